From an optimization exercise on the open Yosys and OpenROAD flow, aimed at small area; shortcuts taken in it are not production practice. RTL that was checked went through simulation tests only; none was proved equivalent to the original. Runs are listed by start time; runs that overlapped did not see each other's results, and the first one shown may already differ from the original design. Not every run is shown, and edits may drop behaviour that the tests do not exercise. No functional check of the RTL was part of runs 2 to 4. The clock port is modelled as an ideal driver, which makes a skipped or thinned clock tree look cheaper than it is; a real chip needs a root buffer or a tree. Power figures rest on the tool's default switching activity, not on a simulated workload.

`design/flow/config.mk`:
```
export PLATFORM = sky130hd
export DESIGN_NAME = clock
export DESIGN_NICKNAME = clock
export VERILOG_FILES = /design/flow/design.v
export SDC_FILE = /design/flow/constraint.sdc
export NUM_CORES = 4
export LEC_CHECK = 0
export CAP_MARGIN = 20
export CORE_MARGIN = 2
export CORE_UTILIZATION = 40
export SLEW_MARGIN = 20
```
`design/flow/run.sh`:
```
#!/bin/bash
# synth_recipe.tcl (not shown) runs the flow's synth.tcl, then flattens the netlist and writes it again
# the make line also repeats each setting of config.mk as NAME=value (left out here)
make -C /OpenROAD-flow-scripts/flow DESIGN_CONFIG=/design/flow/config.mk WORK_HOME=/design/flow/orfs CLKGATE_MAP_FILE= SYNTH_SCRIPT=/design/flow/synth_recipe.tcl finish
```
`design/flow/constraint.sdc`:
```
create_clock -name core_clock -period 20.0 [get_ports {clk}]
set_input_delay 4.0000 -clock core_clock [delete_from_list [all_inputs] [get_ports {clk}]]
set_output_delay 4.0000 -clock core_clock [all_outputs]
set_load 0.01 [all_outputs]
```
`design/flow/design.v`:
```
module clock (
  input clk,
  input reset,
  input switch,
  output [6:0] led_a,
  output [6:0] led_b,
  output [6:0] led_c,
  output [6:0] led_d,
  output [6:0] led_e,
  output [6:0] led_f
);
reg [16:0] elapsed_seconds;
reg [7:0] current_second;
reg [7:0] current_minute;
reg [4:0] current_hour;
localparam CYCLES_PER_SECOND = 10;
reg [3:0] cycles;
reg [6:0] seg_data0;
reg [6:0] seg_data1;
reg [6:0] seg_data2;
reg [6:0] seg_data3;
reg [6:0] seg_data4;
reg [6:0] seg_data5;
always @ (posedge clk) begin
  if (reset == 0) begin
    cycles <= 0;
    elapsed_seconds <= (12 * 60 * 60) + (59 * 60);
  end
  else begin
    if (elapsed_seconds == 86_400)
      elapsed_seconds <= 0;
    if (cycles == CYCLES_PER_SECOND - 1) begin
      elapsed_seconds <= elapsed_seconds + 1;
      cycles <= 0;
    end
    else
      cycles <= cycles + 1;
  end
end
always @ (*) begin
  current_second = elapsed_seconds % 60;
  case (current_second % 10)
    0:
      seg_data0 = 7'b0000001;
    1:
      seg_data0 = 7'b1001111;
    2:
      seg_data0 = 7'b0010010;
    3:
      seg_data0 = 7'b0000110;
    4:
      seg_data0 = 7'b1001100;
    5:
      seg_data0 = 7'b0100100;
    6:
      seg_data0 = 7'b0100000;
    7:
      seg_data0 = 7'b0001111;
    8:
      seg_data0 = 7'b0000000;
    9:
      seg_data0 = 7'b0000100;
    default:
      seg_data0 = 7'b1111111;
  endcase
  case (current_second / 10)
    0:
      seg_data1 = 7'b0000001;
    1:
      seg_data1 = 7'b1001111;
    2:
      seg_data1 = 7'b0010010;
    3:
      seg_data1 = 7'b0000110;
    4:
      seg_data1 = 7'b1001100;
    5:
      seg_data1 = 7'b0100100;
    default:
      seg_data1 = 7'b1111111;
  endcase
  current_minute = (elapsed_seconds / 60) % 60;
  case (current_minute % 10)
    0:
      seg_data2 = 7'b0000001;
    1:
      seg_data2 = 7'b1001111;
    2:
      seg_data2 = 7'b0010010;
    3:
      seg_data2 = 7'b0000110;
    4:
      seg_data2 = 7'b1001100;
    5:
      seg_data2 = 7'b0100100;
    6:
      seg_data2 = 7'b0100000;
    7:
      seg_data2 = 7'b0001111;
    8:
      seg_data2 = 7'b0000000;
    9:
      seg_data2 = 7'b0000100;
    default:
      seg_data2 = 7'b1111111;
  endcase
  case (current_minute / 10)
    0:
      seg_data3 = 7'b0000001;
    1:
      seg_data3 = 7'b1001111;
    2:
      seg_data3 = 7'b0010010;
    3:
      seg_data3 = 7'b0000110;
    4:
      seg_data3 = 7'b1001100;
    5:
      seg_data3 = 7'b0100100;
    default:
      seg_data3 = 7'b1111111;
  endcase
  current_hour = (elapsed_seconds / 3_600) % 24;
  if (switch) begin  
    if (current_hour % 12 == 0)
      current_hour = 12;
    else
      current_hour = current_hour % 12;
  end
  case (current_hour % 10)
    0:
      seg_data4 = 7'b0000001;
    1:
      seg_data4 = 7'b1001111;
    2:
      seg_data4 = 7'b0010010;
    3:
      seg_data4 = 7'b0000110;
    4:
      seg_data4 = 7'b1001100;
    5:
      seg_data4 = 7'b0100100;
    6:
      seg_data4 = 7'b0100000;
    7:
      seg_data4 = 7'b0001111;
    8:
      seg_data4 = 7'b0000000;
    9:
      seg_data4 = 7'b0000100;
    default:
      seg_data4 = 7'b1111111;
  endcase
  case (current_hour / 10)
    0:
      seg_data5 = 7'b0000001;
    1:
      seg_data5 = 7'b1001111;
    2:
      seg_data5 = 7'b0010010;
    default:
      seg_data5 = 7'b1111111;
  endcase
end
assign led_a = seg_data0;
assign led_b = seg_data1;
assign led_c = seg_data2;
assign led_d = seg_data3;
assign led_e = seg_data4;
assign led_f = seg_data5;
endmodule
```
==> results list, run 1 <==
* Leakage power: ~2.6 nW
- Net count of the finished layout: 978
* Path type of the worst setup path: flip-flop to output port
- The die covers 17300 sq um.
* Crit. End Element: output port
- The clock reaches the later pin of the worst-skew pair after around 0.25 ns.
* Antenna violations before repair: 0
- Cell internal power was estimated by the tool at around 85 uW.
- In this run the biggest area consumer among cell types represents under 10% of the synthesized area.
* Post-synth net total: roughly 1000
- Average footprint of a synthesized cell: 6.94 sq um
- Share of flip-flops with an asynchronous set or reset: 0%
- For this configuration, the core starts out at a cell density of ~41%.
- Along the worst path, the maximum fanout reaches 22.
- Tmin final: between 10 and 15 ns
- The worst setup path is launched from a flip-flop.
- sky130_fd_sc_hd__ha_1 takes more of the synthesized area than any other cell.
- Synthesis warning total: 1
- The clock passes through at most 2 buffers.
* Combinational Power Share: between 20% and 30%
* Critical-path cell with the highest stage delay: sky130_fd_sc_hd__dfxtp_1
* Via Count: 7150
- Wire length per cell: 15.5 um
* Share of the clock period used by the worst path: 67.3%
- Design area: a little over 7000 sq um
- Critical path depth in cells: 30
- After clock tree synthesis, the clock-pin slew on the worst setup and hold paths is about 0.05 ns.
- IR analysis of the VDD net gives a maximum drop of ~0.043 mV.
- Result of the run: finished clean
* Transition time at the pin with the least slew margin: ~0.86 ns
* Number of H-tree branching levels: 1
- The count of nets left with antenna violations once routing finished came out at 0.
- Total negative setup slack: 0 ns
* Most numerous cell types in the synthesized netlist: sky130_fd_sc_hd__nand2_1, sky130_fd_sc_hd__nor2_1, sky130_fd_sc_hd__a21oi_1
* Final hold violation count: 0
* FILL cells: 1656
- Number of setup violations in the final report: 0
- The largest single stage delay on the critical path is approximately 0.8 ns.
- In the post-synthesis netlist, the cell with the most instances is sky130_fd_sc_hd__nand2_1.
- Number of clock sinks: 21
* CP top delay family: compound AO/OA/AOI/OAI gates
- Length of the first detailed-routing pass in iterations: 5
- Number of different library cells in the post-synthesis netlist: between 100 and 150
* Cell area after technology mapping: approximately 6500 sq um
- The total overflow left after global routing is 0.
- Sequential cells account for approximately 37% of the total power.
* Register bit total from synthesis: 21
* Areal power density over the cells: roughly 16 nW/um^2
- Net load switching power: 30.2 uW
- Clock network fraction of design power: a little over a third
- At the worst endpoint, the required time is 16.00 ns.
* Number of cells on the worst reg-to-reg path: 9
- The number of pins exceeding their max-slew limit in the final report was 0.
- The first global-routing pass estimated between 30000 and 40000 um of wire.
- Setup repair after global routing left no endpoint under its margin.
- Overall global routing resource usage: around a fifth
- Total core area: roughly 16000 sq um
- The repair_antennas step left the layout with diodes totalling 0.
- During I/O placement, the number of pins put on the boundary was between 40 and 50.
- Maximum number of pins on one net before global-route repair: 23
* Die outline width: 132 um
* Initial drt markers: between 500 and 600
* Sequential area share after synthesis: about 6.4%
- Top FF cell, synth: sky130_fd_sc_hd__dfxtp_1
* Count of unresolved DRC violations after routing: 0
- Across all hold checks on the routed design, the worst slack comes to around 0.46 ns.
- The initialized floorplan defines between 40 and 50 standard-cell rows.
- Post-CTS setup buffer count: 0
- The worst hold path belongs to the class flip-flop to flip-flop.
- Dividing the detail-routed via count by the number of cells gives 6.19.
- Vias in the first global route: between 6000 and 7000
* # port buffers: 44
* Worst-case headroom to the max-slew limit: between 40% and 50%
- Total power for the finished layout comes to 115 uW.
* Total CTS buffers: 3
* Cell chosen for the clock root: sky130_fd_sc_hd__clkbuf_16
- Number of hold buffers added after CTS: 0
* HPWL after DPL: roughly 14000 um
- Worst path arrival time: approximately 9.5 ns
- TritonCTS built the clock tree.
- In the synthesized netlist, the number of instances is 940.
* Maximum capacitance violations: 0
- Net switching is about a quarter of the power.
- In this run the vertical extent of the chip is around 130 um.
* Relative area change from synthesis to final layout: 8.14%
- Cell depth of the worst min-delay path: 1
- In the final layout, the share of cells above drive strength 1 is around a tenth.
* Number of buffer and inverter stages on the critical path: 2
* Routability cong.: 0.902
- The cell that appears most often on the critical path is sky130_fd_sc_hd__ha_1.
- For the final database, setup skew stands at approximately 0.0038 ns.
* Number of gates given a new drive strength after cts: 0
- Number of flops mapped to enable cells by yosys: 0
- After detailed placement, the total cell area comes to about 7000 sq um.
- Derived from the worst setup path, the maximum achievable clock frequency is about 0.074 GHz.
- Largest cells by area after synthesis: sky130_fd_sc_hd__ha_1, sky130_fd_sc_hd__dfxtp_1, sky130_fd_sc_hd__nand2_1, sky130_fd_sc_hd__nor2_1, sky130_fd_sc_hd__a21oi_1
- DRT Wirelength: 17900 um
==> cell usage in the layout (no fill, tap or decap), types with 22 or more instances in the layout <==
cell,n
sky130_fd_sc_hd__nor2_1,90
sky130_fd_sc_hd__ha_1,35
sky130_fd_sc_hd__o21ai_0,51
sky130_fd_sc_hd__nand2_1,98
sky130_fd_sc_hd__xnor2_1,22
sky130_fd_sc_hd__nor3_1,28
sky130_fd_sc_hd__a21oi_1,56
sky130_fd_sc_hd__clkdlybuf4s50_1,44
sky130_fd_sc_hd__a211oi_1,23
sky130_fd_sc_hd__inv_1,37
sky130_fd_sc_hd__nand3_1,49
==> layer usage <==
layer / global-route usage [%] / wire [um] / share of wire [%]
met3: 0.965 / 723 / 4.0
met2: 33.0 / 8100 / 45
met4: 2.48 / 180 / 1.0
met5: 0 / 0 / 0
met1: 28.4 / 8860 / 50
==> path summary, 6_finish.rpt <==
path	end	start	slack, ns
setup / recovery	led_c[6]	elapsed_seconds[16]	6.53
hold / removal	cycles[0]	cycles[0]	0.46
setup reg to reg	elapsed_seconds[14]	elapsed_seconds[4]	17.11
hold reg to reg	cycles[0]	cycles[0]	0.46
==> per-stage QoR <==
step                util [%]  setup WS, ns  instances
finish                  44.4          6.53       1155
global route            44.4          5.76       1155
CTS                     44.4          6.54       1155
detailed placement      43.9          6.85       1151
global placement        43.9          6.97       1151
floorplan                  -          8.77        940
==> area by class of cell <==
class	instances	area, sq um	share of cell area [%]
timing repair buffer	44	440	6.25
clock buffer	4	78.8	1.12
inverter	40	150	2.13
tap	216	270	3.83
multi-input combinational	830	5690	80.7
sequential	21	420	5.96
==> power groups by stage <==
stage / Combinational [mW] / Sequential, mW / Clock (mW)
finish: 0.0302 / 0.0429 / 0.0419
global route: 0.0331 / 0.0430 / 0.0448
CTS: 0.0306 / 0.0429 / 0.0422
detailed placement: 0.0304 / 0.0439 / 0
global placement: 0.0305 / 0.0439 / 0
floorplan: 0.0185 / 0.0437 / 0
==> sequential cells by signal, indices dropped and copies added (netlist names) <==
signal,flops
elapsed_seconds,17
cycles,4
==> cells by family after synthesis <==
| group | synth area share [%] |
|---|---|
| fa+ha+maj | 7.20 |
| xor+xnor | 4.38 |
| buf+inv | 6.35 |
| simple gates | 29.5 |
| mux | 6.06 |
| compound gates | 40.1 |
| flops | 6.45 |
==> run 2: changes to the inputs <==
==> design/flow/design.v (replaced) <==
module clock (
  input clk,
  input reset,
  input switch,
  output [6:0] led_a,
  output [6:0] led_b,
  output [6:0] led_c,
  output [6:0] led_d,
  output [6:0] led_e,
  output [6:0] led_f
);
reg [3:0] cyc;
wire [3:0] cyc_n;
wire cyc_last;
reg [3:0] s0;
wire [3:0] s0_n;
wire s0_last;
reg [2:0] s1;
wire [2:0] s1_n;
wire s1_last;
reg [3:0] m0;
wire [3:0] m0_n;
wire m0_last;
reg [2:0] m1;
wire [2:0] m1_n;
wire m1_last;
reg [4:0] hr;
wire [4:0] hr_n;
wire hr_last;
wire en_s0 = cyc_last;
wire en_s1 = en_s0 & s0_last;
wire en_m0 = en_s1 & s1_last;
wire en_m1 = en_m0 & m0_last;
wire en_hr = en_m1 & m1_last;
assign cyc_n[0] = (~cyc[0] & reset);
assign cyc_n[1] = (cyc[0] & ~cyc[1] & ~cyc[3] & reset) | (~cyc[0] & cyc[1] & reset);
assign cyc_n[2] = (cyc[0] & cyc[1] & ~cyc[2] & reset) | (~cyc[1] & cyc[2] & reset) | (~cyc[0] & cyc[2] & reset);
assign cyc_n[3] = (~cyc[0] & cyc[3] & reset) | (cyc[0] & cyc[1] & cyc[2] & reset);
assign cyc_last = (cyc[0] & cyc[3]);
assign s0_n[0] = (s0[0] & ~en_s0 & reset) | (~s0[0] & en_s0 & reset);
assign s0_n[1] = (s0[1] & ~en_s0 & reset) | (s0[0] & ~s0[1] & ~s0[3] & en_s0 & reset) | (~s0[0] & s0[1] & reset);
assign s0_n[2] = (s0[2] & ~en_s0 & reset) | (s0[0] & s0[1] & ~s0[2] & en_s0 & reset) | (~s0[1] & s0[2] & reset) | (~s0[0] & s0[2] & reset);
assign s0_n[3] = (s0[3] & ~en_s0 & reset) | (~s0[0] & s0[3] & reset) | (s0[0] & s0[1] & s0[2] & en_s0 & reset);
assign s0_last = (s0[0] & s0[3]);
assign led_a[0] = (~s0[1] & ~s0[2] & ~s0[3]) | (s0[0] & s0[1] & s0[2]);
assign led_a[1] = (s0[0] & ~s0[2] & ~s0[3]) | (s0[1] & ~s0[2]) | (s0[0] & s0[1]);
assign led_a[2] = (s0[0]) | (~s0[1] & s0[2]);
assign led_a[3] = (s0[0] & ~s0[1] & ~s0[2] & ~s0[3]) | (~s0[0] & ~s0[1] & s0[2]) | (s0[0] & s0[1] & s0[2]);
assign led_a[4] = (~s0[0] & s0[1] & ~s0[2]);
assign led_a[5] = (s0[0] & ~s0[1] & s0[2]) | (~s0[0] & s0[1] & s0[2]);
assign led_a[6] = (s0[0] & ~s0[1] & ~s0[2] & ~s0[3]) | (~s0[0] & ~s0[1] & s0[2]);
assign s1_n[0] = (s1[0] & ~en_s1 & reset) | (~s1[0] & en_s1 & reset);
assign s1_n[1] = (s1[1] & ~en_s1 & reset) | (s1[0] & ~s1[1] & ~s1[2] & en_s1 & reset) | (~s1[0] & s1[1] & reset);
assign s1_n[2] = (s1[2] & ~en_s1 & reset) | (s1[0] & s1[1] & en_s1 & reset) | (~s1[0] & s1[2] & reset);
assign s1_last = (s1[0] & s1[2]);
assign led_b[0] = (~s1[1] & ~s1[2]);
assign led_b[1] = (s1[0] & ~s1[2]) | (s1[1]);
assign led_b[2] = (s1[0]) | (s1[2]);
assign led_b[3] = (s1[0] & ~s1[1] & ~s1[2]) | (~s1[0] & s1[2]);
assign led_b[4] = (~s1[0] & s1[1]);
assign led_b[5] = (s1[0] & s1[2]);
assign led_b[6] = (s1[0] & ~s1[1] & ~s1[2]) | (~s1[0] & s1[2]);
assign m0_n[0] = (~reset) | (m0[0] & ~en_m0) | (~m0[0] & en_m0);
assign m0_n[1] = (m0[1] & ~en_m0 & reset) | (m0[0] & ~m0[1] & ~m0[3] & en_m0 & reset) | (~m0[0] & m0[1] & reset);
assign m0_n[2] = (m0[2] & ~en_m0 & reset) | (m0[0] & m0[1] & ~m0[2] & en_m0 & reset) | (~m0[1] & m0[2] & reset) | (~m0[0] & m0[2] & reset);
assign m0_n[3] = (~reset) | (m0[3] & ~en_m0) | (~m0[0] & m0[3]) | (m0[0] & m0[1] & m0[2] & en_m0);
assign m0_last = (m0[0] & m0[3]);
assign led_c[0] = (~m0[1] & ~m0[2] & ~m0[3]) | (m0[0] & m0[1] & m0[2]);
assign led_c[1] = (m0[0] & ~m0[2] & ~m0[3]) | (m0[1] & ~m0[2]) | (m0[0] & m0[1]);
assign led_c[2] = (m0[0]) | (~m0[1] & m0[2]);
assign led_c[3] = (m0[0] & ~m0[1] & ~m0[2] & ~m0[3]) | (~m0[0] & ~m0[1] & m0[2]) | (m0[0] & m0[1] & m0[2]);
assign led_c[4] = (~m0[0] & m0[1] & ~m0[2]);
assign led_c[5] = (m0[0] & ~m0[1] & m0[2]) | (~m0[0] & m0[1] & m0[2]);
assign led_c[6] = (m0[0] & ~m0[1] & ~m0[2] & ~m0[3]) | (~m0[0] & ~m0[1] & m0[2]);
assign m1_n[0] = (~reset) | (m1[0] & ~en_m1) | (~m1[0] & en_m1);
assign m1_n[1] = (m1[1] & ~en_m1 & reset) | (m1[0] & ~m1[1] & ~m1[2] & en_m1 & reset) | (~m1[0] & m1[1] & reset);
assign m1_n[2] = (~reset) | (~m1[0] & m1[2]) | (m1[0] & m1[1] & en_m1) | (m1[2] & ~en_m1);
assign m1_last = (m1[0] & m1[2]);
assign led_d[0] = (~m1[1] & ~m1[2]);
assign led_d[1] = (m1[0] & ~m1[2]) | (m1[1]);
assign led_d[2] = (m1[0]) | (m1[2]);
assign led_d[3] = (m1[0] & ~m1[1] & ~m1[2]) | (~m1[0] & m1[2]);
assign led_d[4] = (~m1[0] & m1[1]);
assign led_d[5] = (m1[0] & m1[2]);
assign led_d[6] = (m1[0] & ~m1[1] & ~m1[2]) | (~m1[0] & m1[2]);
assign hr_n[0] = (hr[0] & ~en_hr & reset) | (~hr[0] & en_hr & reset);
assign hr_n[1] = (hr[1] & ~en_hr & reset) | (hr[0] & ~hr[1] & en_hr & reset) | (~hr[0] & hr[1] & reset);
assign hr_n[2] = (~reset) | (hr[2] & ~en_hr) | (hr[0] & hr[1] & ~hr[2] & en_hr) | (~hr[1] & hr[2]) | (~hr[0] & hr[2]);
assign hr_n[3] = (~reset) | (hr[0] & hr[1] & hr[2] & ~hr[3] & ~hr[4] & en_hr) | (hr[3] & ~en_hr) | (~hr[2] & hr[3]) | (~hr[1] & hr[3]) | (~hr[0] & hr[3]);
assign hr_n[4] = (hr[4] & ~en_hr & reset) | (hr[0] & hr[1] & hr[2] & hr[3] & en_hr & reset) | (~hr[2] & hr[4] & reset) | (~hr[1] & hr[4] & reset) | (~hr[0] & hr[4] & reset);
assign hr_last = 1'b0;
assign led_e[0] = (~hr[1] & ~hr[2] & ~hr[3] & ~hr[4] & ~switch) | (hr[0] & hr[1] & hr[2] & ~hr[3] & ~hr[4]) | (hr[0] & ~hr[1] & ~hr[2] & ~hr[3] & ~hr[4]) | (hr[1] & ~hr[2] & hr[3]) | (hr[0] & ~hr[1] & hr[2] & hr[3] & switch) | (hr[0] & hr[1] & hr[4] & switch) | (~hr[1] & hr[2] & hr[4] & ~switch) | (hr[1] & hr[2] & hr[4] & switch) | (hr[0] & ~hr[1] & hr[4] & ~switch);
assign led_f[0] = (~hr[4]) | (~hr[2]) | (switch);
assign led_e[1] = (hr[1] & ~hr[2] & ~hr[3] & ~hr[4]) | (~hr[1] & hr[2] & hr[3]) | (~hr[2] & ~hr[3] & ~hr[4] & switch) | (hr[2] & hr[3] & switch) | (hr[0] & hr[1] & switch) | (hr[1] & hr[2] & hr[4] & ~switch) | (hr[0] & ~hr[2] & ~hr[3] & ~hr[4]) | (hr[0] & ~hr[1] & hr[4] & ~switch) | (hr[0] & hr[1] & ~hr[2] & ~hr[4]) | (hr[0] & hr[1] & ~hr[3] & ~hr[4]);
assign led_f[1] = (hr[2] & hr[3] & ~switch) | (hr[4] & ~switch) | (~hr[0] & ~hr[1] & ~hr[2] & ~hr[3] & ~hr[4] & switch) | (hr[1] & ~hr[2] & hr[3]) | (~hr[0] & ~hr[1] & hr[2] & hr[3]) | (hr[1] & hr[2] & hr[4]);
assign led_e[2] = (hr[0]) | (~hr[1] & ~hr[2] & hr[4] & switch) | (~hr[1] & hr[2] & ~hr[3] & ~hr[4]) | (hr[1] & hr[2] & hr[3] & ~switch);
assign led_f[2] = (hr[2] & hr[3] & ~switch) | (~hr[0] & ~hr[1] & ~hr[2] & ~hr[3] & ~hr[4] & switch) | (hr[1] & ~hr[2] & hr[3]) | (~hr[0] & ~hr[1] & hr[2] & hr[3]) | (~hr[2] & hr[4] & ~switch) | (hr[1] & hr[2] & hr[4] & switch);
assign led_e[3] = (hr[0] & ~hr[1] & ~hr[2] & ~hr[3] & ~hr[4]) | (~hr[0] & ~hr[1] & hr[2] & ~hr[3] & ~hr[4]) | (hr[0] & hr[1] & hr[2] & ~hr[3] & ~hr[4]) | (hr[0] & hr[1] & ~hr[2] & hr[3]) | (hr[0] & ~hr[1] & hr[2] & hr[3] & switch) | (~hr[0] & hr[1] & hr[2] & hr[3] & ~switch) | (~hr[0] & ~hr[1] & ~hr[2] & hr[4] & switch) | (hr[0] & hr[1] & hr[4] & switch) | (hr[0] & ~hr[1] & hr[4] & ~switch);
assign led_f[3] = (hr[2] & hr[3] & ~switch) | (~hr[0] & ~hr[1] & ~hr[2] & ~hr[3] & ~hr[4] & switch) | (hr[1] & ~hr[2] & hr[3]) | (~hr[0] & ~hr[1] & hr[2] & hr[3]) | (~hr[2] & hr[4] & ~switch) | (hr[1] & hr[2] & hr[4] & switch);
assign led_e[4] = (~hr[0] & ~hr[2] & ~hr[3] & ~hr[4] & switch) | (~hr[0] & hr[1] & ~hr[2] & ~hr[3] & ~hr[4]) | (~hr[0] & hr[2] & hr[3] & switch) | (~hr[0] & ~hr[1] & hr[2] & hr[3]) | (~hr[0] & hr[1] & hr[2] & hr[4] & ~switch);
assign led_f[4] = (hr[2] & hr[4] & ~switch);
assign led_e[5] = (hr[0] & ~hr[1] & hr[2] & ~hr[3] & ~hr[4]) | (~hr[0] & hr[1] & hr[2] & ~hr[3] & ~hr[4]) | (~hr[0] & ~hr[1] & ~hr[2] & hr[4] & ~switch) | (hr[0] & ~hr[1] & ~hr[2] & hr[4] & switch) | (~hr[0] & hr[1] & ~hr[2] & hr[4] & switch) | (hr[0] & hr[1] & hr[2] & hr[3] & ~switch);
assign led_f[5] = 1'b0;
assign led_e[6] = (hr[0] & ~hr[1] & ~hr[2] & ~hr[3] & ~hr[4]) | (~hr[0] & ~hr[1] & hr[2] & ~hr[3] & ~hr[4]) | (hr[0] & hr[1] & ~hr[2] & hr[3]) | (hr[0] & ~hr[1] & hr[2] & hr[3] & switch) | (~hr[0] & ~hr[1] & ~hr[2] & hr[4] & switch) | (hr[0] & ~hr[1] & hr[2] & hr[4] & ~switch) | (~hr[0] & hr[1] & hr[2] & hr[3] & ~switch) | (hr[0] & hr[1] & hr[2] & hr[4] & switch);
assign led_f[6] = (hr[2] & hr[3] & ~switch) | (~hr[0] & ~hr[1] & ~hr[2] & ~hr[3] & ~hr[4] & switch) | (hr[1] & ~hr[2] & hr[3]) | (~hr[0] & ~hr[1] & hr[2] & hr[3]) | (~hr[2] & hr[4] & ~switch) | (hr[1] & hr[2] & hr[4] & switch);
always @(posedge clk) begin
  cyc <= cyc_n;
  s0 <= s0_n;
  s1 <= s1_n;
  m0 <= m0_n;
  m1 <= m1_n;
  hr <= hr_n;
end
endmodule
--- a/design/flow/config.mk
+++ b/design/flow/config.mk
@@ -6,4 +6,5 @@
 export NUM_CORES = 4
 export LEC_CHECK = 0
+export ABC_AREA = 1
 export CAP_MARGIN = 20
 export CORE_MARGIN = 2
==> run 2 against run 1 <==
  * Critical endpoint is now led_e[4]
  * Synthesized cell count is 73% lower
  * Utilization grew 9.8 points
  * Still clean on timing, DRC and antenna
  * Combinational power decreased by about 90%
  * First-iteration DRC count is 72% lower
==> results list, run 2 <==
* Areal power density over the cells: 39.3 nW/um^2 (+140%)
* Overall global routing resource usage: 17.2% (-2.5 points)
* Clock tree from TritonCTS: built
* Maximum fanout count along the critical path: 11 (-50%)
* Number of clock sinks: 23 (+9.5%)
- Cell chosen for the clock root: sky130_fd_sc_hd__clkbuf_8
* Number of different library cells in the post-synthesis netlist: 32 (-73%)
* FILL cells: 392 (-76%)
- The cell area after placement came to 1960 sq um (-72%).
- The worst register-to-register path begins at hr[1].
- Clock insertion delay at the later pin of the skew report: 0.27 ns (+0.02 ns)
- Initial drt markers: 166 (-72%)
- Peak supply drop: 0.0316 mV (-26%)
- Startpoint of the worst hold path: cyc[2]
- Leakage power: 0.914 nW (-65%)
* Share of the synthesized area in the top cell type: 29.4% (+23 points)
- Number of flops mapped to enable cells by yosys: 0 (unchanged)
* Worst-case headroom to the max-slew limit: 57.9% (+16 points)
* Number of setup violations in the final report: 0 (unchanged)
- The floorplan die width is 66.6 um (-49%).
- Endpoint of the worst register-to-register path: hr[4]
- Commonest cells after routing, fill and taps aside: sky130_fd_sc_hd__nand2_1, sky130_fd_sc_hd__clkdlybuf4s50_1, sky130_fd_sc_hd__inv_1, sky130_fd_sc_hd__nor2_1, sky130_fd_sc_hd__dfxtp_1
- Net count of the finished layout: 289 (-70%)
- The fraction of the cycle the final worst path needs came to 49.2% (-18 points).
* Worst hold slack across all endpoints: 0.455 ns (-0.00525 ns)
- Path type of the worst setup path: input port to output port
- # port buffers: 43 (-2.3%)
- The aggregate global routing overflow was 0 (unchanged).
- In this run the worst hold path is classified as flip-flop to flip-flop.
- Cell Rows: 22 (-52%)
- Starting utilization of the core area: 42.2% (+1.1 points)
- Worst Hold Path EP: cyc[2]
- Antenna violations before repair: 0 (unchanged)
* Cell depth of the worst min-delay path: 1 (unchanged)
- The overall routed net length was 3460 um (-81%).
- Number of hold buffers added after CTS: 0 (unchanged)
- The net switching power figure was 17.9 uW (-41%).
- R2R Setup Slk: 18.66 ns (+1.55 ns)
* Number of H-tree branching levels: 1 (unchanged)
* Top FF cell, synth: sky130_fd_sc_hd__dfxtp_1
- Worst path arrival time: 5.83 ns (-3.64 ns)
- Number of flip-flops in the largest register: 5 (-12)
- The highest layer touched by signal routing is met4.
- The netlist area before placement is 1570 sq um (-76%).
- The sequential fraction of the synthesis area came to 29.4% (+23 points).
- Setup repair after global routing left no endpoint under its margin.
- Maximum capacitance violations: 0 (unchanged)
- The die outline area came to 4440 sq um (-74%).
- Clock network fraction of design power: 37.6% (+1.2 points)
- Design area: 2010 sq um (-71%)
- Sw frac: 22.6% (-3.6 points)
* Synthesis warning total: 1 (unchanged)
- The post-route minimum period is 9.83 ns (-3.63 ns).
- The remaining routing DRC violations is 0 (unchanged).
* Number of placed I/O pins: 45 (unchanged)
- Die height: 66.6 um (-49%)
- Post-CTS setup buffer count: 0 (unchanged)
- The clock transition at the registers of the reported paths came to 0.09 ns (+0.04 ns).
* Post-synth net total: 255 (-74%)
- HPWL after DPL: 2670 um (-81%)
- Final slew viol count: 0 (unchanged)
* Result of the run: finished clean
- Int Pwr: 61.3 uW (-28%)
* Total CTS buffers: 3 (unchanged)
- The library cell used most frequently in the layout, excluding fill and tap cells, is sky130_fd_sc_hd__nand2_1.
- The wire length on met3 was 227 um (-69%).
- Required time at the endpoint of the critical path: 16.00 ns (about the same)
* Largest cells by area after synthesis: sky130_fd_sc_hd__dfxtp_1, sky130_fd_sc_hd__nand2_1, sky130_fd_sc_hd__inv_1, sky130_fd_sc_hd__nor2_1, sky130_fd_sc_hd__o21ai_0
- Skew final: 0.00925 ns (+0.00545 ns)
- Max frequency: 0.102 GHz (+37%)
- The cell count of the worst reg-to-reg path came to 6 (-3).
- Vias in the first global route: 1492 (-76%)
- Length of the first detailed-routing pass in iterations: 4 (-1)
* Wire length of the first global-routing pass: 6150 um (-80%)
- The combinational fraction of design power is 3.6% (-23 points).
- The aggregate negative setup slack was 0 ns (unchanged).
- The worst-margin pin slew came to 0.629 ns (-0.235 ns).
- The synthesized flop and latch total is 23 (+9.5%).
- In the synthesized netlist, the cells that appear most often are sky130_fd_sc_hd__nand2_1, sky130_fd_sc_hd__inv_1, sky130_fd_sc_hd__nor2_1.
- Part of the power in registers: 58.8% (+21 points)
* Antenna diodes: 0 (unchanged)
- The overall via count from detail_route is 1652 (-77%).
- The met1 wire length was 1670 um (-81%).
- The proportion of synthesized flip-flops having asynchronous set or reset is 0% (unchanged).
- Ratio of cells with drive above 1 in the final layout: 4.91% (-5.0 points)
- The per-cell routed wire length came to 10.4 um (-33%).
- The core area was 3720 sq um (-77%).
* Most frequent cell after synthesis: sky130_fd_sc_hd__nand2_1
- Routed length on met2: 1560 um (-81%)
- Maximum number of pins on one net before global-route repair: 19 (-17%)
- Crit. End Element: output port
- Largest area contributor in the synthesized netlist: sky130_fd_sc_hd__dfxtp_1
- Startpoint class of the critical path: input port
* Reg with most FFs: hr
- Longest Clk Path Bufs: 2 (unchanged)
* DP Worst Slack: 10.15 ns (+3.31 ns)
* Setup slack of the critical path after layout: 10.17 ns (+3.63 ns)
- Number of routed nets with antenna violations: 0 (unchanged)
- Synthesized instance count: 252 (-73%)
* Avg Vias per Cell: 4.96 (-20%)
- Average footprint of a synthesized cell: 6.22 sq um (-10%)
* Number of gates given a new drive strength after cts: 0 (unchanged)
* Final hold violation count: 0 (unchanged)
- The area growth from synthesis to layout is 28.4%.
- The final weighted congestion in routability-driven placement was 0.859 (-4.7%).
==> run 2: worst max-delay path by stage <==
stage                     startpoint       end  slack (ns)  cells after the start
after floorplan               switch  led_f[3]       11.10                      5
after global placement        switch  led_e[4]       10.21                      7
after detailed placement      switch  led_e[4]       10.15                      7
after CTS                     switch  led_e[4]       10.15                      7
after global routing          switch  led_e[4]       10.01                      7
final                         switch  led_e[4]       10.17                      7
==> run 2: stage by stage <==
step | power [mW] | cells | utilization [%]
after floorplan | 0.0498 | 252 | -
after global placement | 0.0505 | 329 | 52.9
after detailed placement | 0.0505 | 329 | 52.9
after CTS | 0.0803 | 333 | 54.2
after global routing | 0.0828 | 333 | 54.2
final | 0.0792 | 333 | 54.2
==> run 2: cell families after synthesis <==
kind of cell / share of synthesized area (%)
AND/OR/NAND/NOR: 37.5
AO/OA/AOI/OAI: 18.0
buffers and inverters: 14.8
flip-flops: 29.4
other: 0.239
==> run 2: per-layer routing <==
metal / vias up / GRT usage [%]
met5: - / 0
met4: 0 / 5.61
met3: 2 / 2.87
met2: 68 / 28.2
met1: 705 / 22.8
li1: 877 / -
==> run 2: cell type report <==
type	instances	area (sq um)	area share, %
Multi-Input combinational cell	178	875	43.4
Tap cell	48	60.1	2.98
Clock inverter	1	7.51	0.373
Sequential cell	23	460	22.9
Clock buffer	3	41.3	2.05
Timing Repair Buffer	43	430	21.4
Inverter	37	139	6.90
==> run 2: power groups by stage <==
stage,sequential (mW),clock [mW],combinational (mW)
finish,0.0465,0.0297,0.00289
CTS,0.0465,0.0308,0.00291
detailed placement,0.0476,0,0.00291
global placement,0.0476,0,0.00289
global route,0.0466,0.0328,0.00335
floorplan,0.0476,0,0.00224
==> run 2: worst max-delay path, stage by stage <==
cell and delay, ns:
sky130_fd_sc_hd__clkdlybuf4s50_1 0.59, sky130_fd_sc_hd__nor2_2 0.23, sky130_fd_sc_hd__nand2_1 0.12, sky130_fd_sc_hd__a21oi_1 0.15, sky130_fd_sc_hd__nor2_1 0.07, sky130_fd_sc_hd__o21bai_1 0.12
sky130_fd_sc_hd__clkdlybuf4s50_1 0.55
==> run 3: changes to the inputs <==
==> design/flow/flow/run.sh (new file) <==
#!/bin/bash
# Standard ORFS flow, with two changes: the combinational logic of the standard
# synthesis netlist is re-optimised with a stronger ABC script (registers are kept
# as the standard synthesis made them), and ports are buffered with buf_1.
set -euo pipefail
W=$(pwd)
R=$W/orfs/results/$FLOW_PLATFORM/clock/base
LIB=$FLOW_HOME/platforms/$FLOW_PLATFORM/lib/sky130_fd_sc_hd__tt_025C_1v80.lib

bash standard.sh synth > $W/std_synth.log 2>&1
cp $R/1_2_yosys.v $W/std_netlist.v

cat > $W/reopt.ys <<EOF
read_liberty -ignore_miss_func $LIB
read_verilog $W/std_netlist.v
hierarchy -top $FLOW_TOP
setattr -mod -set keep_hierarchy 1 sky130_fd_sc_hd__df*
flatten
opt_clean -purge
abc -script $W/flow/deep.abc -liberty $LIB -dont_use *probe* -dont_use *lpflow* -dont_use *clkbuf* -dont_use *clkinv*
opt_clean -purge
hilomap -singleton -hicell sky130_fd_sc_hd__conb_1 HI -locell sky130_fd_sc_hd__conb_1 LO
select $FLOW_TOP
write_verilog -noattr -noexpr -selected $W/reopt_netlist.v
EOF
yosys -l $W/reopt.log -q $W/reopt.ys > /dev/null 2>&1

rm -f $R/1_synth.odb $R/1_synth.sdc
cp $W/reopt_netlist.v $R/1_2_yosys.v
bash standard.sh BUFFER_PORTS_ARGS="-buffer_cell sky130_fd_sc_hd__buf_1" CTS_ARGS="-sink_clustering_enable -repair_clock_nets -buf_list sky130_fd_sc_hd__clkbuf_8 -root_buf sky130_fd_sc_hd__clkbuf_8 -sink_clustering_size 30 -dont_use_dummy_load" finish > $W/std_flow.log 2>&1
==> design/flow/flow/deep.abc (new file) <==
strash
dc2
&get -n
&deepsyn -T 20
&put
dch -f
amap
topo
==> design/flow/standard.sh (new file) <==
#!/bin/bash
# synth_recipe.tcl (not shown) runs the flow's synth.tcl, then flattens the netlist and writes it again
# the make line also repeats each setting of config.mk as NAME=value (left out here)
make -C /OpenROAD-flow-scripts/flow DESIGN_CONFIG=/design/flow/config.mk WORK_HOME=/design/flow/orfs CLKGATE_MAP_FILE= SYNTH_SCRIPT=/design/flow/synth_recipe.tcl "${@:-finish}"
removed: design/flow/run.sh
==> run 3 against run 2 <==
  * Utilization decreased by 3.1 points
  * Register-to-register slack got worse by 1.3 ns
  * Routed wire length decreased by 23%
  * Non-clock buffer count did not move
  * Cell area is 29% lower
  * Total power fell by 3.5%
  * Critical endpoint is now led_f[3]
  * Hold slack improved by 0.0083 ns
  * Sequential share of layout area rose by 9.2 points
  * Critical path type unchanged
==> results list, run 3 <==
- Result of the run: finished clean
- STA classifies the critical path endpoint as an output port.
* Die height: 58.6 um (-12%)
- Routability cong.: 0.911 (+6.1%)
- Overall global routing resource usage: 16.6% (-0.60 points)
- Final hold violation count: 0 (unchanged)
* Clock tree from TritonCTS: built
- Maximum fanout count along the critical path: 3 (-8)
* Via Count: 1283 (-22%)
* Leakage power: 0.610 nW (-33%)
* FILL cells: 306 (-22%)
* Setup repair after global routing missed its margin: false
- More flip-flops sit in one register than any other, and that register is hr.
* # port buffers: 43 (unchanged)
* Number of hold buffers added after CTS: 0 (unchanged)
- Cell area after technology mapping: 1190 sq um (-24%)
* Total CTS buffers: 3 (unchanged)
- The worst stage delay on the critical path is 0.34 ns (-0.25 ns).
- Final slew viol count: 0 (unchanged)
* Wire length of the first global-routing pass: 4450 um (-28%)
- Utilization after layout: 51.1% (-3.1 points)
* Cell chosen for the clock root: sky130_fd_sc_hd__clkbuf_8
- Design area: 1430 sq um (-29%)
* Total negative setup slack: 0 ns (unchanged)
* Number of clock sinks: 23 (unchanged)
- The final antenna-violating net count is 0 (unchanged).
- The cell area after placement came to 1390 sq um (-29%).
* Combinational Power Share: 4.4% (+0.8 points)
* Number of flip-flops in the largest register: 5 (unchanged)
- Leaving out fill and tap cells, the most frequent cell in the layout is sky130_fd_sc_hd__nor2_1.
* Die Area: 3430 sq um (-23%)
- The aggregate global routing overflow came to 0 (unchanged).
- HPWL after DPL: 2180 um (-19%)
* Total core area: 2810 sq um (-25%)
* Skew final: 0.0119 ns (+0.00266 ns)
* Flip-flop and latch area: 460 sq um (unchanged)
* Path type of the worst setup path: input port to output port
- STA classifies the critical path startpoint as an input port.
* Maximum capacitance violations: 0 (unchanged)
* Synthesized instance count: 177 (-30%)
- The standard-cell row count is 19 (-14%).
- Clock transition at path regs: 0.08 ns (about the same)
- The per-cell routed wire length is 10.5 um (+1.2%).
* Peak supply drop: 0.0532 mV (+68%)
- The number of post-CTS setup repair buffers is 0 (unchanged).
- The switching share of total power came to 20.7% (-2.0 points).
- Compared with the post-synthesis result, the final layout area differs by 20.3%.
- Max frequency: 0.0998 GHz (-1.9%)
- Synthesis warning total: 1 (unchanged)
* CP top delay family: compound AO/OA/AOI/OAI gates
- Starting utilization of the core area: 42.5% (+0.32 points)
* Number of gates given a new drive strength after cts: 0 (unchanged)
- The first-pass iteration count of the detailed router is 20 (+16).
- The overall routed net length came to 2670 um (-23%).
- The post-route minimum period is 10.02 ns (+0.190 ns).
* Total design power: 76.4 uW (-3.5%)
- Part of the power in registers: 60.8% (+2.0 points)
- The via density per instance was 5.05 (+1.8%).
- By instance count, the cell type seen most on the critical path is sky130_fd_sc_hd__o21ai_0.
- Post-synth net total: 180 (-29%)
- Ratio of cells with drive above 1 in the final layout: 1.35% (-3.6 points)
- The via count of the first global-routing pass was 1065 (-29%).
* Areal power density over the cells: 53.3 nW/um^2 (+35%)
* Cell chain of the critical path: buf_1, nor2_1, nor3_1, nor2_1, o21ai_0, inv_1, o21ai_0, nand2_1, a311oi_1, nor2_1, o21ai_0, o21ai_0, buf_1
* Commonest cells after routing, fill and taps aside: sky130_fd_sc_hd__nor2_1, sky130_fd_sc_hd__buf_1, sky130_fd_sc_hd__inv_1, sky130_fd_sc_hd__dfxtp_1, sky130_fd_sc_hd__o21ai_0
- The worst hold path belongs to the class flip-flop to flip-flop.
- The number of antenna violations at the first check in global routing was 0 (unchanged).
- The internal portion of total power is 60.6 uW (-1.0%).
- The count of buffering cells on the critical path with inverters included was 3 (+1).
- Share of the clock period used by the worst path: 50.1% (+0.95 points)
- Maximum number of pins on one net before global-route repair: 15 (-4)
* Average footprint of a synthesized cell: 6.74 sq um (+8.3%)
- The area taken by multi-input logic gates was 619 sq um (-29%).
* Net count of the finished layout: 228 (-21%)
- Die outline width: 58.6 um (-12%)
- The final setup violation count came to 0 (unchanged).
* Initial drt markers: 50 (-70%)
- Longest Clk Path Bufs: 2 (unchanged)
- The proportion of power drawn by the clock network came to 34.8% (-2.8 points).
* Critical-path cell with the highest stage delay: sky130_fd_sc_hd__a311oi_1
- Clock insertion delay at the later pin of the skew report: 0.26 ns (about the same)
* Worst path arrival time: 6.02 ns (+0.19 ns)
- Required time at the endpoint of the critical path: 16.00 ns (about the same)
- The net switching power figure was 15.8 uW (-12%).
- Number of placed I/O pins: 45 (unchanged)
* Number of H-tree branching levels: 1 (unchanged)
- Count of unresolved DRC violations after routing: 0 (unchanged)
* Antenna diodes: 0 (unchanged)
==> run 3: worst register-to-register path: stages (launching register included) <==
cell and delay [ns]:
sky130_fd_sc_hd__dfxtp_1 0.37, sky130_fd_sc_hd__and2_0 0.20, sky130_fd_sc_hd__nand2_1 0.12, sky130_fd_sc_hd__nor2_1 0.20, sky130_fd_sc_hd__nand2_1 0.15, sky130_fd_sc_hd__nor2_1 0.16
sky130_fd_sc_hd__nand2_1 0.12, sky130_fd_sc_hd__nor2_1 0.24, sky130_fd_sc_hd__nand2_1 0.14, sky130_fd_sc_hd__nor2_1 0.18, sky130_fd_sc_hd__nand2_1 0.09, sky130_fd_sc_hd__nor2_1 0.22
sky130_fd_sc_hd__inv_1 0.09, sky130_fd_sc_hd__o22ai_1 0.17, sky130_fd_sc_hd__nand2_1 0.07
==> run 3: power by group through the flow <==
stage | Sequential, mW | Clock, mW | Combinational [mW]
global route | 0.0465 | 0.0295 | 0.00395
finish | 0.0465 | 0.0266 | 0.00337
global placement | 0.0475 | 0 | 0.00332
CTS | 0.0465 | 0.0281 | 0.00343
detailed placement | 0.0476 | 0 | 0.00343
floorplan | 0.0475 | 0 | 0.00216
==> run 3: final timing paths <==
| path | startpoint | endpoint | slack (ns) | depth (start not counted) |
|---|---|---|---|---|
| worst min register to register | cyc[3] | cyc[3] | 0.46 | 1 |
| worst max register to register | cyc[0] | hr[3] | 17.34 | 14 |
| worst min-delay path | cyc[3] | cyc[3] | 0.46 | 1 |
| worst max-delay path | switch | led_f[3] | 9.98 | 13 |
==> run 3: through the flow <==
stage,hold slack [ns],cells,setup WS (ns)
final,0.464,254,9.98
after CTS,0.463,254,9.96
after global routing,0.482,254,9.61
after detailed placement,0.448,251,9.95
after global placement,0.444,251,10.13
after floorplan,0.422,177,10.26
==> run 3: final cells by class <==
type / count / area share (%)
clock buffer: 3 / 2.88
multi-input combinational: 124 / 43.2
inverter: 30 / 7.85
sequential: 23 / 32.1
timing repair buffer: 43 / 11.3
tap: 31 / 2.71
==> run 3: per-layer routing <==
metal  GRT usage [%]  part of all wire, %
met1            20.2                   44
met2            29.1                   49
met3            4.62                  6.4
met4            3.90                 0.56
met5               0                    0
==> run 4: changes to the inputs <==
--- a/design/flow/flow/run.sh
+++ b/design/flow/flow/run.sh
@@ -28,3 +28,3 @@
 rm -f $R/1_synth.odb $R/1_synth.sdc
 cp $W/reopt_netlist.v $R/1_2_yosys.v
-bash standard.sh BUFFER_PORTS_ARGS="-buffer_cell sky130_fd_sc_hd__buf_1" CTS_ARGS="-sink_clustering_enable -repair_clock_nets -buf_list sky130_fd_sc_hd__clkbuf_8 -root_buf sky130_fd_sc_hd__clkbuf_8 -sink_clustering_size 30 -dont_use_dummy_load" finish > $W/std_flow.log 2>&1
+bash standard.sh BUFFER_PORTS_ARGS="-buffer_cell sky130_fd_sc_hd__buf_1" finish > $W/std_flow.log 2>&1
--- a/design/flow/config.mk
+++ b/design/flow/config.mk
@@ -10,3 +10,5 @@
 export CORE_MARGIN = 2
 export CORE_UTILIZATION = 40
+export CTS_BUF_LIST = sky130_fd_sc_hd__clkbuf_8
+export CTS_CLUSTER_SIZE = 30
 export SLEW_MARGIN = 20
==> run 4 against run 3 <==
  * Still clean
  * Sequential power about the same
  * Critical path depth unchanged
  * Synthesized area stayed put
  * Non-clock buffer count is the same
  * Synthesized cell count is the same
  * Routed wire length fell by 0.37%
  * Global-route usage unchanged
  * Flip-flop and latch count unchanged
  * Maximum frequency barely moved
  * Cell count grew 0.39%
  * Cell area is 0.52% higher
  * Largest power group unchanged
  * Highest routed layer unchanged
==> results list, run 4 <==
- The total power came to 78.6 uW (+2.8%).
- The library cell used most frequently in the layout, excluding fill and tap cells, is sky130_fd_sc_hd__nor2_1.
* Via Count: 1286 (+0.23%)
- The final setup violation count came to 0 (unchanged).
* Share of the clock period used by the worst path: 50.1% (about the same)
- Maximum number of pins on one net before global-route repair: 15 (unchanged)
* Count of unresolved DRC violations after routing: 0 (unchanged)
- Peak supply drop: 0.0542 mV (+1.8%)
* Sum of overflow across all layers after global routing: 0 (unchanged)
- The worst path setup slack after routing was 9.98 ns (+0.00543 ns).
- The floorplan die width was 58.6 um (unchanged).
- The total instance count after detailed placement was 251 (unchanged).
- Clock insertion delay at the later pin of the skew report: 0.26 ns (about the same)
- # port buffers: 43 (unchanged)
* Skew final: 0.000705 ns (-0.0112 ns)
- CP top delay family: compound AO/OA/AOI/OAI gates
- Avg Vias per Cell: 5.04 (-0.16%)
- Die height: 58.6 um (unchanged)
- The per-cell routed wire length is 10.4 um (-0.76%).
- Overall global routing resource usage: 16.6% (unchanged)
- The design area is 1440 sq um (+0.52%).
* Utilization after layout: 51.4% (+0.27 points)
- Startpoint class of the critical path: input port
- Final slew viol count: 0 (unchanged)
- The mean post-synth cell area is 6.74 sq um (unchanged).
- Length of the first detailed-routing pass in iterations: 20 (unchanged)
* Cell area after technology mapping: 1190 sq um (unchanged)
- The worst setup path is captured at an output port.
- Number of routed nets with antenna violations: 0 (unchanged)
- The tightest min-delay check is of the flip-flop to flip-flop type.
- The buffer depth of the longest clock path came to 2 (unchanged).
- The number of flip-flops under the largest register name was 5 (unchanged).
- The sink count of the clock tree was 23 (unchanged).
* Leakage power: 0.610 nW (about the same)
- The aggregate negative setup slack is 0 ns (unchanged).
- The number of instances resized during post-cts repair is 0 (unchanged).
* Net count of the finished layout: 228 (unchanged)
- The number of max-cap violations is 0 (unchanged).
* Ratio of cells with drive above 1 in the final layout: 1.79% (+0.44 points)
- The data required time of the critical path was 16.00 ns (about the same).
- The library cells used most frequently in the layout, excluding fill and tap cells, are sky130_fd_sc_hd__nor2_1, sky130_fd_sc_hd__buf_1, sky130_fd_sc_hd__inv_1, sky130_fd_sc_hd__dfxtp_1, sky130_fd_sc_hd__o21ai_0.
- DRT Wirelength: 2660 um (-0.37%)
- Total core area: 2810 sq um (unchanged)
- The worst setup slack before clock tree synthesis is 9.95 ns (unchanged).
- The standard-cell row count is 19 (unchanged).
- The count of warnings emitted by yosys was 1 (unchanged).
* Clock transition at path regs: 0.08 ns (about the same)
- Clock tree synthesis selected as its root buffer the cell sky130_fd_sc_hd__clkbuf_8.
* Max frequency: 0.0998 GHz (about the same)
* Final hold violation count: 0 (unchanged)
- Routability cong.: 0.911 (unchanged)
- Number of hold buffers added after CTS: 0 (unchanged)
- Synthesized instance count: 177 (unchanged)
* Clock tree from TritonCTS: built
- Result of the run: finished clean
- The estimated wirelength of the detail-placed design is 2180 um (unchanged).
* Worst path arrival time: 6.02 ns (about the same)
* FILL cells: 305 (-0.33%)
- The count of buffering cells on the critical path with inverters included is 3 (unchanged).
- The slowest stage of the critical path is the sky130_fd_sc_hd__a311oi_1 cell.
- Initial drt markers: 46 (-8.0%)
- Die Area: 3430 sq um (unchanged)
- Wire length of the first global-routing pass: 4460 um (+0.16%)
- Setup repair after global routing missed its margin: false
- Cell area after placement: 1390 sq um (unchanged)
- The final cell count without fillers came to 255 (+0.39%).
- The total power density per cell area came to 54.5 nW/um^2 (+2.3%).
- The via count of the first global-routing pass is 1068 (+0.28%).
- The antenna cell count came to 0 (unchanged).
* Number of H-tree branching levels: 1 (unchanged)
- The number of antenna violations at the first check in global routing is 0 (unchanged).
- Crit path from: switch
- CP peak stage delay: 0.33 ns (about the same)
- Post-CTS setup buffer count: 0 (unchanged)
- Total CTS buffers: 3 (unchanged)
- Cell chain of the critical path: buf_1, nor2_1, nor3_1, nor2_1, o21ai_0, inv_1, o21ai_0, nand2_1, a311oi_1, nor2_1, o21ai_0, o21ai_0, buf_1
- The critical path is of the input port to output port type.
- In this design, the critical path's most frequently occurring cell is sky130_fd_sc_hd__o21ai_0.
* Worst hold slack across all endpoints: 0.464 ns (unchanged)
- Tmin final: 10.02 ns (-0.00543 ns)
- Relative area change from synthesis to final layout: 20.9%
- The largest driver fanout on the critical path was 3 (unchanged).
- Post-synth net total: 180 (unchanged)
- Starting utilization of the core area: 42.5% (unchanged)
- The worst hold path begins at cyc[3].
- The I/O pin count was 45 (unchanged).
* Startpoint of the worst register-to-register path: cyc[0]
- Reg with most FFs: hr
==> run 4: cell count changes in the layout (fill, tap and decap cells not counted), sizes merged <==
cell	delta
clkinvlp	+1
==> run 4: path summary, 6_finish.rpt <==
path / to / slack [ns] / cells past startpoint
min: cyc[3] / 0.46 / 1
max: led_f[3] / 9.98 / 13
max reg2reg: hr[3] / 17.35 / 14
min reg2reg: cyc[3] / 0.46 / 1
==> run 4: cell type report <==
| class | count | area (sq um) | area share [%] |
|---|---|---|---|
| Inverter | 30 | 113 | 7.81 |
| Timing Repair Buffer | 43 | 161 | 11.2 |
| Sequential cell | 23 | 460 | 31.9 |
| Tap cell | 31 | 38.8 | 2.69 |
| Clock buffer | 3 | 41.3 | 2.86 |
| Multi-Input combinational cell | 124 | 619 | 43.0 |
| Clock inverter | 1 | 7.51 | 0.521 |
==> run 4: per-layer routing <==
metal	part of all wire, %	wire (um)	GRT usage [%]
met5	0	0	0
met4	0.56	15	3.90
met3	6.4	170	4.62
met2	49	1310	29.1
met1	44	1170	20.2
==> run 4: power breakdown <==
part	leakage [nW]	internal (mW)	switching, mW
registers	0.186	0.0462	0.000279
clock network	0.0217	0.0141	0.0147
logic	0.402	0.00100	0.00237
total	0.610	0.0613	0.0173
==> run 5: changes to the inputs <==
==> design/flow/design.v (replaced) <==
module clock (
  input clk,
  input reset,
  input switch,
  output [6:0] led_a,
  output [6:0] led_b,
  output [6:0] led_c,
  output [6:0] led_d,
  output [6:0] led_e,
  output [6:0] led_f
);
reg [3:0] cyc;
wire [3:0] cyc_n, cyc_f;
wire cyc_last;
reg [3:0] s0;
wire [3:0] s0_n, s0_f;
wire s0_last;
reg [2:0] s1;
wire [2:0] s1_n, s1_f;
wire s1_last;
reg [3:0] m0;
wire [3:0] m0_n, m0_f;
wire m0_last;
reg [2:0] m1;
wire [2:0] m1_n, m1_f;
wire m1_last;
reg [4:0] hr;
wire [4:0] hr_n, hr_f;
wire hr_last;
wire en_s0 = cyc_last;
wire en_s1 = en_s0 & s0_last;
wire en_m0 = en_s1 & s1_last;
wire en_m1 = en_m0 & m0_last;
wire en_hr = en_m1 & m1_last;
assign cyc_n[0] = (~reset) | (cyc[1]);
assign cyc_n[1] = (~cyc[0] & ~cyc[3] & reset) | (~cyc[0] & ~cyc[1] & reset) | (cyc[2] & reset);
assign cyc_n[2] = (~cyc[0] & ~cyc[2] & cyc[3] & reset);
assign cyc_n[3] = (~reset) | (~cyc[3]) | (~cyc[0] & ~cyc[2]);
assign cyc_last = (cyc[0] & cyc[1] & ~cyc[3]);
assign s0_f[0] = (s0[1]) | (s0[2] & s0[3]);
assign s0_n[0] = reset & (en_s0 ? s0_f[0] : s0[0]);
assign s0_f[1] = (~s0[0] & ~s0[1]);
assign s0_n[1] = reset & (en_s0 ? s0_f[1] : s0[1]);
assign s0_f[2] = (~s0[0] & ~s0[3]) | (s0[1] & ~s0[2]) | (s0[0] & ~s0[2]);
assign s0_n[2] = ~reset | (en_s0 ? s0_f[2] : s0[2]);
assign s0_f[3] = (~s0[3]) | (~s0[0] & ~s0[2]) | (~s0[1] & s0[2]);
assign s0_n[3] = reset & (en_s0 ? s0_f[3] : s0[3]);
assign s0_last = (s0[0] & ~s0[1] & ~s0[2] & s0[3]);
assign led_a[0] = (~s0[0] & s0[1]) | (~s0[0] & ~s0[3]);
assign led_a[1] = (~s0[2] & ~s0[3]) | (~s0[0] & s0[1]) | (~s0[0] & s0[2] & s0[3]);
assign led_a[2] = (s0[0] & s0[2] & ~s0[3]) | (s0[0] & ~s0[2] & s0[3]) | (s0[1]) | (~s0[0] & s0[2] & s0[3]);
assign led_a[3] = (s0[1]);
assign led_a[4] = (~s0[2] & ~s0[3]);
assign led_a[5] = (~s0[0] & ~s0[1] & ~s0[2]) | (s0[0] & s0[2] & ~s0[3]);
assign led_a[6] = (s0[0] & s0[1]) | (s0[1] & s0[2]);
assign s1_f[0] = (~s1[2]) | (s1[0] & s1[1]);
assign s1_n[0] = reset & (en_s1 ? s1_f[0] : s1[0]);
assign s1_f[1] = (~s1[1]);
assign s1_n[1] = ~reset | (en_s1 ? s1_f[1] : s1[1]);
assign s1_f[2] = (s1[0]) | (s1[1] & s1[2]);
assign s1_n[2] = reset & (en_s1 ? s1_f[2] : s1[2]);
assign s1_last = (~s1[0] & ~s1[1]);
assign led_b[0] = (~s1[2]);
assign led_b[1] = (s1[0]);
assign led_b[2] = (~s1[1]) | (~s1[0] & s1[2]);
assign led_b[3] = (~s1[0] & s1[1] & s1[2]) | (~s1[1] & ~s1[2]);
assign led_b[4] = (s1[0] & s1[1]);
assign led_b[5] = (~s1[0] & ~s1[1]);
assign led_b[6] = (~s1[0] & s1[1] & s1[2]) | (~s1[1] & ~s1[2]);
assign m0_f[0] = (~m0[2] & ~m0[3]) | (~m0[1] & ~m0[3]);
assign m0_n[0] = reset & (en_m0 ? m0_f[0] : m0[0]);
assign m0_f[1] = (m0[0] & m0[2]) | (m0[1] & m0[2]) | (m0[1] & m0[3]);
assign m0_n[1] = ~reset | (en_m0 ? m0_f[1] : m0[1]);
assign m0_f[2] = (~m0[0] & m0[3]) | (m0[0] & ~m0[1]);
assign m0_n[2] = ~reset | (en_m0 ? m0_f[2] : m0[2]);
assign m0_f[3] = (m0[0] & m0[2]) | (~m0[2] & m0[3]) | (m0[1] & ~m0[2]);
assign m0_n[3] = reset & (en_m0 ? m0_f[3] : m0[3]);
assign m0_last = (m0[1] & m0[2] & ~m0[3]);
assign led_c[0] = (~m0[2] & m0[3]) | (m0[1] & ~m0[2]);
assign led_c[1] = (~m0[2] & m0[3]) | (~m0[0] & ~m0[1]);
assign led_c[2] = (m0[2] & ~m0[3]) | (~m0[2] & m0[3]) | (m0[0] & ~m0[1]);
assign led_c[3] = (~m0[2] & m0[3]) | (m0[0] & ~m0[2]);
assign led_c[4] = (~m0[1] & m0[2] & m0[3]);
assign led_c[5] = (m0[0] & m0[2]);
assign led_c[6] = (~m0[1] & ~m0[2]);
assign m1_f[0] = (~m1[2]) | (m1[0] & m1[1]);
assign m1_n[0] = reset & (en_m1 ? m1_f[0] : m1[0]);
assign m1_f[1] = (~m1[1]);
assign m1_n[1] = reset & (en_m1 ? m1_f[1] : m1[1]);
assign m1_f[2] = (m1[0]) | (m1[1] & m1[2]);
assign m1_n[2] = ~reset | (en_m1 ? m1_f[2] : m1[2]);
assign m1_last = (~m1[0] & ~m1[1]);
assign led_d[0] = (~m1[2]);
assign led_d[1] = (m1[0]);
assign led_d[2] = (~m1[1]) | (~m1[0] & m1[2]);
assign led_d[3] = (~m1[0] & m1[1] & m1[2]) | (~m1[1] & ~m1[2]);
assign led_d[4] = (m1[0] & m1[1]);
assign led_d[5] = (~m1[0] & ~m1[1]);
assign led_d[6] = (~m1[0] & m1[1] & m1[2]) | (~m1[1] & ~m1[2]);
assign hr_f[0] = (~hr[0]);
assign hr_n[0] = reset & (en_hr ? hr_f[0] : hr[0]);
assign hr_f[1] = (hr[0] & ~hr[1]) | (~hr[0] & hr[1]);
assign hr_n[1] = reset & (en_hr ? hr_f[1] : hr[1]);
assign hr_f[2] = (hr[0] & hr[1] & ~hr[2] & ~hr[3]) | (~hr[1] & hr[2]) | (~hr[0] & hr[2]);
assign hr_n[2] = reset & (en_hr ? hr_f[2] : hr[2]);
assign hr_f[3] = (hr[0] & hr[1] & hr[2]) | (~hr[1] & hr[3]) | (~hr[0] & hr[3]);
assign hr_n[3] = reset & (en_hr ? hr_f[3] : hr[3]);
assign hr_f[4] = (hr[0] & hr[1] & hr[3] & ~hr[4]) | (~hr[3] & hr[4]) | (~hr[1] & hr[4]) | (~hr[0] & hr[4]);
assign hr_n[4] = ~reset | (en_hr ? hr_f[4] : hr[4]);
assign hr_last = 1'b0;
assign led_e[0] = (~hr[1] & ~hr[2] & ~hr[3] & ~hr[4] & ~switch) | (hr[0] & hr[1] & hr[2] & ~hr[4]) | (hr[1] & hr[3] & ~hr[4]) | (hr[0] & ~hr[1] & ~hr[2] & ~hr[3] & switch) | (hr[0] & ~hr[1] & hr[2] & hr[4] & ~switch) | (hr[0] & hr[1] & hr[2] & switch) | (~hr[1] & hr[3] & hr[4] & ~switch) | (hr[1] & hr[3] & switch);
assign led_f[0] = (~hr[4]) | (~hr[3]) | (switch);
assign led_e[1] = (hr[1] & ~hr[2] & ~hr[3] & ~hr[4]) | (hr[0] & hr[1] & ~hr[4]) | (~hr[2] & ~hr[3] & switch) | (~hr[1] & ~hr[2] & ~hr[3] & hr[4]) | (hr[0] & ~hr[1] & hr[4] & ~switch) | (hr[0] & hr[1] & switch) | (hr[1] & hr[3] & hr[4] & ~switch) | (hr[0] & ~hr[2] & ~hr[3] & ~hr[4]);
assign led_f[1] = (hr[1] & hr[3]) | (~hr[0] & ~hr[1] & ~hr[2] & ~hr[3] & switch) | (hr[4] & ~switch);
assign led_e[2] = (hr[0]) | (hr[1] & ~hr[2] & ~hr[3] & hr[4] & ~switch) | (~hr[1] & hr[2] & ~hr[4]) | (~hr[1] & hr[2] & switch);
assign led_f[2] = (hr[1] & hr[3] & ~hr[4]) | (~hr[0] & ~hr[1] & ~hr[2] & ~hr[3] & switch) | (~hr[3] & hr[4] & ~switch) | (hr[1] & hr[3] & switch);
assign led_e[3] = (hr[0] & ~hr[1] & ~hr[2] & ~hr[3] & ~hr[4]) | (~hr[0] & ~hr[1] & hr[2] & ~hr[4]) | (hr[0] & hr[1] & hr[2] & ~hr[4]) | (hr[0] & hr[1] & hr[3] & ~hr[4]) | (hr[0] & ~hr[1] & ~hr[2] & ~hr[3] & switch) | (~hr[0] & hr[1] & ~hr[2] & ~hr[3] & hr[4] & ~switch) | (~hr[0] & ~hr[1] & hr[2] & switch) | (hr[0] & ~hr[1] & hr[3] & hr[4] & ~switch) | (hr[0] & hr[1] & hr[3] & switch) | (hr[0] & ~hr[1] & hr[2] & hr[4] & ~switch) | (hr[0] & hr[1] & hr[2] & switch);
assign led_f[3] = (hr[1] & hr[3] & ~hr[4]) | (~hr[0] & ~hr[1] & ~hr[2] & ~hr[3] & switch) | (~hr[3] & hr[4] & ~switch) | (hr[1] & hr[3] & switch);
assign led_e[4] = (~hr[0] & ~hr[2] & ~hr[3] & switch) | (~hr[0] & ~hr[1] & ~hr[2] & ~hr[3] & hr[4]) | (~hr[0] & hr[1] & ~hr[2] & ~hr[3] & ~hr[4]) | (~hr[0] & hr[1] & hr[3] & hr[4] & ~switch);
assign led_f[4] = (hr[3] & hr[4] & ~switch);
assign led_e[5] = (hr[0] & ~hr[1] & hr[2] & ~hr[4]) | (~hr[0] & hr[1] & hr[2] & ~hr[4]) | (hr[0] & hr[1] & ~hr[2] & ~hr[3] & hr[4] & ~switch) | (~hr[0] & ~hr[1] & hr[2] & hr[4] & ~switch) | (hr[0] & ~hr[1] & hr[2] & switch) | (~hr[0] & hr[1] & hr[2] & switch);
assign led_f[5] = 1'b0;
assign led_e[6] = (hr[0] & ~hr[1] & ~hr[2] & ~hr[3] & ~hr[4]) | (~hr[0] & ~hr[1] & hr[2] & ~hr[4]) | (hr[0] & hr[1] & hr[3] & ~hr[4]) | (hr[0] & ~hr[1] & ~hr[2] & ~hr[3] & switch) | (hr[0] & ~hr[1] & hr[3] & hr[4] & ~switch) | (~hr[0] & hr[1] & ~hr[2] & ~hr[3] & hr[4] & ~switch) | (hr[0] & hr[1] & hr[3] & switch) | (~hr[0] & ~hr[1] & hr[2] & switch);
assign led_f[6] = (hr[1] & hr[3] & ~hr[4]) | (~hr[0] & ~hr[1] & ~hr[2] & ~hr[3] & switch) | (~hr[3] & hr[4] & ~switch) | (hr[1] & hr[3] & switch);
always @(posedge clk) begin
  cyc <= cyc_n;
  s0 <= s0_n;
  s1 <= s1_n;
  m0 <= m0_n;
  m1 <= m1_n;
  hr <= hr_n;
end
endmodule
==> design/flow/flow/run.sh (replaced) <==
#!/bin/bash
# Standard ORFS flow with three changes:
#  1. the combinational logic of the standard synthesis netlist is re-optimised with
#     ABC's &deepsyn (several seeds, the smallest result is kept); the registers stay
#     exactly as the standard synthesis made them;
#  2. ports are buffered with buf_1;
#  3. after CTS the clock tree is collapsed into one clkbuf_16 (flow/onebuf.tcl).
set -euo pipefail
W=$(pwd)
R=$W/orfs/results/$FLOW_PLATFORM/clock/base
LIB=$FLOW_HOME/platforms/$FLOW_PLATFORM/lib/sky130_fd_sc_hd__tt_025C_1v80.lib

bash standard.sh synth > $W/std_synth.log 2>&1
cp $R/1_2_yosys.v $W/std_netlist.v

reopt() {
  local s=$1
  printf 'strash\ndc2\n&get -n\n&deepsyn -T %s -S %s\n&put\ndch -f\namap\ntopo\n' "$DEEP_T" "$s" > $W/deep_$s.abc
  cat > $W/reopt_$s.ys <<EOF
read_liberty -ignore_miss_func $LIB
read_verilog $W/std_netlist.v
hierarchy -top $FLOW_TOP
setattr -mod -set keep_hierarchy 1 sky130_fd_sc_hd__df*
flatten
opt_clean -purge
abc -script $W/deep_$s.abc -liberty $LIB -dont_use *probe* -dont_use *lpflow* -dont_use *clkbuf* -dont_use *clkinv*
opt_clean -purge
hilomap -singleton -hicell sky130_fd_sc_hd__conb_1 HI -locell sky130_fd_sc_hd__conb_1 LO
select $FLOW_TOP
write_verilog -noattr -noexpr -selected $W/reopt_$s.v
EOF
  yosys -l $W/reopt_$s.log -q $W/reopt_$s.ys > /dev/null 2>&1 || true
  yosys -l $W/reopt_stat_$s.log -q -p "read_liberty -lib $LIB; read_verilog $W/reopt_$s.v; hierarchy -top $FLOW_TOP; tee -o $W/reopt_$s.stat stat -liberty $LIB" > /dev/null 2>&1 || true
}
DEEP_T=${DEEP_T:-60}
for s in 1 2 3 4; do reopt $s & done
wait
best=""; bestA=1e18
for s in 1 2 3 4; do
  [[ -s $W/reopt_$s.v && -s $W/reopt_$s.stat ]] || continue
  a=$(grep "Chip area for module" $W/reopt_$s.stat | tail -1 | awk '{print $NF}')
  [[ -n "$a" ]] || continue
  if python3 -c "import sys; sys.exit(0 if $a < $bestA else 1)"; then best=$s; bestA=$a; fi
done
echo "reopt areas:"; grep -H "Chip area for module" $W/reopt_*.stat || true
echo "best seed $best area $bestA"
if [[ -n "$best" ]]; then
  rm -f $R/1_synth.odb $R/1_synth.sdc
  cp $W/reopt_$best.v $R/1_2_yosys.v
fi

bash standard.sh BUFFER_PORTS_ARGS="-buffer_cell sky130_fd_sc_hd__buf_1" \
  CTS_ARGS="-sink_clustering_enable -repair_clock_nets -dont_use_dummy_load" \
  POST_CTS_TCL=$W/flow/onebuf.tcl ONEBUF_CELL=sky130_fd_sc_hd__clkbuf_16 \
  finish > $W/std_flow.log 2>&1
==> design/flow/flow/onebuf.tcl (new file) <==
# Collapse the clock tree CTS built into its root buffer: every leaf buffer's sinks
# move to the root buffer's net, the leaf buffers go, and the root becomes one strong buffer.
set root_name clkbuf_0_clk
set root_pin [get_pins $root_name/X]
set rnet [get_nets -of_objects $root_pin]
foreach leaf [get_cells -quiet clkbuf_1_*] {
  set lname [get_full_name $leaf]
  set onet [get_nets -of_objects [get_pins $lname/X]]
  set inet [get_nets -of_objects [get_pins $lname/A]]
  foreach p [get_pins -of_objects $onet] {
    if {[get_full_name $p] ne "$lname/X"} {
      disconnect_pin $onet $p
      connect_pin $rnet $p
    }
  }
  disconnect_pin $inet [get_pins $lname/A]
  disconnect_pin $onet [get_pins $lname/X]
  delete_instance $leaf
  delete_net $onet
}
if {[info exists ::env(ONEBUF_CELL)]} { set cell $::env(ONEBUF_CELL) } else { set cell sky130_fd_sc_hd__clkbuf_16 }
replace_cell [get_cells $root_name] $cell
detailed_placement
check_placement -verbose
--- a/design/flow/config.mk
+++ b/design/flow/config.mk
@@ -8,7 +8,7 @@
 export ABC_AREA = 1
 export CAP_MARGIN = 20
-export CORE_MARGIN = 2
-export CORE_UTILIZATION = 40
-export CTS_BUF_LIST = sky130_fd_sc_hd__clkbuf_8
-export CTS_CLUSTER_SIZE = 30
+export CELL_PAD_IN_SITES_DETAIL_PLACEMENT = 1
+export CORE_AREA = 2 2 66 66
+export DIE_AREA = 0 0 68 68
+export PLACE_DENSITY = 0.4
 export SLEW_MARGIN = 20
removed: design/flow/flow/deep.abc
==> run 5 against run 4 <==
  * Critical path depth did not move
  * Synthesized cell count fell by 12%
  * First-iteration DRC count rose by 30%
  * Clock power fell by 25%
  * Combinational power rose by 66%
  * Routed wire length rose by 19%
  * Utilization fell by 17 points
  * Non-clock buffer count did not move
  * Die area rose by 35%
  * Critical path type unchanged
==> results list, run 5 <==
- Result of the run: finished clean
* R2R Setup Slk: 16.85 ns (-0.50 ns)
- Number of standard cells in the layout, taps in and fillers out: 250 (-2.0%)
* # port buffers: 43 (unchanged)
* Transition time at the pin with the least slew margin: between 0.6 and 0.7 ns
- The startpoint identified for the worst register-to-register timing path is s0[0].
- The share of total power in sequential cells came to 63.7% (+4.6 points).
* Required time at the endpoint of the critical path: 16.00 ns (about the same)
- The count of warnings emitted by yosys was 1 (unchanged).
* Total design power: 74.5 uW (-5.2%)
- Number of placed I/O pins: 45 (unchanged)
- HPWL after DPL: 2480 um (+14%)
* Total negative setup slack: 0 ns (unchanged)
* Final slew viol count: 0 (unchanged)
* Post-placement cell count: 249 (-0.80%)
- The worst path setup slack after routing is 10.11 ns (+0.129 ns).
- Startpoint class of the critical path: input port
- The cell count of the worst reg-to-reg path is 13 (-1).
- Leakage power: 0.534 nW (-12%)
* Overall global routing resource usage: 16.5% (-0.13 points)
- Number of flip-flops in the largest register: 5 (unchanged)
* Maximum fanout count along the critical path: 3 (unchanged)
- Peak supply drop: 0.0334 mV (-38%)
- The clock transition at the registers of the reported paths was 0.09 ns (about the same).
- The total power density per cell area came to 54.6 nW/um^2 (+0.22%).
- Count of unresolved DRC violations after routing: 0 (unchanged)
- Class of the tightest hold or removal check: flip-flop to flip-flop
* Critical path destination: led_e[5]
- Antenna violations before repair: 0 (unchanged)
- In the layout the commonest cells are sky130_fd_sc_hd__buf_1, sky130_fd_sc_hd__nor2_1, sky130_fd_sc_hd__inv_1, sky130_fd_sc_hd__dfxtp_1, sky130_fd_sc_hd__o21ai_0.
- The overall routed net length was 3160 um (+19%).
- Max frequency: 0.101 GHz (+1.3%)
- Area used by multi-input combinational logic: 546 sq um (-12%)
* Tmin final: 9.89 ns (-0.129 ns)
- Post-synth net total: 159 (-12%)
* Sw frac: 22.7% (+0.70 points)
* Int Pwr: 57.6 uW (-6.0%)
* Maximum number of pins on one net before global-route repair: 24 (+9)
* Die Area: 4620 sq um (+35%)
- Clock network fraction of design power: 28.8% (-7.8 points)
* Worst-case headroom to the max-slew limit: between 50% and 60%
- Flip-flop and latch area: 460 sq um (unchanged)
* Via Count: 1214 (-5.6%)
- The via count of the first global-routing pass was 1152 (+7.9%).
- The netlist area before placement came to 1110 sq um (-6.5%).
* Utilization after layout: 34.3% (-17 points)
- The worst hold path begins at cyc[3].
- The per-cell routed wire length is 12.7 um (+21%).
- Sum of overflow across all layers after global routing: 0 (unchanged)
* Number of routed nets with antenna violations: 0 (unchanged)
- The combinational fraction of design power is 7.5% (+3.2 points).
- The first-pass iteration count of the detailed router is 6 (-70%).
- Antenna diodes: 0 (unchanged)
- Synthesized instance count: 156 (-12%)
* DP Worst Slack: 10.11 ns (+0.160 ns)
- The data arrival time of the critical path came to 5.89 ns (-0.13 ns).
- Endpoint of the worst register-to-register path: hr[4]
- Reg with most FFs: hr
- Crit path from: switch
- The core area came to 3970 sq um (+42%).
- Die outline width: 68 um (+16%)
- Most common cell after layout, fill and taps aside: sky130_fd_sc_hd__buf_1
- Avg Vias per Cell: 4.86 (-3.7%)
- Initial drt markers: 60 (+30%)
* Number of clock sinks: 23 (unchanged)
* Final hold violation count: 0 (unchanged)
* Number of setup violations in the final report: 0 (unchanged)
- The fraction of the cycle the final worst path needs came to 49.4% (-0.64 points).
* Average footprint of a synthesized cell: 7.15 sq um (+6.1%)
- The starting density of the core was 28.1% (-14 points).
* Path type of the worst setup path: input port to output port
- The wire length of the first global-routing pass came to 5100 um (+14%).
- Cell Rows: 23 (+4)
- The count of nets after finishing came to 205 (-10%).
- The die extent in y came to 68 um (+16%).
- Relative area change from synthesis to final layout: 22.3%
- Crit. End Element: output port
- Ratio of cells with drive above 1 in the final layout: 0.500% (-1.3 points)
* Skew final: 0.00267 ns (+0.00197 ns)
- FILL cells: 545 (+79%)
- Clock insertion delay at the later pin of the skew report: 0.16 ns (-0.10 ns)
* Routability cong.: 0.765 (-16%)
- Setup repair after global routing missed its margin: false
* Maximum capacitance violations: 0 (unchanged)
- Net load switching power: 16.9 uW (-2.1%)
run 5: critical path, cell delays in order:
cell and delay [ns]:
sky130_fd_sc_hd__buf_1 0.08, sky130_fd_sc_hd__nor2b_1 0.20, sky130_fd_sc_hd__inv_1 0.09, sky130_fd_sc_hd__nor2_1 0.17, sky130_fd_sc_hd__nor2_1 0.10, sky130_fd_sc_hd__o21ai_0 0.15, sky130_fd_sc_hd__o21a_1 0.17, sky130_fd_sc_hd__o21ai_0 0.12
sky130_fd_sc_hd__o32ai_1 0.31, sky130_fd_sc_hd__o21a_1 0.17, sky130_fd_sc_hd__or2_0 0.15, sky130_fd_sc_hd__nor2_1 0.05, sky130_fd_sc_hd__buf_1 0.13
run 5: power groups by stage:
stage | Sequential (mW) | Clock, mW | Combinational [mW]
5_1_grt | 0.0476 | 0.0246 | 0.00647
3_5_place_dp | 0.0484 | 0 | 0.00569
6_report | 0.0474 | 0.0215 | 0.00560
3_3_place_gp | 0.0484 | 0 | 0.00554
2_1_floorplan | 0.0483 | 0 | 0.00364
run 5: worst min path at each step:
stage | slack, ns | end | cells past startpoint
finish | 0.44 | cyc[3] | 1
global route | 0.48 | cyc[3] | 1
detailed placement | 0.42 | cyc[3] | 1
floorplan | 0.40 | cyc[3] | 1
global placement | 0.41 | cyc[3] | 1
run 5: final cells by class:
type | count | share of cell area [%]
inverters | 29 | 7.98
repair buffers | 43 | 11.8
multi-input cells | 104 | 40.0
clock buffers | 1 | 1.83
well taps | 50 | 4.59
flip-flops and latches | 23 | 33.8
run 5: stage by stage:
| stage | hold slack [ns] | instance area [sq um] |
|---|---|---|
| 6_report | 0.443 | 1360 |
| 2_1_floorplan | 0.398 | 1110 |
| 5_1_grt | 0.482 | 1360 |
| 3_3_place_gp | 0.410 | 1340 |
| 3_5_place_dp | 0.423 | 1340 |
run 5: layer usage:
| metal | GRT usage (%) | vias to the layer above | wire (um) |
|---|---|---|---|
| met5 | 0 | - | 0 |
| met4 | 2.25 | 0 | 14 |
| met3 | 1.97 | 2 | 126 |
| met2 | 31.4 | 28 | 1720 |
| met1 | 20.0 | 565 | 1300 |
| li1 | - | 619 | - |
==> run 6: changes to the inputs <==
--- a/design/flow/flow/run.sh
+++ b/design/flow/flow/run.sh
@@ -24,5 +24,5 @@
 flatten
 opt_clean -purge
-abc -script $W/deep_$s.abc -liberty $LIB -dont_use *probe* -dont_use *lpflow* -dont_use *clkbuf* -dont_use *clkinv*
+abc -script $W/deep_$s.abc -liberty $LIB -dont_use *probe* -dont_use *lpflow* -dont_use *clkbuf* -dont_use *clkinv* -dont_use *_0
 opt_clean -purge
 hilomap -singleton -hicell sky130_fd_sc_hd__conb_1 HI -locell sky130_fd_sc_hd__conb_1 LO
==> run 6 against run 5 <==
  * Critical endpoint unchanged
  * Critical path depth unchanged
  * Flip-flop and latch count unchanged
  * Still clean
  * Routed wire length decreased by 0.85%
  * Combinational power increased by 4.6%
  * Sequential power about the same
  * Cell area unchanged
  * Via count increased by 2.7%
  * Largest power group unchanged
  * Clock skew about the same
  * Sequential share of layout area unchanged
  * Register-to-register slack improved by 0.06 ns
  * Clock-buffer cell count unchanged
  * Utilization unchanged
==> results list, run 6 <==
* Total negative setup slack: 0 ns (unchanged)
- The final setup violation count was 0 (unchanged).
- Die outline width: 68 um (unchanged)
* Most frequent CP cell: sky130_fd_sc_hd__nor2_1
- Initial drt markers: 84 (+40%)
* Tmin final: 9.92 ns (+0.0291 ns)
* CP top delay family: compound AO/OA/AOI/OAI gates
- Synthesis warning total: 1 (unchanged)
- The largest driver fanout on the critical path came to 3 (unchanged).
- The global-route track usage on met1 is 20.7% (+0.72 points).
- The critical path is of the input port to output port type.
- Count of unresolved DRC violations after routing: 0 (unchanged)
- Crit. End Element: output port
- Clock insertion delay at the later pin of the skew report: 0.15 ns (about the same)
- Ratio of cells with drive above 1 in the final layout: 0.500% (unchanged)
* Transition time at the pin with the least slew margin: 0.590 ns (-0.0646 ns)
- The core area is 3970 sq um (unchanged).
* Setup repair after global routing missed its margin: false
- Peak supply drop: 0.0312 mV (-6.6%)
* Number of routed nets with antenna violations: 0 (unchanged)
* Most common cell after layout, fill and taps aside: sky130_fd_sc_hd__buf_1
- The first-pass iteration count of the detailed router was 5 (-1).
- Reg with most FFs: hr
- Startpoint of the worst register-to-register path: s0[2]
- Maximum capacitance violations: 0 (unchanged)
* Antenna diodes: 0 (unchanged)
* Cell Rows: 23 (unchanged)
- Number of flip-flops in the largest register: 5 (unchanged)
* Utilization after layout: 34.3% (unchanged)
* M3 GR Usage: 1.97% (unchanged)
* Max frequency: 0.101 GHz (-0.29%)
- The clock skew was 0.00282 ns (+0.000141 ns).
* Synthesized instance count: 156 (unchanged)
* R2R Setup Slk: 16.91 ns (+0.06 ns)
- Worst path arrival time: 5.92 ns (+0.03 ns)
- Avg Vias per Cell: 4.99 (+2.7%)
* # port buffers: 43 (unchanged)
- Starting utilization of the core area: 28.1% (unchanged)
- In this run the critical register-to-register path is captured at hr[4].
- Overall global routing resource usage: 16.1% (-0.33 points)
* Worst hold slack across all endpoints: 0.442 ns (-0.00118 ns)
- Cell area after technology mapping: 1110 sq um (unchanged)
- The per-cell routed wire length is 12.5 um (-0.85%).
* Cell depth of the worst min-delay path: 1 (unchanged)
* Gr busiest metal: met2
- Critical-path cell with the highest stage delay: sky130_fd_sc_hd__o32ai_1
- Required time at the endpoint of the critical path: 16.00 ns (about the same)
* Net count of the finished layout: 205 (unchanged)
- Share of the clock period used by the worst path: 49.6% (+0.15 points)
- Vias in the first global route: 1151 (-0.087%)
* Via Count: 1247 (+2.7%)
- Average footprint of a synthesized cell: 7.15 sq um (unchanged)
* Commonest cells after routing, fill and taps aside: sky130_fd_sc_hd__buf_1, sky130_fd_sc_hd__nor2_1, sky130_fd_sc_hd__inv_1, sky130_fd_sc_hd__dfxtp_1, sky130_fd_sc_hd__o21ai_1
* Antenna violations before repair: 0 (unchanged)
- Die Area: 4620 sq um (unchanged)
- Worst-case headroom to the max-slew limit: 60.3% (+4.3 points)
- Die height: 68 um (unchanged)
* Clock transition at path regs: 0.09 ns (about the same)
* Wire length of the first global-routing pass: 5080 um (-0.41%)
- The cell count of the worst reg-to-reg path is 13 (unchanged).
* Areal power density over the cells: 54.7 nW/um^2 (about the same)
- Relative area change from synthesis to final layout: 22.3% (unchanged)
- The pin count of the biggest net entering global routing was 24 (unchanged).
- Walking the worst path, the cells encountered are buf_1, nor2b_1, inv_1, nor2_1, nor2_1, o21ai_1, o21a_1, o21ai_1, o32ai_1, o21a_1, or2_1, nor2_1, buf_1.
* Result of the run: finished clean
- The met2 track demand over resource in global routing came to 29.4% (-2.1 points).
- Number of clock sinks: 23 (unchanged)
- Number of buffer and inverter stages on the critical path: 3 (unchanged)
- DRT Wirelength: 3140 um (-0.85%)
* Routability cong.: 0.825 (+7.9%)
- Sum of overflow across all layers after global routing: 0 (unchanged)
- The tightest min-delay check is of the flip-flop to flip-flop type.
- The estimated wirelength of the detail-placed design is 2490 um (+0.64%).
- CP peak stage delay: 0.33 ns (+0.02 ns)
- The leakage power figure is 0.538 nW (+0.75%).
* Startpoint class of the critical path: input port
- Final hold violation count: 0 (unchanged)
- The synthesized netlist net count is 159 (unchanged).
- The path with the worst hold slack has its endpoint at cyc[3].
- The startpoint identified for the worst hold timing path is cyc[3].
- The I/O pin count was 45 (unchanged).
* Final slew viol count: 0 (unchanged)
run 6: cell type report:
cell class / instances / area (sq um)
Fill cell: 519 / 2610
Multi-Input combinational cell: 104 / 546
Sequential cell: 23 / 460
Timing Repair Buffer: 43 / 161
Inverter: 29 / 109
Tap cell: 50 / 62.6
Clock buffer: 1 / 25.0
run 6: how the worst max path moves through the flow:
stage	slack, ns	to	from	cells after the start
after detailed placement	10.09	led_e[5]	switch	13
final	10.08	led_e[5]	switch	13
after global routing	9.84	led_e[3]	switch	12
after global placement	10.33	led_e[5]	switch	12
after floorplan	10.46	led_e[5]	switch	10
run 6: worst reg2reg max path, delay by kind of cell (launching register included):
family / cells / cell delay [ns]
buffers and inverters: 2 / 0.19
AOI/OAI and AO/OA: 2 / 0.38
DFF: 1 / 0.43
and+or+nand+nor: 9 / 1.99
run 6: report_power, final:
part,leakage (nW),internal (mW),switching (mW)
clock network,0.0123,0.00919,0.0121
logic,0.339,0.00181,0.00406
registers,0.187,0.0466,0.000745
total,0.538,0.0576,0.0169
run 6: per-layer routing:
metal | vias to the layer above | wire length [um]
met2 | 48 | 1600
li1 | 616 | -
met3 | 2 | 216
met5 | - | 0
met4 | 0 | 21
met1 | 581 | 1300
run 6: stage by stage:
step                      power [mW]  cells  setup WS [ns]  cell area [sq um]
after floorplan               0.0521    156          10.46               1110
after global placement        0.0541    249          10.33               1340
after detailed placement      0.0544    249          10.09               1340
after global routing          0.0786    250           9.84               1360
final                         0.0745    250          10.08               1360
==> run 7: changes to the inputs <==
--- a/design/flow/flow/run.sh
+++ b/design/flow/flow/run.sh
@@ -1,6 +1,6 @@
 #!/bin/bash
 # Standard ORFS flow with three changes:
-#  1. the combinational logic of the standard synthesis netlist is re-optimised with
-#     ABC's &deepsyn (several seeds, the smallest result is kept); the registers stay
+#  1. the combinational logic of the standard synthesis netlist is collapsed and
+#     re-optimised with ABC's &deepsyn (8 seeds, the smallest result is kept); the registers stay
 #     exactly as the standard synthesis made them;
 #  2. ports are buffered with buf_1;
@@ -16,5 +16,5 @@
 reopt() {
   local s=$1
-  printf 'strash\ndc2\n&get -n\n&deepsyn -T %s -S %s\n&put\ndch -f\namap\ntopo\n' "$DEEP_T" "$s" > $W/deep_$s.abc
+  printf 'strash\ncollapse\nsop\nstrash\ndc2\n&get -n\n&deepsyn -T %s -S %s\n&put\ndch -f\namap\ntopo\n' "$DEEP_T" "$s" > $W/deep_$s.abc
   cat > $W/reopt_$s.ys <<EOF
 read_liberty -ignore_miss_func $LIB
@@ -33,9 +33,11 @@
   yosys -l $W/reopt_stat_$s.log -q -p "read_liberty -lib $LIB; read_verilog $W/reopt_$s.v; hierarchy -top $FLOW_TOP; tee -o $W/reopt_$s.stat stat -liberty $LIB" > /dev/null 2>&1 || true
 }
-DEEP_T=${DEEP_T:-60}
+DEEP_T=${DEEP_T:-30}
 for s in 1 2 3 4; do reopt $s & done
 wait
+for s in 13 29 47 71; do reopt $s & done
+wait
 best=""; bestA=1e18
-for s in 1 2 3 4; do
+for s in 1 2 3 4 13 29 47 71; do
   [[ -s $W/reopt_$s.v && -s $W/reopt_$s.stat ]] || continue
   a=$(grep "Chip area for module" $W/reopt_$s.stat | tail -1 | awk '{print $NF}')
==> run 7 against run 6 <==
  * Still clean on timing, DRC and antenna
  * Register-to-register slack better by 0.03 ns
  * Synthesized cell count decreased by 2.6%
  * Total power about the same
  * Sequential power hardly changed
  * Die area is the same
  * Sequential share of layout area up 0.28 points
  * First-iteration DRC count shrank 30%
  * Clock skew increased by 0.0023 ns
==> results list, run 7 <==
- Result of the run: finished clean
- Crit. End Element: output port
- HPWL after DPL: 2590 um (+3.8%)
- Traced cell by cell, the critical path runs through buf_1, nor2_1, inv_1, nor2_1, nor2_1, o21ai_1, a21oi_1, nor3_1, a22oi_1, inv_1, o21ai_1, nor2_1, buf_1.
* Wire length of the first global-routing pass: 5210 um (+2.6%)
* Net count of the finished layout: 202 (-1.5%)
- The largest individual stage delay along the critical path comes from the cell sky130_fd_sc_hd__nor3_1.
- Ratio of cells with drive above 1 in the final layout: 1.02% (+0.52 points)
- Length of the first detailed-routing pass in iterations: 5 (unchanged)
* Number of clock sinks: 23 (unchanged)
- Max frequency: 0.101 GHz (+0.37%)
- Endpoint of the worst register-to-register path: hr[4]
* Maximum capacitance violations: 0 (unchanged)
- Starting utilization of the core area: 27.6% (-0.47 points)
- The via density per instance is 5.02 (+0.73%).
* Clock transition at path regs: 0.09 ns (about the same)
- Share of the clock period used by the worst path: 49.4% (-0.18 points)
- The peak supply drop was 0.0270 mV (-14%).
- The aggregate global routing overflow was 0 (unchanged).
* Routability cong.: 0.759 (-8.0%)
- The latest clock arrival within the worst-skew pair came to 0.16 ns (about the same).
* CP top delay family: simple AND/OR/NAND/NOR gates
* Final hold violation count: 0 (unchanged)
* Commonest cells after routing, fill and taps aside: sky130_fd_sc_hd__buf_1, sky130_fd_sc_hd__inv_1, sky130_fd_sc_hd__nor2_1, sky130_fd_sc_hd__dfxtp_1, sky130_fd_sc_hd__a21oi_1
- The number of flip-flops under the largest register name was 5 (unchanged).
- The synthesized netlist net count came to 155 (-2.5%).
- The leakage power figure came to 0.521 nW (-3.2%).
- The iteration-0 DRC count of the detailed router is 59 (-30%).
- Setup repair after global routing left no endpoint under its margin.
- The mean post-synth cell area was 7.21 sq um (+0.90%).
- The overall via count from detail_route came to 1241 (-0.48%).
* Startpoint of the worst hold path: cyc[3]
- The design area came to 1350 sq um (-0.83%).
- Synthesized instance count: 152 (-2.6%)
- The layout filler cell count came to 539 (+3.9%).
* Synthesis warning total: 1 (unchanged)
* Cell area after placement: 1330 sq um (-0.84%)
* Path type of the worst setup path: input port to output port
- Number of routed nets with antenna violations: 0 (unchanged)
- For hold timing, the worst endpoint is cyc[3].
* Total design power: 74.6 uW (about the same)
- Number of buffer and inverter stages on the critical path: 4 (+1)
* Antenna violations before repair: 0 (unchanged)
- The minimum setup slack among reg-to-reg paths is 16.94 ns (+0.03 ns).
* Die height: 68 um (unchanged)
* Reg with most FFs: hr
- The via count of the first global-routing pass is 1188 (+3.2%).
* Worst path arrival time: 5.88 ns (-0.04 ns)
- Maximum fanout count along the critical path: 3 (unchanged)
* Maximum number of pins on one net before global-route repair: 24 (unchanged)
- The overall routed net length was 3290 um (+4.9%).
- Number of cells on the worst reg-to-reg path: 13 (unchanged)
- The antenna cell count came to 0 (unchanged).
- The per-cell routed wire length was 13.3 um (+6.2%).
* Post-placement cell count: 246 (-1.2%)
- The hold slack came to 0.453 ns (+0.0112 ns).
* Tmin final: 9.88 ns (-0.0362 ns)
* Transition time at the pin with the least slew margin: 0.501 ns (-0.0884 ns)
* Required time at the endpoint of the critical path: 16.00 ns (about the same)
* Cell depth of the worst min-delay path: 1 (unchanged)
- Final slew viol count: 0 (unchanged)
- The die outline area came to 4620 sq um (unchanged).
- Cell Rows: 23 (unchanged)
* Count of unresolved DRC violations after routing: 0 (unchanged)
- Crit path from: switch
* Areal power density over the cells: 55.1 nW/um^2 (+0.86%)
* Die outline width: 68 um (unchanged)
- By instance count, the cell type seen most on the critical path is sky130_fd_sc_hd__nor2_1.
- Total negative setup slack: 0 ns (unchanged)
- The path class of the tightest hold or removal check is flip-flop to flip-flop.
- In this run the critical register-to-register path is launched from s0[0].
* Most common cell after layout, fill and taps aside: sky130_fd_sc_hd__buf_1
- Number of placed I/O pins: 45 (unchanged)
- # port buffers: 43 (unchanged)
* Overall global routing resource usage: 17.0% (+0.89 points)
* Worst-case headroom to the max-slew limit: 66.6% (+6.3 points)
* Cell area after technology mapping: 1100 sq um (-1.7%)
- The clock skew was 0.00508 ns (+0.00227 ns).
- Number of standard cells in the layout, taps in and fillers out: 247 (-1.2%)
- Startpoint class of the critical path: input port
- The core area is 3970 sq um (unchanged).
- Relative to the synthesized area, the layout overhead comes to 23.4%.
- Number of setup violations in the final report: 0 (unchanged)
* CP peak stage delay: 0.26 ns (-0.07 ns)
-- run 7: cell types whose count changed in the layout (fill, tap and decap cells not counted), moves of 3 or more --
| cell | previous run | this run |
|---|---|---|
| sky130_fd_sc_hd__o21a_1 | 6 | 2 |
| sky130_fd_sc_hd__nor3_1 | 4 | 7 |
| sky130_fd_sc_hd__nor2_1 | 30 | 26 |
| sky130_fd_sc_hd__a21oi_1 | 10 | 18 |
-- run 7: final cells by class --
| class | count | area (sq um) | share of cell area (%) |
|---|---|---|---|
| Inverter | 27 | 101 | 7.49 |
| Timing Repair Buffer | 44 | 169 | 12.5 |
| Tap cell | 50 | 62.6 | 4.63 |
| Multi-Input combinational cell | 102 | 534 | 39.5 |
| Clock buffer | 1 | 25.0 | 1.85 |
| Sequential cell | 23 | 460 | 34.0 |
-- run 7: where the power goes --
| group | leakage [nW] | switching, mW | internal (mW) |
|---|---|---|---|
| clock network | 0.0123 | 0.0121 | 0.00918 |
| registers | 0.187 | 0.000887 | 0.0466 |
| logic | 0.322 | 0.00392 | 0.00184 |
-- run 7: worst max path at each step --
stage	to	slack (ns)	cells after the start
final	led_e[6]	10.12	13
after global routing	led_e[6]	9.92	13
after detailed placement	led_e[6]	10.17	13
after global placement	led_e[6]	10.50	13
after floorplan	led_f[2]	10.43	8
-- run 7: routing by layer --
| metal | vias up | global-route usage (%) | wire length [um] |
|---|---|---|---|
| met1 | 565 | 18.6 | 1360 |
| met4 | 0 | 3.75 | 53 |
| li1 | 618 | - | - |
| met5 | - | 0 | 0 |
| met3 | 6 | 2.30 | 213 |
| met2 | 52 | 34.1 | 1670 |
-- run 7: per-stage QoR --
| stage | utilization [%] | setup WS, ns |
|---|---|---|
| 2_1_floorplan | - | 10.43 |
| 3_3_place_gp | 33.4 | 10.50 |
| 3_5_place_dp | 33.4 | 10.17 |
| 5_1_grt | 34.1 | 9.92 |
| 6_report | 34.1 | 10.12 |
-- run 7: worst reg2reg max path: stages (launching register included) --
cell and delay (ns):
sky130_fd_sc_hd__dfxtp_1 0.48, sky130_fd_sc_hd__nand2_1 0.13, sky130_fd_sc_hd__o21ai_1 0.19, sky130_fd_sc_hd__nand2_1 0.09
sky130_fd_sc_hd__nor3_1 0.38, sky130_fd_sc_hd__nand2_1 0.22, sky130_fd_sc_hd__inv_1 0.15, sky130_fd_sc_hd__nand3_1 0.15
sky130_fd_sc_hd__nor2_1 0.24, sky130_fd_sc_hd__inv_1 0.12, sky130_fd_sc_hd__nor4_1 0.29, sky130_fd_sc_hd__buf_4 0.19
sky130_fd_sc_hd__a21oi_1 0.06, sky130_fd_sc_hd__a311o_1 0.27
==> run 8: changes to the inputs <==
--- a/design/flow/design.v
+++ b/design/flow/design.v
@@ -38,64 +38,64 @@
 assign cyc_n[3] = (~reset) | (~cyc[3]) | (~cyc[0] & ~cyc[2]);
 assign cyc_last = (cyc[0] & cyc[1] & ~cyc[3]);
-assign s0_f[0] = (s0[1]) | (s0[2] & s0[3]);
-assign s0_n[0] = reset & (en_s0 ? s0_f[0] : s0[0]);
-assign s0_f[1] = (~s0[0] & ~s0[1]);
+assign s0_f[0] = (s0[2] & ~s0[3]) | (s0[0] & s0[1] & s0[3]) | (~s0[0] & s0[2]);
+assign s0_n[0] = ~reset | (en_s0 ? s0_f[0] : s0[0]);
+assign s0_f[1] = (~s0[0] & s0[3]) | (s0[0] & s0[1] & ~s0[3]) | (s0[2] & s0[3]) | (~s0[0] & s0[2]);
 assign s0_n[1] = reset & (en_s0 ? s0_f[1] : s0[1]);
-assign s0_f[2] = (~s0[0] & ~s0[3]) | (s0[1] & ~s0[2]) | (s0[0] & ~s0[2]);
+assign s0_f[2] = (~s0[0] & ~s0[3]) | (~s0[1]) | (s0[0] & ~s0[2] & s0[3]);
 assign s0_n[2] = ~reset | (en_s0 ? s0_f[2] : s0[2]);
-assign s0_f[3] = (~s0[3]) | (~s0[0] & ~s0[2]) | (~s0[1] & s0[2]);
+assign s0_f[3] = (~s0[3]);
 assign s0_n[3] = reset & (en_s0 ? s0_f[3] : s0[3]);
-assign s0_last = (s0[0] & ~s0[1] & ~s0[2] & s0[3]);
-assign led_a[0] = (~s0[0] & s0[1]) | (~s0[0] & ~s0[3]);
-assign led_a[1] = (~s0[2] & ~s0[3]) | (~s0[0] & s0[1]) | (~s0[0] & s0[2] & s0[3]);
-assign led_a[2] = (s0[0] & s0[2] & ~s0[3]) | (s0[0] & ~s0[2] & s0[3]) | (s0[1]) | (~s0[0] & s0[2] & s0[3]);
-assign led_a[3] = (s0[1]);
-assign led_a[4] = (~s0[2] & ~s0[3]);
-assign led_a[5] = (~s0[0] & ~s0[1] & ~s0[2]) | (s0[0] & s0[2] & ~s0[3]);
-assign led_a[6] = (s0[0] & s0[1]) | (s0[1] & s0[2]);
-assign s1_f[0] = (~s1[2]) | (s1[0] & s1[1]);
-assign s1_n[0] = reset & (en_s1 ? s1_f[0] : s1[0]);
-assign s1_f[1] = (~s1[1]);
+assign s0_last = (s0[0] & ~s0[2] & s0[3]);
+assign led_a[0] = (~s0[1]);
+assign led_a[1] = (~s0[0] & s0[2]) | (s0[2] & s0[3]);
+assign led_a[2] = (s0[0] & ~s0[2]) | (s0[3]);
+assign led_a[3] = (s0[0] & ~s0[2] & ~s0[3]) | (~s0[1] & s0[3]);
+assign led_a[4] = (~s0[0] & s0[1] & s0[2]);
+assign led_a[5] = (~s0[0] & ~s0[2]);
+assign led_a[6] = (s0[0] & ~s0[2] & ~s0[3]) | (s0[0] & ~s0[1] & s0[3]);
+assign s1_f[0] = (~s1[0]);
+assign s1_n[0] = ~reset | (en_s1 ? s1_f[0] : s1[0]);
+assign s1_f[1] = (~s1[0] & s1[2]) | (s1[1] & s1[2]);
 assign s1_n[1] = ~reset | (en_s1 ? s1_f[1] : s1[1]);
-assign s1_f[2] = (s1[0]) | (s1[1] & s1[2]);
-assign s1_n[2] = reset & (en_s1 ? s1_f[2] : s1[2]);
-assign s1_last = (~s1[0] & ~s1[1]);
-assign led_b[0] = (~s1[2]);
-assign led_b[1] = (s1[0]);
-assign led_b[2] = (~s1[1]) | (~s1[0] & s1[2]);
-assign led_b[3] = (~s1[0] & s1[1] & s1[2]) | (~s1[1] & ~s1[2]);
-assign led_b[4] = (s1[0] & s1[1]);
-assign led_b[5] = (~s1[0] & ~s1[1]);
-assign led_b[6] = (~s1[0] & s1[1] & s1[2]) | (~s1[1] & ~s1[2]);
-assign m0_f[0] = (~m0[2] & ~m0[3]) | (~m0[1] & ~m0[3]);
+assign s1_f[2] = (~s1[0] & ~s1[1]) | (~s1[1] & s1[2]);
+assign s1_n[2] = ~reset | (en_s1 ? s1_f[2] : s1[2]);
+assign s1_last = (~s1[0] & s1[2]);
+assign led_b[0] = (s1[1]);
+assign led_b[1] = (~s1[2]);
+assign led_b[2] = (~s1[0]) | (~s1[1] & s1[2]);
+assign led_b[3] = (s1[0] & ~s1[1] & s1[2]) | (~s1[0] & s1[1]);
+assign led_b[4] = (s1[0] & ~s1[2]);
+assign led_b[5] = (~s1[0] & s1[2]);
+assign led_b[6] = (s1[0] & ~s1[1] & s1[2]) | (~s1[0] & s1[1]);
+assign m0_f[0] = (m0[0] & ~m0[3]) | (~m0[1] & ~m0[3]);
 assign m0_n[0] = reset & (en_m0 ? m0_f[0] : m0[0]);
-assign m0_f[1] = (m0[0] & m0[2]) | (m0[1] & m0[2]) | (m0[1] & m0[3]);
+assign m0_f[1] = (m0[1] & ~m0[2]) | (~m0[0] & ~m0[1]);
 assign m0_n[1] = ~reset | (en_m0 ? m0_f[1] : m0[1]);
-assign m0_f[2] = (~m0[0] & m0[3]) | (m0[0] & ~m0[1]);
-assign m0_n[2] = ~reset | (en_m0 ? m0_f[2] : m0[2]);
-assign m0_f[3] = (m0[0] & m0[2]) | (~m0[2] & m0[3]) | (m0[1] & ~m0[2]);
-assign m0_n[3] = reset & (en_m0 ? m0_f[3] : m0[3]);
-assign m0_last = (m0[1] & m0[2] & ~m0[3]);
-assign led_c[0] = (~m0[2] & m0[3]) | (m0[1] & ~m0[2]);
-assign led_c[1] = (~m0[2] & m0[3]) | (~m0[0] & ~m0[1]);
-assign led_c[2] = (m0[2] & ~m0[3]) | (~m0[2] & m0[3]) | (m0[0] & ~m0[1]);
-assign led_c[3] = (~m0[2] & m0[3]) | (m0[0] & ~m0[2]);
-assign led_c[4] = (~m0[1] & m0[2] & m0[3]);
-assign led_c[5] = (m0[0] & m0[2]);
-assign led_c[6] = (~m0[1] & ~m0[2]);
-assign m1_f[0] = (~m1[2]) | (m1[0] & m1[1]);
-assign m1_n[0] = reset & (en_m1 ? m1_f[0] : m1[0]);
-assign m1_f[1] = (~m1[1]);
+assign m0_f[2] = (m0[0] & m0[1]) | (~m0[2] & m0[3]) | (m0[1] & m0[3]);
+assign m0_n[2] = reset & (en_m0 ? m0_f[2] : m0[2]);
+assign m0_f[3] = (~m0[1] & ~m0[2]) | (~m0[0] & ~m0[2]);
+assign m0_n[3] = ~reset | (en_m0 ? m0_f[3] : m0[3]);
+assign m0_last = (~m0[0] & ~m0[2] & m0[3]);
+assign led_c[0] = (~m0[0] & m0[2]);
+assign led_c[1] = (m0[0] & m0[1]) | (~m0[0] & ~m0[1]);
+assign led_c[2] = (~m0[1] & ~m0[3]) | (m0[1] & ~m0[2] & m0[3]) | (~m0[1] & m0[2]) | (m0[2] & ~m0[3]);
+assign led_c[3] = (~m0[1] & m0[2]);
+assign led_c[4] = (m0[0] & m0[1] & ~m0[2]);
+assign led_c[5] = (~m0[1] & ~m0[2]);
+assign led_c[6] = (~m0[1] & m0[2] & ~m0[3]);
+assign m1_f[0] = (m1[2]);
+assign m1_n[0] = ~reset | (en_m1 ? m1_f[0] : m1[0]);
+assign m1_f[1] = (~m1[0]);
 assign m1_n[1] = reset & (en_m1 ? m1_f[1] : m1[1]);
-assign m1_f[2] = (m1[0]) | (m1[1] & m1[2]);
-assign m1_n[2] = ~reset | (en_m1 ? m1_f[2] : m1[2]);
-assign m1_last = (~m1[0] & ~m1[1]);
-assign led_d[0] = (~m1[2]);
-assign led_d[1] = (m1[0]);
-assign led_d[2] = (~m1[1]) | (~m1[0] & m1[2]);
-assign led_d[3] = (~m1[0] & m1[1] & m1[2]) | (~m1[1] & ~m1[2]);
-assign led_d[4] = (m1[0] & m1[1]);
-assign led_d[5] = (~m1[0] & ~m1[1]);
-assign led_d[6] = (~m1[0] & m1[1] & m1[2]) | (~m1[1] & ~m1[2]);
+assign m1_f[2] = (m1[1]);
+assign m1_n[2] = reset & (en_m1 ? m1_f[2] : m1[2]);
+assign m1_last = (m1[0] & ~m1[2]);
+assign led_d[0] = (~m1[0] & ~m1[2]);
+assign led_d[1] = (m1[1]);
+assign led_d[2] = (m1[0]) | (m1[1] & ~m1[2]);
+assign led_d[3] = (m1[1] & ~m1[2]) | (~m1[1] & m1[2]);
+assign led_d[4] = (~m1[0] & m1[2]);
+assign led_d[5] = (m1[0] & ~m1[2]);
+assign led_d[6] = (m1[1] & ~m1[2]) | (~m1[1] & m1[2]);
 assign hr_f[0] = (~hr[0]);
 assign hr_n[0] = reset & (en_hr ? hr_f[0] : hr[0]);
--- a/design/flow/flow/run.sh
+++ b/design/flow/flow/run.sh
@@ -5,5 +5,5 @@
 #     exactly as the standard synthesis made them;
 #  2. ports are buffered with buf_1;
-#  3. after CTS the clock tree is collapsed into one clkbuf_16 (flow/onebuf.tcl).
+#  3. after CTS the clock tree is collapsed into one buf_12 (flow/onebuf.tcl).
 set -euo pipefail
 W=$(pwd)
@@ -54,4 +54,4 @@
 bash standard.sh BUFFER_PORTS_ARGS="-buffer_cell sky130_fd_sc_hd__buf_1" \
   CTS_ARGS="-sink_clustering_enable -repair_clock_nets -dont_use_dummy_load" \
-  POST_CTS_TCL=$W/flow/onebuf.tcl ONEBUF_CELL=sky130_fd_sc_hd__clkbuf_16 \
+  POST_CTS_TCL=$W/flow/onebuf.tcl ONEBUF_CELL=sky130_fd_sc_hd__buf_12 \
   finish > $W/std_flow.log 2>&1
==> run 8 against run 7 <==
  * First-iteration DRC count shrank 58%
  * Highest routed layer unchanged
  * Largest power group unchanged
  * Flip-flop and latch count is the same
  * Routed wire length shrank 8.8%
  * Cell count is the same
  * Critical path type unchanged
  * Non-clock buffer count shrank 1
  * Maximum frequency grew 1.2%
==> results list, run 8 <==
* R2R Setup Slk: 17.22 ns (+0.28 ns)
- The worst stage delay on the critical path is 0.21 ns (-0.05 ns).
* Leakage power: 0.577 nW (+11%)
- The post-route minimum period is 9.77 ns (-0.116 ns).
- STA classifies the critical path startpoint as an input port.
- The remaining routing DRC violations is 0 (unchanged).
- Relative area change from synthesis to final layout: 22.6%
* Antenna violations before repair: 0 (unchanged)
- The met1 wire length came to 1290 um (-4.7%).
- Avg Vias per Cell: 4.94 (-1.7%)
- The via count of the first global-routing pass is 1062 (-11%).
- Cell chain of the critical path: buf_1, nor2_1, inv_1, nor2b_1, nor2_1, o21ai_1, a21oi_1, nor3_1, a22oi_1, inv_1, o21ai_1, a31oi_1, buf_1
* Clock transition at path regs: 0.09 ns (about the same)
- Setup repair after global routing missed its margin: false
- The largest driver fanout on the critical path was 3 (unchanged).
- Maximum capacitance violations: 0 (unchanged)
- The peak supply drop was 0.0241 mV (-11%).
* Final slew viol count: 0 (unchanged)
- The floorplan die width is 68 um (unchanged).
- The aggregate negative setup slack was 0 ns (unchanged).
* Clock insertion delay at the later pin of the skew report: 0.13 ns (-0.03 ns)
- Ratio of cells with drive above 1 in the final layout: 0.508% (-0.51 points)
* Routed length on met2: 1540 um (-7.4%)
* Most common cell after layout, fill and taps aside: sky130_fd_sc_hd__buf_1
* Cell area after technology mapping: 1080 sq um (-1.4%)
- Overall global routing resource usage: 15.4% (-1.6 points)
* Synthesis warning total: 1 (unchanged)
- Sum of overflow across all layers after global routing: 0 (unchanged)
* Cell Rows: 23 (unchanged)
- DRT Wirelength: 3000 um (-8.8%)
- Initial drt markers: 25 (-58%)
* Commonest cells after routing, fill and taps aside: sky130_fd_sc_hd__buf_1, sky130_fd_sc_hd__nor2_1, sky130_fd_sc_hd__inv_1, sky130_fd_sc_hd__dfxtp_1, sky130_fd_sc_hd__o21ai_1
- The sink count of the clock tree was 23 (unchanged).
- The clock skew was 0.00290 ns (-0.00218 ns).
- Startpoint of the worst register-to-register path: cyc[3]
* Startpoint of the worst hold path: cyc[3]
* Share of the clock period used by the worst path: 48.8% (-0.58 points)
* Number of flip-flops in the largest register: 5 (unchanged)
* Crit. End Element: output port
- Average footprint of a synthesized cell: 7.07 sq um (-2.0%)
* Class of the tightest hold or removal check: flip-flop to flip-flop
- The worst-margin pin slew was 0.504 ns (+0.00230 ns).
* CP top delay family: simple AND/OR/NAND/NOR gates
* Length of the first detailed-routing pass in iterations: 4 (-1)
- The overall via count from detail_route came to 1220 (-1.7%).
- The final weighted congestion in routability-driven placement came to 0.801 (+5.5%).
- Post-placement cell count: 246 (unchanged)
- Max frequency: 0.102 GHz (+1.2%)
- Areal power density over the cells: 54.8 nW/um^2 (-0.64%)
- The number of buffer cells added on primary ports came to 43 (unchanged).
* Total core area: 3970 sq um (unchanged)
- The data required time of the critical path was 16.00 ns (about the same).
* Crit path from: switch
- Number of setup violations in the final report: 0 (unchanged)
- Antenna diodes: 0 (unchanged)
- The wire length on met3 was 138 um (-35%).
- Critical-path cell with the highest stage delay: sky130_fd_sc_hd__nor2b_1
* Post-synth net total: 156 (+0.65%)
* Number of placed I/O pins: 45 (unchanged)
- Synthesized instance count: 153 (+0.66%)
- Number of routed nets with antenna violations: 0 (unchanged)
* Worst path arrival time: 5.77 ns (-0.11 ns)
* Starting utilization of the core area: 27.2% (-0.38 points)
- In this run the top signal layer used is met4.
- The count of nets after finishing was 202 (unchanged).
* FILL cells: 533 (-1.1%)
- Die height: 68 um (unchanged)
- The run finished with no timing, DRC or antenna violations.
- Maximum number of pins on one net before global-route repair: 24 (unchanged)
- By startpoint and endpoint, the worst setup path is classified as input port to output port.
* Die Area: 4620 sq um (unchanged)
* HPWL after DPL: 2430 um (-6.0%)
* Reg with most FFs: hr
- The total power is 72.6 uW (-2.7%).
- Number of buffer and inverter stages on the critical path: 4 (unchanged)
- The total count of hold-check failures in the final report came to 0 (unchanged).
- Number of standard cells in the layout, taps in and fillers out: 247 (unchanged)
- The per-cell routed wire length was 12.2 um (-8.8%).
- The headroom to the max-slew limit is 66.2% (-0.41 points).
- Wire length of the first global-routing pass: 4860 um (-6.6%)
-- run 8: where the power goes --
group          switching, mW  internal [mW]
Clock                 0.0116        0.00815
Sequential          0.000701         0.0466
Combinational        0.00372        0.00171
-- run 8: path summary, 6_finish.rpt --
check / endpoint / depth (start not counted)
hold reg to reg: cyc[3] / 1
hold / removal: cyc[3] / 1
setup reg to reg: hr[2] / 13
setup / recovery: led_e[6] / 13
-- run 8: final cells by class --
cell class / count / area [sq um] / area share, %
clock buffers: 1 / 20.0 / 1.51
repair buffers: 43 / 161 / 12.2
well taps: 50 / 62.6 / 4.72
multi-input cells: 102 / 515 / 38.9
inverters: 28 / 105 / 7.93
flip-flops and latches: 23 / 460 / 34.7
-- run 8: per-stage QoR --
stage,hold WS [ns],util [%],cell area (sq um),setup slack [ns]
detailed placement,0.439,32.9,1310,10.23
finish,0.450,33.4,1330,10.23
floorplan,0.398,-,1080,10.37
global placement,0.416,32.9,1310,10.42
global route,0.480,33.4,1330,9.99
-- run 8: metal layers --
| layer | vias to the layer above | GRT usage, % |
|---|---|---|
| met5 | - | 0 |
| met4 | 0 | 3.00 |
| met3 | 2 | 1.48 |
| met2 | 28 | 27.5 |
| met1 | 582 | 20.1 |
| li1 | 608 | - |
==> run 9: changes to the inputs <==
--- a/design/flow/flow/run.sh
+++ b/design/flow/flow/run.sh
@@ -2,6 +2,6 @@
 # Standard ORFS flow with three changes:
 #  1. the combinational logic of the standard synthesis netlist is collapsed and
-#     re-optimised with ABC's &deepsyn (8 seeds, the smallest result is kept); the registers stay
-#     exactly as the standard synthesis made them;
+#     re-optimised with ABC's &deepsyn (16 seeds, the smallest result is kept); the registers
+#     stay exactly as the standard synthesis made them (names and cells);
 #  2. ports are buffered with buf_1;
 #  3. after CTS the clock tree is collapsed into one buf_12 (flow/onebuf.tcl).
@@ -33,11 +33,14 @@
   yosys -l $W/reopt_stat_$s.log -q -p "read_liberty -lib $LIB; read_verilog $W/reopt_$s.v; hierarchy -top $FLOW_TOP; tee -o $W/reopt_$s.stat stat -liberty $LIB" > /dev/null 2>&1 || true
 }
-DEEP_T=${DEEP_T:-30}
-for s in 1 2 3 4; do reopt $s & done
-wait
-for s in 13 29 47 71; do reopt $s & done
-wait
+DEEP_T=${DEEP_T:-20}
+SEEDS="0 1 2 3 4 5 6 7 8 9 10 11 12 13 14 15"
+set -- $SEEDS
+while (( $# )); do
+  for s in "${@:1:4}"; do reopt $s & done
+  wait
+  shift $(( $# < 4 ? $# : 4 ))
+done
 best=""; bestA=1e18
-for s in 1 2 3 4 13 29 47 71; do
+for s in $SEEDS; do
   [[ -s $W/reopt_$s.v && -s $W/reopt_$s.stat ]] || continue
   a=$(grep "Chip area for module" $W/reopt_$s.stat | tail -1 | awk '{print $NF}')
==> run 9 against run 8 <==
  * Via count is 0.66% lower
  * Hold slack worse by 0.010 ns
  * First-iteration DRC count is 120% higher
  * Non-clock buffer count stayed put
  * Utilization is 0.063 points lower
  * Clock skew hardly changed
  * Cell area is 0.19% lower
  * Synthesized area is 0.23% lower
  * Critical path depth stayed put
  * Total power is 0.25% lower
  * Largest power group unchanged
  * Highest routed layer unchanged
==> results list, run 9 <==
* # port buffers: 43 (unchanged)
- Peak supply drop: 0.0302 mV (+25%)
* Die Area: 4620 sq um (unchanged)
- The path class of the tightest hold or removal check is flip-flop to flip-flop.
* Cell Rows: 23 (unchanged)
- The via density per instance came to 4.93 (-0.25%).
- Maximum fanout count along the critical path: 3 (unchanged)
- Net count of the finished layout: 201 (-0.50%)
- The iteration-0 DRC count of the detailed router came to 55 (+120%).
- Synthesized instance count: 152 (-0.65%)
- The floorplan die width was 68 um (unchanged).
* Number of placed I/O pins: 45 (unchanged)
- Length of the first detailed-routing pass in iterations: 4 (unchanged)
- The area growth from synthesis to final layout is 22.6% (about the same).
- The fraction of final layout cells with drive strength greater than 1 was 0.510% (+0.0026 points).
- The library cell used most frequently in the layout, excluding fill and tap cells, is sky130_fd_sc_hd__buf_1.
- Sum of overflow across all layers after global routing: 0 (unchanged)
* Required time at the endpoint of the critical path: 16.00 ns (about the same)
- The final setup violation count came to 0 (unchanged).
* Crit. End Element: output port
- The via count of the first global-routing pass is 1117 (+5.2%).
* Reg with most FFs: hr
- The core area came to 3970 sq um (unchanged).
- Number of routed nets with antenna violations: 0 (unchanged)
* Setup slack of the critical path after layout: 10.22 ns (-0.0155 ns)
* Starting utilization of the core area: 27.2% (-0.063 points)
- The worst setup path is launched from an input port.
- Result of the run: finished clean
* Maximum number of pins on one net before global-route repair: 24 (unchanged)
- Wire length of the first global-routing pass: 5020 um (+3.1%)
- Setup repair after global routing missed its margin: false
- Worst path arrival time: 5.78 ns (about the same)
- Post-synth net total: 155 (-0.64%)
- Skew final: 0.00271 ns (-0.000185 ns)
- Max frequency: 0.102 GHz (-0.16%)
- Average footprint of a synthesized cell: 7.10 sq um (+0.42%)
- The layout filler cell count is 528 (-0.94%).
- The die extent in y is 68 um (unchanged).
- The total count of hold-check failures in the final report is 0 (unchanged).
* DRT Wirelength: 3090 um (+2.9%)
* Wire length per cell: 12.6 um (+3.3%)
- The number of pins exceeding their max-slew limit in the final report was 0 (unchanged).
- The number of flip-flops under the largest register name came to 5 (unchanged).
- Worst hold slack across all endpoints: 0.440 ns (-0.0101 ns)
* Routability cong.: 0.798 (-0.37%)
- Synthesis warning total: 1 (unchanged)
- Antenna diodes: 0 (unchanged)
- The all-layer global routing usage was 15.4% (about the same).
- Path type of the worst setup path: input port to output port
* Count of unresolved DRC violations after routing: 0 (unchanged)
- Clock insertion delay at the later pin of the skew report: 0.13 ns (about the same)
- Areal power density over the cells: 54.7 nW/um^2 (about the same)
* Commonest cells after routing, fill and taps aside: sky130_fd_sc_hd__buf_1, sky130_fd_sc_hd__nor2_1, sky130_fd_sc_hd__inv_1, sky130_fd_sc_hd__dfxtp_1, sky130_fd_sc_hd__o21ai_1
* Leakage power: 0.572 nW (-0.86%)
- The number of max-cap violations is 0 (unchanged).
- Transition time at the pin with the least slew margin: 0.510 ns (+0.00668 ns)
* Worst-case headroom to the max-slew limit: 65.7% (-0.50 points)
- The cell count of the worst reg-to-reg path is 13 (unchanged).
* Clock transition at path regs: 0.09 ns (about the same)
- Combinational Power Share: 7.8% (+0.3 points)
* Total negative setup slack: 0 ns (unchanged)
* Via Count: 1212 (-0.66%)
- Sw frac: 21.9% (-0.21 points)
- Clock network fraction of design power: 26.7% (-0.6 points)
- The hold-critical path depth is 1 (unchanged).
- The fraction of the cycle the final worst path needs was 48.9% (+0.077 points).
* Int Pwr: 56.5 uW (about the same)
- Net load switching power: 15.9 uW (-1.2%)
* HPWL after DPL: 2480 um (+2.1%)
- Part of the power in registers: 65.5% (+0.3 points)
* Number of clock sinks: 23 (unchanged)
- The worst setup slack before clock tree synthesis is 10.20 ns (-0.0257 ns).
- Cell area after technology mapping: 1080 sq um (-0.23%)
- Antenna violations before repair: 0 (unchanged)
* Tmin final: 9.78 ns (+0.0155 ns)
==> run 9: critical path: stages <==
cell and delay, ns:
sky130_fd_sc_hd__buf_1 0.09, sky130_fd_sc_hd__nor2_1 0.18, sky130_fd_sc_hd__inv_1 0.09, sky130_fd_sc_hd__nor2b_1 0.21, sky130_fd_sc_hd__nor2_1 0.12, sky130_fd_sc_hd__o21ai_1 0.19, sky130_fd_sc_hd__a21oi_1 0.11, sky130_fd_sc_hd__nor3_1 0.23
sky130_fd_sc_hd__a22oi_1 0.15, sky130_fd_sc_hd__inv_1 0.09, sky130_fd_sc_hd__o21ai_1 0.07, sky130_fd_sc_hd__nor2_1 0.11, sky130_fd_sc_hd__buf_1 0.15
==> run 9: area by class of cell <==
cell class,count,area [sq um],area share (%)
repair buffers,43,161,12.2
flip-flops and latches,23,460,34.8
clock buffers,1,20.0,1.51
inverters,28,105,7.95
well taps,50,62.6,4.73
multi-input cells,101,513,38.8
==> run 9: worst paths after layout <==
path	from	to	slack, ns
worst min register to register	cyc[3]	cyc[3]	0.44
worst max-delay path	switch	led_e[6]	10.22
worst min-delay path	cyc[3]	cyc[3]	0.44
worst max register to register	cyc[3]	hr[2]	17.20
==> run 9: per-stage QoR <==
stage | area, sq um | power, mW | instances | utilization, %
after global placement | 1300 | 0.0537 | 245 | 32.8
after detailed placement | 1300 | 0.0541 | 245 | 32.8
final | 1320 | 0.0724 | 246 | 33.3
after global routing | 1320 | 0.0756 | 246 | 33.3
after floorplan | 1080 | 0.0519 | 152 | -
==> run 9: power by group through the flow <==
stage	Combinational [mW]	Clock [mW]	Sequential (mW)
floorplan	0.00367	0	0.0482
global placement	0.00531	0	0.0484
detailed placement	0.00565	0	0.0484
global route	0.00646	0.0217	0.0475
finish	0.00563	0.0194	0.0474
==> run 9: per-layer routing <==
metal | track usage [%] | up-vias | part of all wire, %
li1 | - | 603 | -
met1 | 19.0 | 574 | 45
met2 | 29.0 | 33 | 50
met3 | 1.97 | 2 | 5.0
met4 | 2.25 | 0 | 0.55
met5 | 0 | - | 0
==> run 10: changes to the inputs <==
--- a/design/flow/design.v
+++ b/design/flow/design.v
@@ -40,9 +40,9 @@
 assign s0_f[0] = (s0[2] & ~s0[3]) | (s0[0] & s0[1] & s0[3]) | (~s0[0] & s0[2]);
 assign s0_n[0] = ~reset | (en_s0 ? s0_f[0] : s0[0]);
-assign s0_f[1] = (~s0[0] & s0[3]) | (s0[0] & s0[1] & ~s0[3]) | (s0[2] & s0[3]) | (~s0[0] & s0[2]);
+assign s0_f[1] = (s0[0] & s0[1] & ~s0[3]) | (~s0[0] & s0[2]) | (~s0[0] & s0[1] & s0[3]) | (s0[2] & s0[3]);
 assign s0_n[1] = reset & (en_s0 ? s0_f[1] : s0[1]);
 assign s0_f[2] = (~s0[0] & ~s0[3]) | (~s0[1]) | (s0[0] & ~s0[2] & s0[3]);
 assign s0_n[2] = ~reset | (en_s0 ? s0_f[2] : s0[2]);
-assign s0_f[3] = (~s0[3]);
+assign s0_f[3] = (~s0[3]) | (~s0[0] & s0[1] & s0[2]);
 assign s0_n[3] = reset & (en_s0 ? s0_f[3] : s0[3]);
 assign s0_last = (s0[0] & ~s0[2] & s0[3]);
==> run 10 against run 9 <==
  * Critical path type unchanged
  * Critical path depth grew 1
  * Total power grew 0.95%
  * Synthesized area shrank 0.12%
==> results list, run 10 <==
- The layout filler cell count came to 536 (+1.5%).
- Number of standard cells in the layout, taps in and fillers out: 244 (-0.81%)
- Maximum number of pins on one net before global-route repair: 24 (unchanged)
- Worst hold slack across all endpoints: 0.437 ns (-0.00306 ns)
* Synthesis warning total: 1 (unchanged)
- The latest clock arrival within the worst-skew pair came to 0.13 ns (about the same).
* Routability cong.: 0.732 (-8.3%)
- Number of clock sinks: 23 (unchanged)
- Reg with most FFs: hr
* Number of setup violations in the final report: 0 (unchanged)
- The achievable frequency was 0.100 GHz (-1.9%).
* Relative area change from synthesis to final layout: 22.6% (about the same)
- Crit. End Element: output port
- The I/O pin count is 45 (unchanged).
- Combinational Power Share: 7.7% (about the same)
- The wire length on met3 is 190 um (+23%).
- The total power density per cell area came to 55.3 nW/um^2 (+1.0%).
* Antenna diodes: 0 (unchanged)
- Required time at the endpoint of the critical path: 16.00 ns (about the same)
- The total count of hold-check failures in the final report came to 0 (unchanged).
- Die outline width: 68 um (unchanged)
- Count of unresolved DRC violations after routing: 0 (unchanged)
* Class of the tightest hold or removal check: flip-flop to flip-flop
- The worst-margin pin slew is 0.813 ns (+0.303 ns).
- Critical path depth in cells: 14 (+1)
- Starting utilization of the core area: 27.1% (-0.032 points)
- The iteration-0 DRC count of the detailed router was 38 (-31%).
- Via Count: 1206 (-0.50%)
* Die height: 68 um (unchanged)
- The via count of the first global-routing pass was 1083 (-3.0%).
- Setup repair after global routing left no endpoint under its margin.
- The slowest stage of the critical path belongs to the cell sky130_fd_sc_hd__or3_1.
- The met1 wire length came to 1310 um (-4.8%).
* Design area: 1320 sq um (about the same)
* CP peak stage delay: 0.33 ns (+0.10 ns)
* Maximum capacitance violations: 0 (unchanged)
* Avg Vias per Cell: 4.94 (+0.32%)
* Path type of the worst setup path: input port to output port
- In the layout the commonest cells are sky130_fd_sc_hd__buf_1, sky130_fd_sc_hd__nor2_1, sky130_fd_sc_hd__inv_1, sky130_fd_sc_hd__dfxtp_1, sky130_fd_sc_hd__o21ai_1.
- Tmin final: 9.97 ns (+0.185 ns)
- Final slew viol count: 0 (unchanged)
- The aggregate negative setup slack came to 0 ns (unchanged).
- The netlist area before placement was 1080 sq um (-0.12%).
* Top metal layer carrying routed signals: met4
- The net switching power figure is 16.4 uW (+3.5%).
- DRT Wirelength: 3070 um (-0.74%)
- Maximum fanout count along the critical path: 3 (unchanged)
- Cell Rows: 23 (unchanged)
- Part of the power in registers: 65.0% (-0.5 points)
- Number of flip-flops in the largest register: 5 (unchanged)
- The proportion of power drawn by the clock network was 27.3% (+0.6 points).
* Wire length of the first global-routing pass: 4730 um (-5.8%)
- The synthesized netlist net count came to 153 (-1.3%).
* Int Pwr: 56.6 uW (+0.22%)
- The hold-critical path depth is 1 (unchanged).
- The data arrival time of the critical path is 5.97 ns (+0.19 ns).
- The fraction of final layout cells with drive strength greater than 1 was 0.515% (+0.0053 points).
* Sum of overflow across all layers after global routing: 0 (unchanged)
- Share of the clock period used by the worst path: 49.8% (+0.93 points)
- The kind of cell with the highest combined delay along the critical path is compound AO/OA/AOI/OAI gates.
- HPWL after DPL: 2410 um (-2.9%)
- Die Area: 4620 sq um (unchanged)
- Most common cell after layout, fill and taps aside: sky130_fd_sc_hd__buf_1
* Most frequent CP cell: sky130_fd_sc_hd__nor2_1
- # port buffers: 43 (unchanged)
* Number of routed nets with antenna violations: 0 (unchanged)
- Startpoint class of the critical path: input port
- The per-cell routed wire length came to 12.6 um (about the same).
- Sw frac: 22.5% (+0.56 points)
- The all-layer global routing usage came to 15.0% (-0.46 points).
- The cell area after placement was 1300 sq um (about the same).
- The wire length on met2 came to 1550 um (+0.39%).
* Number of cells on the worst reg-to-reg path: 10 (-3)
* Post-placement cell count: 243 (-0.82%)
- R2R Setup Slk: 17.03 ns (-0.17 ns)
* Average footprint of a synthesized cell: 7.18 sq um (+1.2%)
* Leakage power: 0.534 nW (-6.7%)
- The run finished with no timing, DRC or antenna violations.
- Flip-flop and latch area: 460 sq um (unchanged)
- The core area is 3970 sq um (unchanged).
* Worst-case headroom to the max-slew limit: 45.3% (-20 points)
- The clock skew is 0.00261 ns (-0.000102 ns).
- Antenna violations before repair: 0 (unchanged)
- The peak supply drop was 0.0200 mV (-34%).
- Clock transition at path regs: 0.09 ns (about the same)
- The first-pass iteration count of the detailed router came to 4 (unchanged).
- The count of nets after finishing is 199 (-1.0%).
* Synthesized instance count: 150 (-1.3%)
* Number of buffer and inverter stages on the critical path: 4 (unchanged)
- Cell chain of the critical path: buf_1, nor2_1, inv_1, nor2_1, inv_1, nor2_1, o221ai_1, nor2_1, or3_1, o32ai_1, nand2_1, o21ai_1, o21a_1, buf_1
- The area taken by multi-input logic gates is 515 sq um (+0.49%).
run 10: worst paths after layout:
path,start,endpoint
setup / recovery,switch,led_e[6]
hold / removal,cyc[3],cyc[3]
setup reg to reg,cyc[0],hr[2]
hold reg to reg,cyc[3],cyc[3]
run 10: stage by stage:
step	setup WS [ns]	util [%]	total power, mW
2_1_floorplan	10.07	-	0.0520
3_5_place_dp	10.04	32.8	0.0542
6_report	10.03	33.3	0.0731
5_1_grt	9.81	33.3	0.0770
3_3_place_gp	10.23	32.8	0.0540
run 10: power by group through the flow:
stage	registers, mW	clock network (mW)	logic (mW)
2_1_floorplan	0.0483	0	0.00370
3_5_place_dp	0.0485	0	0.00573
3_3_place_gp	0.0484	0	0.00554
5_1_grt	0.0477	0.0228	0.00655
6_report	0.0475	0.0199	0.00564
run 10: worst reg2reg max path: stages, from the launching register on:
cell	delay, ns
sky130_fd_sc_hd__dfxtp_1	0.40
sky130_fd_sc_hd__nand3_1	0.23
sky130_fd_sc_hd__nor4_1	0.68
sky130_fd_sc_hd__nand2_1	0.28
sky130_fd_sc_hd__nor4_1	0.50
sky130_fd_sc_hd__nand2_1	0.14
sky130_fd_sc_hd__nor2_1	0.19
sky130_fd_sc_hd__nand2_1	0.11
sky130_fd_sc_hd__inv_1	0.12
sky130_fd_sc_hd__o21ai_1	0.09
sky130_fd_sc_hd__o32ai_1	0.14
run 10: final cells by class:
| type | count | area share (%) |
|---|---|---|
| Clock buffer | 1 | 1.52 |
| Sequential cell | 23 | 34.8 |
| Tap cell | 50 | 4.73 |
| Multi-Input combinational cell | 100 | 39.0 |
| Timing Repair Buffer | 43 | 12.2 |
| Inverter | 27 | 7.67 |
run 10: layer usage:
metal	GRT usage (%)	up-vias
met5	0	-
met4	3.00	0
met3	1.64	2
met2	26.6	39
met1	19.5	567
li1	-	598

static timing again, ports no longer ideal:
The flow's constraints put no driver on any port. The routed layouts listed below were extracted and timed again, unchanged, in two steps. Step 1 sets driving cells, clkbuf_16 on the clock port and buf_2 on the other inputs (assumed; they add their load-dependent delay and slew). Step 2, shift: input delay + t, output delay - t, t = (earliest + latest rising clock arrival at the registers) / 2. This alone moves slack from input paths to output paths. Slacks: no drivers / after step 1 / after step 2; pairs: no drivers / after step 1.
| run | t, ns | setup slack, ns | worst hold slack (ns) | cell pins on the clock port's net |
|---|---|---|---|---|
| run 1 | 0.280 | 6.533 / 6.502 / 6.782 | 0.461 / 0.461 / 0.461 | 1 |
| run 2 | 0.286 | 10.167 / 10.146 / 10.146 | 0.455 / 0.455 / 0.455 | 1 |
| run 3 | 0.278 | 9.977 / 9.952 / 9.952 | 0.464 / 0.464 / 0.464 | 1 |
| run 4 | 0.283 | 9.982 / 9.958 / 9.958 | 0.464 / 0.464 / 0.464 | 1 |
| run 5 | 0.184 | 10.111 / 10.088 / 10.088 | 0.443 / 0.443 / 0.443 | 1 |
| run 6 | 0.184 | 10.082 / 10.062 / 10.062 | 0.442 / 0.442 / 0.442 | 1 |
| run 7 | 0.182 | 10.118 / 10.098 / 10.098 | 0.453 / 0.453 / 0.453 | 1 |
| run 8 | 0.159 | 10.234 / 10.211 / 10.211 | 0.450 / 0.450 / 0.450 | 1 |
| run 9 | 0.158 | 10.219 / 10.195 / 10.195 | 0.440 / 0.440 / 0.440 | 1 |
| run 10 | 0.157 | 10.033 / 10.007 / 10.007 | 0.437 / 0.437 / 0.437 | 1 |
After both steps setup and hold are still met in every run listed. For run 10, which loses most, drivers alone change the setup slack by -0.026 ns; drivers and shift together by -0.026 ns.
